From an optimization exercise on the open Yosys and OpenROAD flow, aimed at small area, a short achievable clock period and few clock cycles; shortcuts taken in it are not production practice.
The RTL was checked by simulation tests, not by an equivalence proof against the original design.
Runs are listed by start time; runs that overlapped did not see each other's results, and the first one shown may already differ from the original design.
The series may have gaps, and a smaller design here may also do less where the tests do not look.
Power is estimated from default activity; no workload was simulated.

==> design.v <==
`timescale 1ns / 1ps
module toplama
	(
	input 	[31:0] sayi1,
	input 	[31:0] sayi2,
	input 	clk,
	input 	rst,
	input 	basla,
	output 	[63:0] sonuc,
	output 	hazir,
	output  gecerli,
	output	tasma
	);
	reg [31:0] temp_sonuc;
	reg [31:0] temp_sayi1;
	reg [31:0] temp_sayi2;
	reg carry_out;                           
	reg temp_hazir;
	reg temp_carry;
	reg [5:0] i;
	always@(posedge clk) begin
	   if (rst) begin
	       temp_hazir <= 1'b1;
	       i <= 6'd0;
	   end
	   else if (temp_hazir) begin
	       if (basla) begin
	           temp_hazir <= 1'b0;
	           temp_sonuc <= 32'b0;
	           temp_sayi1 <= sayi1;
	           temp_sayi2 <= sayi2;
	           carry_out <= 1'b0;
	           i <= 6'd0;
	       end
	   end
	   else begin
	       i <= i + 6'd1;
	       if (i < 6'd32) begin
	           temp_sonuc <= {temp_sayi1[0] ^ temp_sayi2[0] ^ carry_out, temp_sonuc[31:1]};
	           carry_out  <= (temp_sayi1[0] & temp_sayi2[0]) | (carry_out & (temp_sayi1[0] ^ temp_sayi2[0]));
	           temp_sayi1 <= temp_sayi1 >> 1;
	           temp_sayi2 <= temp_sayi2 >> 1;
	       end
	       else begin
	           temp_hazir <= 1'b1;
	           temp_carry <= carry_out;
	       end
	   end
	end
    assign sonuc[63:0] = {15'b0, temp_carry, temp_sonuc, 16'b0};
    assign hazir = temp_hazir;
    assign gecerli = 1'b1;
    assign tasma = 1'b0;                     
endmodule
`timescale 1ns / 1ps
module cikarma
    (
	input 	[31:0] sayi1,
	input 	[31:0] sayi2,
	input 	clk,
	input 	rst,
	input 	basla,
	output 	[63:0] sonuc,
	output 	hazir,
	output  gecerli,
	output	tasma
	);
	reg [31:0] temp_sonuc;
	reg [31:0] temp_sayi1;
	reg [31:0] temp_sayi2;
	reg carry_out;                           
	reg temp_hazir;
	reg temp_carry;
	reg [5:0] i;
	always@(posedge clk) begin
	   if (rst) begin
	       temp_hazir <= 1'b1;
	       i <= 6'd0;
	   end
	   else if (temp_hazir) begin
	       if (basla) begin
	           temp_hazir <= 1'b0;
	           temp_sonuc <= 32'b0;
	           temp_sayi1 <= sayi1;
	           temp_sayi2 <= ~sayi2;            
	           carry_out <= 1'b1;
	           i <= 6'd0;
	       end
	   end
	   else begin
	       i <= i + 6'd1;
	       if (i < 6'd32) begin
	           temp_sonuc <= {temp_sayi1[0] ^ temp_sayi2[0] ^ carry_out, temp_sonuc[31:1]};
	           carry_out  <= (temp_sayi1[0] & temp_sayi2[0]) | (carry_out & (temp_sayi1[0] ^ temp_sayi2[0]));
	           temp_sayi1 <= temp_sayi1 >> 1;
	           temp_sayi2 <= temp_sayi2 >> 1;
	       end
	       else begin
	           temp_hazir <= 1'b1;
	           temp_carry <= carry_out;         
	       end
	   end
	end
    assign sonuc[63:0] = {{16{~temp_carry}}, temp_sonuc, 16'b0};
    assign hazir = temp_hazir;
    assign gecerli = 1'b1;
    assign tasma = ~temp_carry;              
endmodule
`timescale 1ns / 1ps
module carpma(
    input clk, rst, basla,
    input [31:0] sayi1, 
    input [31:0] sayi2,
    output hazir,
    output gecerli, tasma, 
    output [63:0] sonuc
    );
    reg [64:0] sonuc_temp;
    reg [31:0] temp_sayi1;
    reg [5:0] i;
    reg temp_hazir;
    always @(posedge clk) begin
        if (rst) begin
            temp_hazir <= 1'b1;
        end
        else if (temp_hazir) begin
            if (basla) begin
                temp_hazir <= 1'b0;
                sonuc_temp <= {33'b0, sayi2};
                temp_sayi1 <= sayi1;
                i <= 6'd1;
            end
        end
        else begin
            if (sonuc_temp[0] == 1)
                sonuc_temp <= ({1'b0, temp_sayi1, 32'b0} + sonuc_temp) >> 1;   
            else
                sonuc_temp <= sonuc_temp >> 1;
            i <= i + 6'd1;
            if (i == 6'd32)
                temp_hazir <= 1'b1;
        end
    end
    assign sonuc = sonuc_temp[63:0];
    assign hazir = temp_hazir;
    assign gecerli = 1'b1;
    assign tasma = 1'b0;
endmodule
`timescale 1ns / 1ps
module bolme
	(
	input 	[31:0] bolunen,
	input 	[31:0] bolen,
	input 	clk,
	input 	rst,
	input 	basla,
	output 	[63:0] sonuc,
	output 	hazir,
	output  gecerli,
	output	tasma
	);
	reg [47:0] temp_sonuc;														 
	reg [31:0] reg_sonuc;														 
	reg [47:0] temp_bolunen;													 
	reg [79:0] temp_bolen;														 
	reg [5:0] tur;
	reg	temp_hazir;
	reg temp_gecerli;
	reg	temp_tasma;
	always @( posedge clk ) begin
		if (rst) begin
			temp_hazir <= 1'b1;
		end
		else if( temp_hazir ) begin										 
			if (basla) begin
				temp_hazir <= 1'b0;
				tur <= 47;
				temp_sonuc <= 0;												 
				temp_tasma <= 1'b0;												 
				temp_gecerli <= 1'b1;
				temp_bolunen <= {bolunen[31:0], 16'b0};							 
				temp_bolen <= {1'b0, bolen[31:0], 47'b0};
				if(bolen == 32'd0 || bolunen == 32'd0)begin						 
					temp_hazir <= 1'b1;											 
					temp_gecerli <= (bolen != 32'd0);
					reg_sonuc <= 32'd0;
				end
			end
		end
		else begin
			temp_bolen <= temp_bolen >> 1;										 
			tur <= tur - 1;														 
			if({32'b0, temp_bolunen} >= temp_bolen) begin						 
				temp_sonuc[tur] <= 1'b1;										 
				temp_bolunen <= temp_bolunen - temp_bolen[47:0];
			end
			if(tur == 0) begin													 
				temp_hazir <= 1'b1;
				reg_sonuc <= {temp_sonuc[31:1], ({32'b0, temp_bolunen} >= temp_bolen)};
				if (temp_sonuc[47:32] != 16'd0)									 
					temp_tasma <= 1'b1;
            end
		end
	end
	assign sonuc[63:0] = {16'b0, reg_sonuc[31:0], 16'b0};								
	assign hazir = temp_hazir;
	assign gecerli = temp_gecerli;
	assign tasma = temp_tasma;													 
endmodule
`timescale 1ns / 1ps
module karekok
    (
    input [31:0] sayi,
    input clk,
    input rst,
    input basla,
    output [63:0] sonuc,
    output hazir,
    output gecerli,
    output tasma
    );
    reg [31:0] temp_sayi;
    reg [15:0] temp_sonuc;
    reg [15:0] temp;
    reg [17:0] sol,sag,hatirlat;
    integer i;
    always@(*)begin
    temp_sayi = sayi;
    temp_sonuc = 0;
    sol = 0;    
    sag = 0;  
    hatirlat = 0;   
        for(i=0;i<16;i=i+1) begin 
            sag = {temp_sonuc,hatirlat[17],1'b1};
            sol = {hatirlat[15:0],temp_sayi[31:30]};
            temp_sayi = {temp_sayi[29:0],2'b00};     
            if (hatirlat[17] == 1)  
                hatirlat = sol + sag;
            else     
                hatirlat = sol - sag;
            temp_sonuc = {temp_sonuc[14:0],!hatirlat[17]};
        end
    end
    always@(posedge clk)begin
        if (basla && !rst)
            temp <= temp_sonuc;
    end
    assign sonuc = {24'b0, temp, 24'b0};
    assign hazir = 1'b1;
    assign tasma = 1'b0;
    assign gecerli = 1'b1;
endmodule
`timescale 1ns / 1ps
module anaModul
    (
	input 	[31:0] sayi1,
	input 	[31:0] sayi2,
	input   [2:0] tur,
	input   basla,
	input 	clk,
	input   rst,
	output 	[63:0] sonuc,
	output 	hazir,
	output  gecerli,
	output	tasma
	);
	reg [2:0] temp_tur;
	wire [63:0] temp_sonuc[4:0];
	wire temp_tasma [4:0];
	wire temp_hazir [4:0];
	wire temp_gecerli [4:0];
	wire [4:0] temp_basla;
	reg [63:0] son_sonuc;
	reg son_hazir;
	reg son_tasma;
	reg son_gecerli;
	wire kabul = basla & son_hazir & ~rst;            
	assign temp_basla[0] = kabul & (tur == 3'b000);
	assign temp_basla[1] = kabul & (tur == 3'b001);
	assign temp_basla[2] = kabul & (tur == 3'b010);
	assign temp_basla[3] = kabul & (tur == 3'b011);
	assign temp_basla[4] = kabul & (tur == 3'b100);
    toplama toplama1(.sayi1(sayi1),.sayi2(sayi2),.clk(clk),.rst(rst),.basla(temp_basla[0]),.sonuc(temp_sonuc[0]),.hazir( temp_hazir[0]),.gecerli(temp_gecerli[0]),.tasma(temp_tasma[0]));
	cikarma cikarma1(.sayi1(sayi1),.sayi2(sayi2),.clk(clk),.rst(rst),.basla(temp_basla[1]),.sonuc(temp_sonuc[1]),.hazir( temp_hazir[1]),.gecerli(temp_gecerli[1]),.tasma(temp_tasma[1]));
	carpma carpma1(.sayi1(sayi1),.sayi2(sayi2),.clk(clk),.rst(rst),.basla(temp_basla[2]),.sonuc(temp_sonuc[2]),.hazir( temp_hazir[2]),.gecerli(temp_gecerli[2]),.tasma(temp_tasma[2]));
	bolme bolme1(.bolunen(sayi1),.bolen(sayi2),.clk(clk),.rst(rst),.basla(temp_basla[3]),.sonuc(temp_sonuc[3]),.hazir( temp_hazir[3]),.gecerli(temp_gecerli[3]),.tasma(temp_tasma[3]));
	karekok karekok1(.sayi(sayi1),.clk(clk),.rst(rst),.basla(temp_basla[4]),.sonuc(temp_sonuc[4]),.hazir( temp_hazir[4]),.gecerli(temp_gecerli[4]),.tasma(temp_tasma[4]));
    always@(posedge clk) begin
        if (rst)
            temp_tur <= 3'b111;
        else if (kabul)
            temp_tur <= tur;
    end
    always@* begin
        case (temp_tur)
            3'b000:  begin son_sonuc = temp_sonuc[0]; son_hazir = temp_hazir[0]; son_gecerli = temp_gecerli[0]; son_tasma = temp_tasma[0]; end
            3'b001:  begin son_sonuc = temp_sonuc[1]; son_hazir = temp_hazir[1]; son_gecerli = temp_gecerli[1]; son_tasma = temp_tasma[1]; end
            3'b010:  begin son_sonuc = temp_sonuc[2]; son_hazir = temp_hazir[2]; son_gecerli = temp_gecerli[2]; son_tasma = temp_tasma[2]; end
            3'b011:  begin son_sonuc = temp_sonuc[3]; son_hazir = temp_hazir[3]; son_gecerli = temp_gecerli[3]; son_tasma = temp_tasma[3]; end
            3'b100:  begin son_sonuc = temp_sonuc[4]; son_hazir = temp_hazir[4]; son_gecerli = temp_gecerli[4]; son_tasma = temp_tasma[4]; end
            default: begin son_sonuc = 64'b0;         son_hazir = 1'b1;          son_gecerli = 1'b0;            son_tasma = 1'b0;          end
        endcase
    end
	assign sonuc[63:0] = son_sonuc[63:0];
	assign tasma = son_tasma;
	assign gecerli = son_gecerli;
	assign hazir = son_hazir;
endmodule
==> run.sh <==
#!/bin/bash
# synth_recipe.tcl (not shown) runs the flow's synth.tcl, then flattens the netlist and writes it again
# the make line also repeats each setting of config.mk as NAME=value (left out here)
make -C /OpenROAD-flow-scripts/flow DESIGN_CONFIG=/design/flow/config.mk WORK_HOME=/design/flow/orfs CLKGATE_MAP_FILE= SYNTH_SCRIPT=/design/flow/synth_recipe.tcl finish
==> config.mk <==
export PLATFORM = sky130hd
export DESIGN_NAME = anaModul
export DESIGN_NICKNAME = anaModul
export VERILOG_FILES = /design/flow/design.v
export SDC_FILE = /design/flow/constraint.sdc
export NUM_CORES = 4
export LEC_CHECK = 0
export CAP_MARGIN = 20
export CORE_MARGIN = 2
export CORE_UTILIZATION = 40
export SLEW_MARGIN = 20
==> constraint.sdc <==
create_clock -name core_clock -period 55.0 [get_ports {clk}]
set_input_delay 11.0000 -clock core_clock [delete_from_list [all_inputs] [get_ports {clk}]]
set_output_delay 11.0000 -clock core_clock [all_outputs]
set_load 0.01 [all_outputs]
==> run notes, run 1 <==
result of the run=complete, no violations; number of filler cells placed in the layout=8480; final count of hold timing violations=0; required time of the critical path=55.37 ns; Worst Setup Path Type=input port to register; share of the yosys chip area belonging to registers=44.0%; beginning of the worst register-to-register path=bolme1.temp_bolen[1]$_SDFFCE_PP0P_; final cycle utilization of the critical path=93.6%; wire length per cell after detailed routing=19.3 µm; worst setup path startpoint=sayi1[28]; first-pass GRT wire length=147000 µm; share of Yosys cell area claimed by the top area cell type=43.0%; top cell types by occurrence after synthesis=edfxtp_1 (528), nor2_1 (297), ha_1 (269); flip-flop and latch count after synthesis=547; IO Port Bufs=136; arrival time reported for the critical path endpoint=51.84 ns; largest cells by area after synthesis=edfxtp_1 (43%), ha_1 (9.1%), xnor2_1 (5.2%); CTS tree=yes; FMAX=19.4 MHz; library cell with the largest summed area after synthesis=edfxtp_1; Core ar.=91500 µm²; total number of H-tree levels=2; final setup violating endpoints=0; average cell area after synthesis=10.6 µm²; Starting Density=40.3%; Die H=308 µm; delay of the slowest critical-path stage=0.63 ns; slew at the pin with the worst max-slew slack=1.07 ns; library cell with the highest instance count after synthesis=edfxtp_1; Hold WC Path Type=register to register; synthesized instance count=3485; net count after synthesis=3828; number of global-route vias before repair=25700; post-route ant nets=0; minimum hold slack=0.491 ns; remaining global-route overflow=0; P&R area growth vs syn=13.2%; Post-layout nets=3959; worst skew pair latency=0.63 ns; number of antenna violations at the first check in global routing=2; count of boundary I/O pins=137; worst-case setup margin in the final layout=3.53 ns; DR vias=26300; # rows=111; post-detailed-route via-to-cell ratio=5.42; layout cells sized above 1=11.5%; worst clock skew=0.0382 ns; Storage cell area=16300 µm²; share of flip-flops with an asynchronous set or reset=0%; Synthesis Warnings=6; Maximum Capacitance Violations=0; largest net degree at the start of global routing=88; buffer type at the clock tree root=clkbuf_16; worst setup slack after placement=-0.117 ns; slowest stage cell on the critical path=clkdlybuf4s50_1; number of sinks on the clock net=547; final-report max-slew violation count=0; drt drc=0; clock buffer count from CTS=57; Die Width=308 µm; footprint of the multi-input gates=19400 µm²; Clock Path Buffers=3; Mapped Area=36900 µm²; count of unique library cells instantiated by Yosys=111; Crit path top cell by count=o21a_1; First-pass DRT Iterations=6; launch instance of the worst min-delay path=toplama1.i[1]$_SDFFE_PP0P_; sort of element at the start of the critical path=input port; EDFF count, synth=528; minimum clock period after layout=51.47 ns; estimated wirelength of the detail-placed design=67600 µm; Max-slew headroom=28.7%; routed wire length=93700 µm; prevailing post-synth register cell=edfxtp_1; Critical Path End Type=register; clock-pin slew reported for the worst setup and hold paths after clock tree synthesis=0.06 ns; violation count after the first detailed-route iteration=1908; largest driver fanout on the critical path=12; global-route usage over all layers=19.6%; global placement routability congestion=0.864; area enclosed by the die boundary=94700 µm²; Total Neg Setup Slack=0 ns
## final timing paths
check | slack (ns) | end | cells past startpoint
worst max-delay path | 3.53 | karekok1.temp[0]$_DFFE_PP_ | 234
worst min-delay path | 0.49 | toplama1.i[1]$_SDFFE_PP0P_ | 2
worst max register to register | 46.88 | bolme1.temp_bolunen[9]$_SDFFCE_PP0P_ | 30
worst min register to register | 0.49 | toplama1.i[1]$_SDFFE_PP0P_ | 2
## cells in the final DEF (no fill, tap or decap), types with 77 or more instances in the layout
master / count
edfxtp_1: 528
a21oi_1: 180
xor2_1: 100
o21ai_0: 169
inv_1: 229
nor3_1: 93
xnor2_1: 214
a21o_1: 77
nand2_1: 165
nor2b_1: 150
nor2_1: 294
clkdlybuf4s50_1: 133
mux2_2: 158
ha_1: 267
## state kept, by name, summed over array words and instances (netlist names), 47 cells and up
register	cells
bolme1.temp_bolen	79
carpma1.sonuc_temp	64
bolme1.temp_bolunen	48
bolme1.temp_sonuc	47
## cells by family (layout without fill, tap and decap cells)
| group | Yosys count | after routing | synth area share (%) |
|---|---|---|---|
| compound gates | 734 | 734 | 13.0 |
| xor+xnor | 337 | 337 | 8.55 |
| fa+ha+maj | 277 | 277 | 9.45 |
| buf+inv | 375 | 553 | 4.00 |
| flops | 547 | 547 | 44.0 |
| mux | 244 | 244 | 7.76 |
| other cells | 0 | 1 | 0 |
| simple gates | 971 | 971 | 13.2 |
## worst max-delay path, delay by kind of cell
| family | cells | cell delay [ns] |
|---|---|---|
| AOI/OAI and AO/OA | 114 | 20.52 |
| and+or+nand+nor | 65 | 7.53 |
| xor gates and xnor gates | 27 | 5.57 |
| adders and majority gates | 15 | 4.57 |
| buffers and inverters | 10 | 1.64 |
| muxes | 3 | 1.02 |
## repair_timing
item / 4_1_cts / 5_1_grt
setup buffers: 0 / 22
gates resized for setup: 0 / 32
hold buffers: 0 / 0
endpoints found under the setup margin: 0 / 2
## layer usage
layer  up-vias  track usage [%]  wire (µm)
met3        92             2.85       4590
met2       556             32.2      43500
met5         -                0          0
li1      12800                -          -
met4         0             4.21       1690
met1     12800             27.5      44000
## area by class of cell
type / instances / area share, %
diodes: 1 / 0.00599
clock buffers: 72 / 3.55
clock inverters: 34 / 0.838
inverters: 242 / 2.20
multi-input cells: 2563 / 46.4
flip-flops and latches: 547 / 38.9
well taps: 1186 / 3.55
repair buffers: 205 / 4.53
## metrics by stage
stage,util (%),cell area (µm²),instances
6_report,45.7,41800,4850
5_1_grt,45.7,41800,4850
4_1_cts,45.3,41500,4827
3_5_place_dp,43.3,39600,4721
3_3_place_gp,43.3,39600,4721
2_1_floorplan,-,36900,3485
Testbench counts, summed over its fixed seeds: cycles 48,230.
Power of run 1 is left out: the tool's default activity adds up to more than one toggle a clock period on the data nets, which glitch-free logic cannot reach.
==> run 2: changes to the inputs <==
==> design.v (replaced) <==
module anaModul
    (
    input   [31:0] sayi1,
    input   [31:0] sayi2,
    input   [2:0] tur,
    input   basla,
    input   clk,
    input   rst,
    output  [63:0] sonuc,
    output  hazir,
    output  gecerli,
    output  tasma
    );
    localparam K = 2;            
    reg        busy;
    reg [2:0]  op;
    reg [5:0]  cnt;              
    reg [63:0] P;
    reg [31:0] X;
    reg        gec, tas;
    wire op_add = (op == 3'd0);
    wire op_sub = (op == 3'd1);
    wire op_mul = (op == 3'd2);
    wire op_div = (op == 3'd3);
    wire op_sqr = (op == 3'd4);
    reg [31:0] hi, lo;
    reg [15:0] q;
    reg [32:0] a, b, s;
    reg        ci, co, ge, ovf;
    reg [33:0] sum;
    reg [32:0] s0;               
    reg        ge0;
    integer i;
    always @* begin
        hi  = P[63:32];
        lo  = P[31:0];
        q   = (cnt == 6'd0) ? 16'd0 : X[15:0];
        ovf = 1'b0;
        for (i = 0; i < K; i = i + 1) begin
            if (op_mul)
                a = {1'b0, hi};
            else if (i == 0 && (op_add | op_sub))
                a = {1'b0, lo};
            else
                a = {hi, lo[31] & ~cnt[5]};
            if (op_mul)
                b = lo[0] ? {1'b0, X} : 33'd0;
            else if (op_sqr)
                b = ~{15'd0, q, ~lo[30]};
            else if (op_add)
                b = {1'b0, X};
            else
                b = ~{1'b0, X};
            ci  = ~(op_mul | op_add);
            sum = {1'b0, a} + {1'b0, b} + {33'd0, ci};
            s   = sum[32:0];
            ge  = sum[33];
            if (i == 0) begin s0 = s; ge0 = ge; end
            ovf = ovf | (lo[31] & cnt[5]);
            if (op_mul) begin
                hi = s[32:1];
                lo = {s[0], lo[31:1]};
            end else if (op_sqr) begin
                hi = ge ? {s[30:0], ~lo[30]} : {a[30:0], lo[30]};
                lo = {lo[29:0], 2'b00};
                q  = {q[14:0], ge};
            end else begin
                hi = ge ? s[31:0] : a[31:0];
                lo = {lo[30:0], ge};
            end
        end
    end
    wire [5:0] cnt_n = cnt + K;
    wire last = op_mul ? (cnt_n == 6'd32) : op_div ? (cnt_n == 6'd48) : (cnt_n == 6'd16);
    always @(posedge clk) begin
        if (rst)
            busy <= 1'b0;
        else if (!busy)
            busy <= basla;
        else if (!(op_mul | op_div | op_sqr) || (op_div && X == 32'd0) || last)
            busy <= 1'b0;
    end
    always @(posedge clk) begin
        if (!busy) begin
            if (basla) begin
                op  <= tur;
                cnt <= 6'd0;
                P   <= {32'd0, sayi1};
                X   <= sayi2;
            end
        end else begin
            cnt <= cnt_n;
            case (op)
            3'd0: begin
                P <= {15'd0, s0, 16'd0};
                gec <= 1'b1; tas <= 1'b0;
            end
            3'd1: begin
                P <= {{16{~ge0}}, s0[31:0], 16'd0};
                gec <= 1'b1; tas <= ~ge0;
            end
            3'd2: begin
                P <= {hi, lo};
                gec <= 1'b1; tas <= 1'b0;
            end
            3'd3: begin
                if (X == 32'd0) begin
                    P <= 64'd0; gec <= 1'b0; tas <= 1'b0;
                end else begin
                    if (cnt == 6'd0) tas <= 1'b0;
                    if (ovf) tas <= 1'b1;
                    gec <= 1'b1;
                    P <= last ? {16'd0, lo, 16'd0} : {hi, lo};
                end
            end
            3'd4: begin
                X[15:0] <= q;
                P <= last ? {24'd0, q, 24'd0} : {hi, lo};
                gec <= 1'b1; tas <= 1'b0;
            end
            default: begin
                P <= 64'd0; gec <= 1'b0; tas <= 1'b0;
            end
            endcase
        end
    end
    assign sonuc   = P;
    assign hazir   = ~busy;
    assign gecerli = gec;
    assign tasma   = tas;
endmodule
==> run 2 against run 1 <==
  * Still clean
  * Via count decreased by 41%
  * Area after synthesis decreased by 63%
  * Die area decreased by 63%
  * Critical path depth decreased by 232
  * Hold slack improved by 0.18 ns
  * Final area decreased by 63%
  * Global-route usage increased by 14 points
  * Maximum frequency increased to 3.9 times the previous value
  * Sequential share of layout area decreased by 18 points
  * Wire length decreased by 34%
==> run notes, run 2 <==
required time of the critical path=44.00 ns (-11.37 ns); number of filler cells placed in the layout=3444 (-59%); count of cells along the worst hold path=1 (-1); number of buffers inserted for hold repair after clock tree synthesis=0 (unchanged); Post-layout nets=2018 (-49%); number of flip-flops in the largest register=64 (-19%); largest driver fanout on the critical path=25 (+13); top library cells by usage in the layout, fill and taps aside=nand2_1 (262), a21oi_1 (222), nor2_1 (210), o21ai_0 (156), clkdlybuf4s50_1 (136); post-detailed-route via-to-cell ratio=6.64 (+22%); Worst Setup Path Type=register to output pin; final cycle utilization of the critical path=23.9% (-70 points); synthesized instance count=1860 (-47%); worst setup slack after placement=42.23 ns (+42.35 ns); footprint of the multi-input gates=9690 µm² (-50%); largest net degree at the start of global routing=79 (-10%); number of global-route vias before repair=13700 (-47%); post-CTS setup buffer count=0 (unchanged); P&R area growth vs syn=13.5%; final-report max-slew violation count=0 (unchanged); EDFF count, synth=106 (-80%); top flop regs=P x64, X x32, cnt x5; arrival time reported for the critical path endpoint=2.16 ns (-49.68 ns); placed cell areas=15100 µm² (-62%); global placement routability congestion=1.03 (+19%); first-pass GRT wire length=89800 µm (-39%); Hold WC Path Type=register to register; slew at the pin with the worst max-slew slack=1.14 ns (+0.0730 ns); top cell types by occurrence after synthesis=nand2_1 (263), a21oi_1 (225), nor2_1 (215); delay of the slowest critical-path stage=1.02 ns (+0.39 ns); result of the run=complete, no violations; number of sinks on the clock net=107 (-80%); worst skew pair latency=0.40 ns (-0.23 ns); setup repair after global routing missed its margin=false; library cell with the largest summed area after synthesis=edfxtp_1; Starting Density=40.5% (+0.21 points); worst-case setup margin in the final layout=41.84 ns (+38.31 ns); share of Yosys cell area claimed by the top area cell type=23.4% (-20 points); Clock Path Buffers=2 (-1); clock buffer count from CTS=9 (-84%); share of flip-flops with an asynchronous set or reset=0% (unchanged); global-route usage over all layers=33.8% (+14 points); register with the most flip-flops=P; Critical Path End Type=output pin; total inserted antenna cells=0 (-1); violation count after the first detailed-route iteration=2738 (+44%); remaining global-route overflow=0 (unchanged); buffer type at the clock tree root=clkbuf_16; wire length per cell after detailed routing=26.4 µm (+37%); count of unique library cells instantiated by Yosys=89 (-20%); worst clock skew=0.0208 ns (-0.0174 ns); routed wire length=61600 µm (-34%); most frequent standard cell in the layout excluding fill and tap cells=nand2_1; cells traversed along the worst timing path=clkinv_1 > clkdlybuf4s50_1; # rows=67 (-40%); First-pass DRT Iterations=6 (unchanged); number of antenna violations at the first check in global routing=0 (-2); share of the yosys chip area belonging to registers=23.6% (-20 points); Maximum Capacitance Violations=0 (unchanged); Synthesis Warnings=1 (-5); Die Width=188 µm (-39%); estimated wirelength of the detail-placed design=46400 µm (-31%); Total Neg Setup Slack=0 ns (unchanged); library cell with the highest instance count after synthesis=nand2_1; post-route standard cell area excluding fillers=15400 µm² (-63%); average cell area after synthesis=7.31 µm² (-31%); IO Port Bufs=136 (unchanged); number of gates resized after cts=0 (unchanged); Storage cell area=3200 µm² (-80%); CTS tree=yes; post-route ant nets=0 (unchanged); final setup violating endpoints=0 (unchanged); final count of hold timing violations=0 (unchanged); Core ar.=33500 µm² (-63%); Max-slew headroom=23.2% (-5.5 points); overall power consumption=548 µW; flip-flop and latch count after synthesis=107 (-80%); Mapped Area=13600 µm² (-63%); prevailing post-synth register cell=edfxtp_1; Die H=188 µm (-39%); FMAX=76.0 MHz (+290%); drt drc=0 (unchanged); total number of H-tree levels=3 (+1); area enclosed by the die boundary=35500 µm² (-63%); minimum clock period after layout=13.16 ns (-38.31 ns); worst vdd rail ir drop=0.0175 mV; sort of element at the start of the critical path=register; slowest stage cell on the critical path=dfxtp_1; Worst R2R Path Depth=29 (-3.3%); DR vias=15500 (-41%); count of boundary I/O pins=137 (unchanged); Power Dens Cells=35.5 nW/µm²; clock-pin slew reported for the worst setup and hold paths after clock tree synthesis=0.07 ns (about the same); layout cells sized above 1=5.41% (-6.1 points); largest cells by area after synthesis=edfxtp_1 (23%), a21oi_1 (8.3%), nand2_1 (7.3%); Leakage Power=5.56 nW; net count after synthesis=1999 (-48%)
run 2: cell type report:
| type | instances | area share [%] |
|---|---|---|
| sequential | 107 | 20.8 |
| multi-input combinational | 1568 | 62.8 |
| tap | 448 | 3.63 |
| inverter | 29 | 0.706 |
| clock buffer | 10 | 1.48 |
| timing repair buffer | 164 | 10.2 |
| clock inverter | 6 | 0.389 |
run 2: routing by layer:
metal,track usage (%),vias to the layer above,routed length [µm]
met4,12.3,0,2220
met5,0,-,0
li1,-,7011,-
met2,47.4,1044,24900
met3,8.18,98,7340
met1,49.7,7330,27200
run 2: cell families (layout without fill, tap and decap cells):
logic type | Yosys count | in the layout | synth area share [%]
fa+ha+maj | 69 | 69 | 6.57
simple gates | 642 | 642 | 20.7
compound gates | 744 | 744 | 35.5
buf+inv | 185 | 209 | 5.68
mux | 54 | 54 | 4.15
flops | 107 | 107 | 23.6
xor+xnor | 59 | 59 | 3.91
run 2: report_power, final:
part / switching, mW / total, mW / internal, mW
sequential: 0.0150 / 0.115 / 0.0996
clock: 0.0367 / 0.0685 / 0.0318
combinational: 0.240 / 0.364 / 0.125
total: 0.292 / 0.548 / 0.256
run 2: worst paths after layout:
path / endpoint / slack, ns / startpoint
max: hazir / 41.84 / busy$_SDFF_PP0_
min: cnt[1]$_SDFFCE_PN0P_ / 0.68 / cnt[1]$_SDFFCE_PN0P_
max reg2reg: P[33]$_SDFFCE_PN0P_ / 44.86 / op[1]$_DFFE_PP_
min reg2reg: cnt[1]$_SDFFCE_PN0P_ / 0.68 / cnt[1]$_SDFFCE_PN0P_
run 2: metrics by stage:
step           util, %  hold slack [ns]  std cells
6_report          46.0            0.675       2332
5_1_grt           46.0            0.724       2332
4_1_cts           46.0            0.678       2332
3_5_place_dp      45.1            0.665       2316
3_3_place_gp      45.1            0.665       2316
2_1_floorplan        -            0.432       1860
run 2: critical path, delay by kind of cell, from the launching register on:
kind / cells / cell delay, ns
flops: 1 / 1.02
buf+inv: 2 / 0.76
Testbench counts for the RTL of run 2, summed over its fixed seeds: cycles 17,799.
==> run 3: changes to the inputs <==
--- a/design.v
+++ b/design.v
@@ -12,6 +12,8 @@
     output  tasma
     );
     localparam K = 2;            
+    localparam MSTEPS = (32 % K == 0) ? 32 : 33;
+    localparam SREM = 16 % K;    
     reg        busy;
     reg [2:0]  op;
     reg [5:0]  cnt;              
@@ -24,16 +26,17 @@
     wire op_div = (op == 3'd3);
     wire op_sqr = (op == 3'd4);
     reg [31:0] hi, lo;
-    reg [15:0] q;
+    reg [15:0] q, q1;
     reg [32:0] a, b, s;
     reg        ci, co, ge, ovf;
     reg [33:0] sum;
     reg [32:0] s0;               
     reg        ge0;
     integer i;
+    wire skip = op_div & (cnt == 6'd0) & (|X[31:24]);
     always @* begin
-        hi  = P[63:32];
-        lo  = P[31:0];
+        hi  = skip ? {8'd0, P[31:8]}   : P[63:32];
+        lo  = skip ? {P[7:0], 24'd0}   : P[31:0];
         q   = (cnt == 6'd0) ? 16'd0 : X[15:0];
         ovf = 1'b0;
         for (i = 0; i < K; i = i + 1) begin
@@ -42,7 +45,7 @@
             else if (i == 0 && (op_add | op_sub))
                 a = {1'b0, lo};
             else
-                a = {hi, lo[31] & ~cnt[5]};
+                a = {hi, lo[31] & (cnt + i < 32)};
             if (op_mul)
                 b = lo[0] ? {1'b0, X} : 33'd0;
             else if (op_sqr)
@@ -56,7 +59,7 @@
             s   = sum[32:0];
             ge  = sum[33];
             if (i == 0) begin s0 = s; ge0 = ge; end
-            ovf = ovf | (lo[31] & cnt[5]);
+            ovf = ovf | (lo[31] & (cnt + i >= 32));
             if (op_mul) begin
                 hi = s[32:1];
                 lo = {s[0], lo[31:1]};
@@ -64,28 +67,32 @@
                 hi = ge ? {s[30:0], ~lo[30]} : {a[30:0], lo[30]};
                 lo = {lo[29:0], 2'b00};
                 q  = {q[14:0], ge};
+                if (i == SREM - 1) q1 = q;
             end else begin
                 hi = ge ? s[31:0] : a[31:0];
                 lo = {lo[30:0], ge};
             end
         end
     end
-    wire [5:0] cnt_n = cnt + K;
-    wire last = op_mul ? (cnt_n == 6'd32) : op_div ? (cnt_n == 6'd48) : (cnt_n == 6'd16);
+    wire [5:0] cnt_n = (skip ? 6'd24 : cnt) + K;
+    wire last = op_mul ? (cnt_n == MSTEPS) : op_div ? (cnt_n == 6'd48) : (cnt_n >= 6'd16);
+    wire [15:0] qfin = (SREM == 0) ? q : q1;
+    wire done = !(op_mul | op_div | op_sqr) || (op_div && X == 32'd0) || last;
+    wire busy_n = rst ? 1'b0 : busy ? ~done : basla;
+    reg  hazir_q;                
     always @(posedge clk) begin
-        if (rst)
-            busy <= 1'b0;
-        else if (!busy)
-            busy <= basla;
-        else if (!(op_mul | op_div | op_sqr) || (op_div && X == 32'd0) || last)
-            busy <= 1'b0;
+        busy    <= busy_n;
+        hazir_q <= ~busy_n;
     end
     always @(posedge clk) begin
         if (!busy) begin
             if (basla) begin
                 op  <= tur;
                 cnt <= 6'd0;
-                P   <= {32'd0, sayi1};
+                if (MSTEPS == 33 && tur == 3'd2)
+                    P <= {31'd0, sayi1, 1'b0};
+                else
+                    P <= {32'd0, sayi1};
                 X   <= sayi2;
             end
         end else begin
@@ -115,7 +122,7 @@
             end
             3'd4: begin
                 X[15:0] <= q;
-                P <= last ? {24'd0, q, 24'd0} : {hi, lo};
+                P <= last ? {24'd0, qfin, 24'd0} : {hi, lo};
                 gec <= 1'b1; tas <= 1'b0;
             end
             default: begin
@@ -125,7 +132,7 @@
         end
     end
     assign sonuc   = P;
-    assign hazir   = ~busy;
+    assign hazir   = hazir_q;
     assign gecerli = gec;
     assign tasma   = tas;
 endmodule
==> run 3 against run 2 <==
  * Still clean
  * Die area is 4.6% higher
  * Clock skew is 0.0020 ns lower
  * Flip-flop and latch count up 2
  * Wire length grew 15%
  * Power increased by 14%
  * Critical path depth fell by 1
  * Clock power rose by 2%
  * Global-route usage increased by 3.7 points
  * Combinational power up 19%
  * First-iteration DRC count increased by 8.2%
  * Largest power group unchanged
  * Highest routed layer is now met5
==> run notes, run 3 <==
wire length per cell after detailed routing=29.5 µm (+12%); number of flip-flops in the largest register=64 (unchanged); number of filler cells placed in the layout=3614 (+4.9%); Power Dens Cells=38.7 nW/µm² (+8.9%); Maximum Capacitance Violations=0 (unchanged); Starting Density=40.3% (-0.22 points); Worst R2R Path Depth=30 (+3.4%); Buf/Inv on CP=1 (-1); average cell area after synthesis=7.47 µm² (+2.2%); P&R area growth vs syn=13.2%; worst skew pair latency=0.40 ns (about the same); post-route ant nets=0 (unchanged); launch instance of the worst min-delay path=cnt[0]$_SDFFCE_PN0P_; crit-path leading delay family=flip-flops; first-pass GRT wire length=101000 µm (+12%); end point of the worst hold path=cnt[0]$_SDFFCE_PN0P_; setup repair after global routing missed its margin=false; largest driver fanout on the critical path=7 (-72%); Clock Path Buffers=2 (unchanged); Max-slew headroom=26.7% (+3.6 points); final setup violating endpoints=0 (unchanged); CTS tree=yes; minimum clock period after layout=12.76 ns (-0.397 ns); clock buffer count from CTS=9 (unchanged); prevailing post-synth register cell=edfxtp_1; drt drc=0 (unchanged); global-route usage over all layers=37.4% (+3.7 points); violation count after the first detailed-route iteration=2963 (+8.2%); First-pass DRT Iterations=7 (+1); most frequent standard cell in the layout excluding fill and tap cells=nand2_1; sort of element at the start of the critical path=register; flip-flop and latch count after synthesis=109 (+1.9%); synthesized instance count=1906 (+2.5%); Post-layout nets=2068 (+2.5%); DR vias=16600 (+7.1%); result of the run=complete, no violations; global placement routability congestion=1.04 (+0.85%); buffer type at the clock tree root=clkbuf_16; worst clock skew=0.0188 ns (-0.00204 ns); beginning of the worst register-to-register path=op[0]$_DFFE_PP_; Mapped Area=14200 µm² (+4.7%); # rows=69 (+3.0%); FMAX=78.3 MHz (+3.1%); top flop regs=P x64, X x32, cnt x6; top library cells by usage in the layout, fill and taps aside=nand2_1 (235), a21oi_1 (221), nor2_1 (191), o21ai_0 (155), clkdlybuf4s50_1 (136); number of sinks on the clock net=109 (+1.9%); Critical Path End Type=output pin; count of unique library cells instantiated by Yosys=110 (+24%); Die Width=193 µm (+2.3%); Total Neg Setup Slack=0 ns (unchanged); final-report max-slew violation count=0 (unchanged); estimated wirelength of the detail-placed design=53600 µm (+15%); number of global-route vias before repair=14700 (+8.0%); final count of hold timing violations=0 (unchanged); Hold WC Path Type=register to register; count of boundary I/O pins=137 (unchanged); library cell with the highest instance count after synthesis=nand2_1; number of antenna violations at the first check in global routing=4 (+4); Core ar.=35300 µm² (+5.3%); delay of the slowest critical-path stage=0.73 ns (-0.29 ns); Worst Setup Path Type=register to output pin; post-detailed-route via-to-cell ratio=6.92 (+4.3%); layout cells sized above 1=7.70% (+2.3 points); final cycle utilization of the critical path=23.2% (-0.72 points); share of flip-flops with an asynchronous set or reset=0% (unchanged); top cell types by occurrence after synthesis=nand2_1 (237), a21oi_1 (223), nor2_1 (197); cells traversed along the worst timing path=clkdlybuf4s50_1; worst vdd rail ir drop=0.0281 mV (+61%); area enclosed by the die boundary=37100 µm² (+4.6%); placed cell areas=15800 µm² (+4.5%); clock-pin slew reported for the worst setup and hold paths after clock tree synthesis=0.08 ns (about the same); total number of H-tree levels=3 (unchanged); net count after synthesis=2045 (+2.3%); Leakage Power=5.79 nW (+4.0%); share of Yosys cell area claimed by the top area cell type=22.6% (-0.85 points); r2r endpoint=P[34]$_SDFFCE_PN0P_; worst-case register-to-register setup slack=44.21 ns (-0.65 ns); required time of the critical path=44.00 ns (about the same); largest net degree at the start of global routing=84 (+6.3%); library cell with the largest summed area after synthesis=edfxtp_1; number of buffers inserted for hold repair after clock tree synthesis=0 (unchanged); EDFF count, synth=107 (+0.94%); post-route standard cell area excluding fillers=16100 µm² (+4.5%); Die H=193 µm (+2.3%); remaining global-route overflow=0 (unchanged); post-CTS setup buffer count=0 (unchanged); IO Port Bufs=136 (unchanged); share of the yosys chip area belonging to registers=22.8% (-0.71 points); count of cells along the worst hold path=1 (unchanged); arrival time reported for the critical path endpoint=1.76 ns (-0.40 ns); Synthesis Warnings=1 (unchanged); number of gates resized after cts=0 (unchanged); register with the most flip-flops=P; slowest stage cell on the critical path=edfxtp_1; largest cells by area after synthesis=edfxtp_1 (23%), a21oi_1 (7.8%), nand2_1 (6.2%); slew at the pin with the worst max-slew slack=1.09 ns (-0.0476 ns); routed wire length=70700 µm (+15%)
[run 3: through the flow]
stage          util [%]  setup slack (ns)  cells  hold WS [ns]  total power [mW]
2_1_floorplan         -             42.15   1906         0.432             0.387
3_5_place_dp       44.8             42.04   2379         0.662             0.531
3_3_place_gp       44.7             42.08   2378         0.655             0.528
6_report           45.7             42.24   2396         0.686             0.623
5_1_grt            45.7             42.23   2395         0.716             0.651
4_1_cts            45.6             42.27   2395         0.685             0.601
[run 3: worst max path at each step]
stage | end | cells past startpoint | from | slack, ns
floorplan | P[0]$_DFFE_PP_ | 2 | basla | 42.15
CTS | sonuc[19] | 1 | P[19]$_DFFE_PP_ | 42.27
detailed placement | P[53]$_SDFFCE_PN0P_ | 4 | basla | 42.04
finish | sonuc[19] | 1 | P[19]$_DFFE_PP_ | 42.24
global route | sonuc[19] | 1 | P[19]$_DFFE_PP_ | 42.23
global placement | P[53]$_SDFFCE_PN0P_ | 4 | basla | 42.08
[run 3: report_power, final]
part	switching [mW]	leakage, nW	internal (mW)	total [mW]
combinational	0.289	4.53	0.144	0.433
sequential	0.0182	1.11	0.103	0.121
clock	0.0363	0.149	0.0333	0.0696
[run 3: cell families after synthesis]
kind of cell             synth area share, %
multiplexers                            4.13
adder cells (fa/ha/maj)                 6.27
XOR/XNOR                                3.44
flip-flops                              22.8
buffers and inverters                   5.83
AND/OR/NAND/NOR                         19.6
AO/OA/AOI/OAI                           37.9
[run 3: area by class of cell]
cell class | instances | area [µm²] | area share (%)
Sequential cell | 109 | 3250 | 20.2
Inverter | 33 | 124 | 0.768
Clock inverter | 6 | 62.6 | 0.388
Clock buffer | 10 | 239 | 1.48
Antenna cell | 1 | 2.50 | 0.0155
Tap cell | 461 | 577 | 3.58
Timing Repair Buffer | 173 | 1650 | 10.2
Multi-Input combinational cell | 1603 | 10200 | 63.4
[run 3: metal layers]
| layer | part of all wire, % | wire [µm] | global-route usage [%] |
|---|---|---|---|
| met2 | 40 | 28600 | 52.1 |
| met5 | 0.045 | 32 | 0 |
| met1 | 41 | 29200 | 53.1 |
| met3 | 15 | 10400 | 13.8 |
| met4 | 3.5 | 2460 | 11.7 |
Testbench counts for the RTL of run 3, summed over its fixed seeds: cycles 15,231.
==> run 4: changes to the inputs <==
==> flow/run.sh (new file) <==
#!/bin/bash
# The standard layout (standard.sh: the standard flow's synthesis and ORFS flow), with one
# change: the buffers that ORFS puts on the input and output ports are buf_2
# cells instead of the cell buffer_ports picks by default (clkdlybuf4s50_1).
set -e
export BUFFER_PORTS_ARGS="-buffer_cell sky130_fd_sc_hd__buf_2"
bash standard.sh > standard.log 2>&1
==> standard.sh (new file) <==
#!/bin/bash
# synth_recipe.tcl (not shown) runs the flow's synth.tcl, then flattens the netlist and writes it again
# the make line also repeats each setting of config.mk as NAME=value (left out here)
make -C /OpenROAD-flow-scripts/flow DESIGN_CONFIG=/design/flow/config.mk WORK_HOME=/design/flow/orfs CLKGATE_MAP_FILE= SYNTH_SCRIPT=/design/flow/synth_recipe.tcl "${@:-finish}"
removed: run.sh
==> run 4 against run 3 <==
  * Critical path type unchanged
  * Still clean on timing, DRC and antenna
  * Wire length down 4.1%
  * Sequential share of layout area up 0.87 points
  * Via count up 0.16%
  * Sequential power about the same
==> run notes, run 4 <==
result of the run=complete, no violations; First-pass DRT Iterations=10 (+3); routed wire length=67800 µm (-4.1%); top library cells by usage in the layout, fill and taps aside=nand2_1 (235), a21oi_1 (221), nor2_1 (190), o21ai_0 (155), buf_2 (136); final setup violating endpoints=0 (unchanged); Worst Setup Path Type=register to output pin; count of cells along the worst hold path=1 (unchanged); number of buffers inserted for hold repair after clock tree synthesis=0 (unchanged); post-detailed-route via-to-cell ratio=6.94 (+0.20%); total number of H-tree levels=3 (unchanged); CTS tree=yes; prevailing post-synth register cell=edfxtp_1; P_sw=332 µW (-3.2%); drt drc=0 (unchanged); met2 usage=49.9% (-2.2 points); IO Port Bufs=136 (unchanged); total inserted antenna cells=0 (-1); worst clock skew=0.0182 ns (-0.000563 ns); share of the yosys chip area belonging to registers=22.8% (unchanged); P&R area growth vs syn=8.54%; clock-pin slew reported for the worst setup and hold paths after clock tree synthesis=0.09 ns (about the same); remaining global-route overflow=0 (unchanged); number of antenna violations at the first check in global routing=2 (-2); launch instance of the worst min-delay path=cnt[0]$_SDFFCE_PN0P_; count of boundary I/O pins=137 (unchanged); library cell with the highest instance count after synthesis=nand2_1; delay of the slowest critical-path stage=0.72 ns (about the same); estimated wirelength of the detail-placed design=51200 µm (-4.4%); Power Dens Cells=39.2 nW/µm² (+1.4%); minimum clock period after layout=12.36 ns (-0.404 ns); largest driver fanout on the critical path=6 (-1); library cell with the largest summed area after synthesis=edfxtp_1; number of gates resized after cts=0 (unchanged); net count after synthesis=2045 (unchanged); count of unique library cells instantiated by Yosys=110 (unchanged); final-report max-slew violation count=0 (unchanged); layout cells sized above 1=14.8% (+7.1 points); global routing met3 resource utilization=11.7% (-2.2 points); worst-case register-to-register setup slack=44.24 ns (+0.03 ns); violation count after the first detailed-route iteration=2738 (-7.6%); cells traversed along the worst timing path=buf_2; Clock Path Buffers=2 (unchanged); wire length per cell after detailed routing=28.3 µm (-4.1%); r2r endpoint=P[48]$_SDFFCE_PN0P_; switching fraction of total power=54.9% (-0.22 points); average cell area after synthesis=7.47 µm² (unchanged); worst vdd rail ir drop=0.0191 mV (-32%); most frequent standard cell in the layout excluding fill and tap cells=nand2_1; required time of the critical path=44.00 ns (about the same); worst setup slack after placement=42.49 ns (+0.447 ns); Critical Path End Type=output pin; buffer type at the clock tree root=clkbuf_16; EDFF count, synth=107 (unchanged); Internal Power=273 µW (-2.4%); slew at the pin with the worst max-slew slack=1.08 ns (-0.0143 ns); register with the most flip-flops=P; setup repair after global routing missed its margin=false; arrival time reported for the critical path endpoint=1.36 ns (-0.40 ns); Starting Density=40.3% (unchanged); flip-flop and latch count after synthesis=109 (unchanged); Combinational Power Share=67.9% (-1.5 points); FMAX=80.9 MHz (+3.3%); Hold WC Path Type=register to register; number of global-route vias before repair=14400 (-2.3%); sort of element at the start of the critical path=register; top cell types by occurrence after synthesis=nand2_1 (237), a21oi_1 (223), nor2_1 (197); final count of hold timing violations=0 (unchanged); busiest layer in global routing=met2; largest cells by area after synthesis=edfxtp_1 (23%), a21oi_1 (7.8%), nand2_1 (6.2%); first-pass GRT wire length=96200 µm (-4.8%); Synthesis Warnings=1 (unchanged); Post-layout nets=2068 (unchanged); post-CTS setup buffer count=0 (unchanged); worst setup path startpoint=P[28]$_DFFE_PP_; final cycle utilization of the critical path=22.5% (-0.74 points); share of Yosys cell area claimed by the top area cell type=22.6% (unchanged); Core ar.=35300 µm² (unchanged); number of flip-flops in the largest register=64 (unchanged); Leakage Power=5.84 nW (+0.86%); share of flip-flops with an asynchronous set or reset=0% (unchanged); top flop regs=P x64, X x32, cnt x6; synthesized instance count=1906 (unchanged); global-route usage over all layers=35.4% (-2.1 points); crit-path leading delay family=flip-flops; Total Neg Setup Slack=0 ns (unchanged); clock buffer count from CTS=9 (unchanged); clock network fraction of design power=12.0% (+0.8 points); Worst R2R Path Depth=33 (+10%); number of sinks on the clock net=109 (unchanged); DR vias=16600 (+0.16%); beginning of the worst register-to-register path=op[0]$_DFFE_PP_; worst skew pair latency=0.40 ns (about the same); area enclosed by the die boundary=37100 µm² (unchanged); largest net degree at the start of global routing=81 (-3.6%); slowest stage cell on the critical path=edfxtp_1; global placement routability congestion=1.06 (+2.1%); sequential power share=20.1% (+0.7 points); Die Width=193 µm (unchanged); Maximum Capacitance Violations=0 (unchanged); Die H=193 µm (unchanged); Buf/Inv on CP=1 (unchanged); post-route ant nets=0 (unchanged); met1 Use GR=49.1% (-4.0 points); Mapped Area=14200 µm² (unchanged); Max-slew headroom=27.8% (+1.0 points); worst-case setup margin in the final layout=42.64 ns (+0.404 ns); # rows=69 (unchanged); end point of the worst hold path=cnt[0]$_SDFFCE_PN0P_
## run 4: cell counts after synthesis
Identical to the previous run, type by type.
## run 4: cell families (layout without fill, tap and decap cells)
kind of cell    count (synthesis)  count (layout)  synth area share [%]
compound gates                801             801                  37.9
xor+xnor                       56              56                  3.44
fa+ha+maj                      69              69                  6.27
buf+inv                       194             222                  5.83
flops                         109             109                  22.8
mux                            54              54                  4.13
simple gates                  623             623                  19.6
## run 4: per-stage QoR
| stage | power (mW) | instances | utilization, % | hold WS [ns] | instance area, µm² |
|---|---|---|---|---|---|
| after floorplan | 0.387 | 1906 | - | 0.432 | 14200 |
| after detailed placement | 0.513 | 2378 | 42.8 | 0.642 | 15100 |
| after CTS | 0.584 | 2394 | 43.7 | 0.665 | 15400 |
| final | 0.606 | 2395 | 43.8 | 0.658 | 15500 |
| after global placement | 0.510 | 2378 | 42.8 | 0.642 | 15100 |
| after global routing | 0.631 | 2395 | 43.8 | 0.702 | 15500 |
## run 4: per-layer routing
metal	routed length (µm)	vias to the layer above
met1	27200	7875
li1	-	7317
met5	18	-
met3	9730	223
met2	27700	1196
met4	3200	2
## run 4: area by class of cell
class / count / area, µm²
Sequential cell: 109 / 3250
Tap cell: 461 / 577
Timing Repair Buffer: 173 / 978
Clock inverter: 5 / 48.8
Clock buffer: 11 / 253
Fill cell: 3626 / 19900
Multi-Input combinational cell: 1603 / 10200
Inverter: 33 / 124
## run 4: worst max path at each step
stage,endpoint,slack (ns),cells past startpoint
2_1_floorplan,P[0]$_DFFE_PP_,42.15,2
3_3_place_gp,P[55]$_SDFFCE_PN0P_,42.52,4
3_5_place_dp,P[51]$_SDFFCE_PN0P_,42.49,4
4_1_cts,sonuc[28],42.73,1
5_1_grt,sonuc[19],42.65,1
6_report,sonuc[28],42.64,1
## run 4: power by group through the flow
stage                     clock network [mW]  logic (mW)  registers (mW)
after floorplan                            0       0.273           0.114
after global placement                     0       0.388           0.122
after detailed placement                   0       0.391           0.122
after CTS                             0.0721       0.392           0.120
after global routing                  0.0738       0.435           0.122
final                                 0.0724       0.411           0.122
==> run 5: changes to the inputs <==
--- a/design.v
+++ b/design.v
@@ -27,9 +27,10 @@
     wire op_sqr = (op == 3'd4);
     reg [31:0] hi, lo;
     reg [15:0] q, q1;
-    reg [32:0] a, b, s;
-    reg        ci, co, ge, ovf;
-    reg [33:0] sum;
+    reg [32:0] s;
+    reg [33:0] a, b, sum;
+    reg        ci, ge, ovf, neg;
+    reg        rn;               
     reg [32:0] s0;               
     reg        ge0;
     integer i;
@@ -39,38 +40,40 @@
         lo  = skip ? {P[7:0], 24'd0}   : P[31:0];
         q   = (cnt == 6'd0) ? 16'd0 : X[15:0];
         ovf = 1'b0;
+        neg = rn & (cnt != 6'd0);
         for (i = 0; i < K; i = i + 1) begin
             if (op_mul)
-                a = {1'b0, hi};
+                a = {2'b0, hi};
             else if (i == 0 && (op_add | op_sub))
-                a = {1'b0, lo};
+                a = {2'b0, lo};
             else
-                a = {hi, lo[31] & (cnt + i < 32)};
+                a = {neg & op_div, hi, lo[31] & (cnt + i < 32)};
             if (op_mul)
-                b = lo[0] ? {1'b0, X} : 33'd0;
+                b = lo[0] ? {2'b0, X} : 34'd0;
             else if (op_sqr)
-                b = ~{15'd0, q, ~lo[30]};
-            else if (op_add)
-                b = {1'b0, X};
+                b = ~{16'd0, q, ~lo[30]};
+            else if (op_add | (op_div & neg))
+                b = {2'b0, X};
             else
-                b = ~{1'b0, X};
-            ci  = ~(op_mul | op_add);
-            sum = {1'b0, a} + {1'b0, b} + {33'd0, ci};
+                b = ~{2'b0, X};
+            ci  = ~(op_mul | op_add | (op_div & neg));
+            sum = a + b + {33'd0, ci};
             s   = sum[32:0];
-            ge  = sum[33];
+            ge  = ~sum[33];
             if (i == 0) begin s0 = s; ge0 = ge; end
             ovf = ovf | (lo[31] & (cnt + i >= 32));
             if (op_mul) begin
                 hi = s[32:1];
                 lo = {s[0], lo[31:1]};
             end else if (op_sqr) begin
-                hi = ge ? {s[30:0], ~lo[30]} : {a[30:0], lo[30]};
+                hi = {12'd0, ge ? {s[18:0], ~lo[30]} : {a[18:0], lo[30]}};
                 lo = {lo[29:0], 2'b00};
                 q  = {q[14:0], ge};
                 if (i == SREM - 1) q1 = q;
             end else begin
-                hi = ge ? s[31:0] : a[31:0];
-                lo = {lo[30:0], ge};
+                hi  = s[31:0];
+                neg = ~ge;
+                lo  = {lo[30:0], ge};
             end
         end
     end
@@ -114,6 +117,7 @@
                 if (X == 32'd0) begin
                     P <= 64'd0; gec <= 1'b0; tas <= 1'b0;
                 end else begin
+                    rn <= neg;
                     if (cnt == 6'd0) tas <= 1'b0;
                     if (ovf) tas <= 1'b1;
                     gec <= 1'b1;
==> run.sh (new file) <==
#!/bin/bash
# synth_recipe.tcl (not shown) runs the flow's synth.tcl, then flattens the netlist and writes it again
# the make line also repeats each setting of config.mk as NAME=value (left out here)
make -C /OpenROAD-flow-scripts/flow DESIGN_CONFIG=/design/flow/config.mk WORK_HOME=/design/flow/orfs CLKGATE_MAP_FILE= SYNTH_SCRIPT=/design/flow/synth_recipe.tcl finish
removed: flow/run.sh
removed: standard.sh
==> run 5 against run 4 <==
  * Utilization grew 2.8 points
  * Non-clock buffer count grew 1
  * Count of clock-buffer cells in the layout is the same
  * Maximum frequency shrank 2.8%
  * Final area shrank 1.9%
  * Register-to-register slack lost 1.1 ns
  * Clock power shrank 2%
  * Critical path type unchanged
  * Largest cell class unchanged
==> run notes, run 5 <==
result of the run=complete, no violations; slowest stage cell on the critical path=edfxtp_1; Die Width=186 µm (-3.7%); crit-path leading delay family=flip-flops; Post-layout nets=1904 (-7.9%); first-pass GRT wire length=94600 µm (-1.6%); share of the core filled with cells in the final layout=46.6% (+2.8 points); beginning of the worst register-to-register path=cnt[0]$_SDFFCE_PN0P_; worst vdd rail ir drop=0.0374 mV (+95%); Die H=186 µm (-3.7%); library cell with the highest instance count after synthesis=nand2_1; First-pass DRT Iterations=8 (-2); library cell with the largest summed area after synthesis=edfxtp_1; number of antenna violations at the first check in global routing=1 (-1); global placement routability congestion=1.02 (-3.8%); overall power consumption=675 µW (+11%); end point of the worst hold path=cnt[1]$_SDFFCE_PN0P_; # rows=66 (-4.3%); number of flip-flops in the largest register=64 (unchanged); net count after synthesis=1866 (-8.8%); number of filler cells placed in the layout=3316 (-8.5%); total number of H-tree levels=3 (unchanged); Hold WC Path Type=register to register; Core ar.=32500 µm² (-7.9%); register with the most flip-flops=P; clock buffer count from CTS=9 (unchanged); cells traversed along the worst timing path=clkdlybuf4s50_1; share of Yosys cell area claimed by the top area cell type=24.6% (+2.0 points); worst-case register-to-register setup slack=43.19 ns (-1.05 ns); final-report max-slew violation count=0 (unchanged); Total Neg Setup Slack=0 ns (unchanged); number of buffers inserted for hold repair after clock tree synthesis=0 (unchanged); post-route ant nets=0 (unchanged); Critical Path End Type=output pin; DR vias=15600 (-6.4%); clock-pin slew reported for the worst setup and hold paths after clock tree synthesis=0.09 ns (about the same); wire length per cell after detailed routing=30.0 µm (+6.0%); largest net degree at the start of global routing=71 (-12%); share of the yosys chip area belonging to registers=24.9% (+2.0 points); count of cells along the worst hold path=1 (unchanged); routed wire length=66400 µm (-2.1%); launch instance of the worst min-delay path=cnt[1]$_SDFFCE_PN0P_; prevailing post-synth register cell=edfxtp_1; Final Instance Count excl. Fillers=2212 (-7.6%); delay of the slowest critical-path stage=0.68 ns (-0.04 ns); EDFF count, synth=108 (+0.93%); violation count after the first detailed-route iteration=2414 (-12%); Buf/Inv on CP=1 (unchanged); sort of element at the start of the critical path=register; total inserted antenna cells=0 (unchanged); slew at the pin with the worst max-slew slack=1.13 ns (+0.0497 ns); count of boundary I/O pins=137 (unchanged); Leakage Power=5.60 nW (-4.1%); Clock Path Buffers=2 (unchanged); Storage cell area=3280 µm² (+0.92%); minimum clock period after layout=12.71 ns (+0.355 ns); largest driver fanout on the critical path=7 (+1); P&R area growth vs syn=14.9%; Starting Density=40.5% (+0.22 points); count of unique library cells instantiated by Yosys=92 (-16%); Worst Setup Path Type=register to output pin; Max-slew headroom=24.2% (-3.5 points); final setup violating endpoints=0 (unchanged); top cell types by occurrence after synthesis=nand2_1 (185), nor2_1 (172), a21oi_1 (167); CTS tree=yes; post-detailed-route via-to-cell ratio=7.03 (+1.3%); Maximum Capacitance Violations=0 (unchanged); footprint of the multi-input gates=9240 µm² (-9.6%); flip-flop and latch count after synthesis=110 (+0.92%); global-route usage over all layers=38.1% (+2.7 points); remaining global-route overflow=0 (unchanged); final cycle utilization of the critical path=23.1% (+0.64 points); number of gates resized after cts=0 (unchanged); synthesized instance count=1727 (-9.4%); layout cells sized above 1=6.10% (-8.7 points); number of global-route vias before repair=13600 (-5.8%); estimated wirelength of the detail-placed design=50400 µm (-1.7%); Power Dens Cells=44.5 nW/µm² (+14%); top flop regs=P x64, X x32, cnt x6; FMAX=78.6 MHz (-2.8%); most frequent standard cell in the layout excluding fill and tap cells=nand2_1; area enclosed by the die boundary=34500 µm² (-7.2%); required time of the critical path=44.00 ns (about the same); average cell area after synthesis=7.64 µm² (+2.3%); arrival time reported for the critical path endpoint=1.71 ns (+0.35 ns); Mapped Area=13200 µm² (-7.3%); IO Port Bufs=136 (unchanged); drt drc=0 (unchanged); Synthesis Warnings=1 (unchanged); post-CTS setup buffer count=0 (unchanged); buffer type at the clock tree root=clkbuf_16; r2r endpoint=P[49]$_SDFFCE_PN0P_; Cell Count Post-Placement=2196 (-7.7%); Worst R2R Path Depth=32 (-3.0%); setup repair after global routing missed its margin=false; worst clock skew=0.0150 ns (-0.00317 ns); share of flip-flops with an asynchronous set or reset=0% (unchanged); number of sinks on the clock net=110 (+0.92%); final count of hold timing violations=0 (unchanged); top library cells by usage in the layout, fill and taps aside=nand2_1 (183), nor2_1 (169), a21oi_1 (167), clkdlybuf4s50_1 (136), o21ai_0 (113); largest cells by area after synthesis=edfxtp_1 (25%), a21oi_1 (6.3%), ha_1 (6.2%); worst skew pair latency=0.40 ns (about the same)
-- run 5: cell count changes after synthesis, sizes merged, moves of 12 or more --
cell,previous run,this run
nor2,201,173
mux2,22,10
buf,51,37
o21ai,178,115
nand2,240,186
o22ai,50,80
a21oi,225,169
a22oi,44,29
a211oi,33,50
a22o,17,36
-- run 5: where the power goes --
part / total (mW) / switching, mW / internal, mW / leakage [nW]
logic: 0.481 / 0.321 / 0.160 / 4.33
clock network: 0.0706 / 0.0363 / 0.0343 / 0.150
registers: 0.123 / 0.0188 / 0.105 / 1.12
-- run 5: logic make-up (layout without fill, tap and decap cells) --
family                     count (synthesis)  in the layout  synth area share, %
AOI/OAI and AO/OA                        720            720                 36.8
DFF                                      110            110                 24.9
buffers and inverters                    182            225                 5.59
muxes                                     44             44                 3.43
and+or+nand+nor                          542            542                 18.5
adders and majority gates                 69             69                 6.77
xor gates and xnor gates                  60             60                 3.98
-- run 5: layout make-up --
class | instances | share of cell area, %
Clock buffer | 11 | 1.67
Sequential cell | 110 | 21.7
Tap cell | 442 | 3.65
Timing Repair Buffer | 174 | 10.9
Multi-Input combinational cell | 1435 | 61.0
Clock inverter | 5 | 0.322
Inverter | 35 | 0.867
-- run 5: metal layers --
layer	track usage (%)	part of all wire, %	vias up
li1	-	-	6729
met1	55.7	42	7419
met2	52.0	39	1234
met3	11.1	14	168
met4	14.4	4.4	0
met5	0	0	-
-- run 5: worst max-delay path by stage --
| stage | start | endpoint | slack, ns | cells past startpoint |
|---|---|---|---|---|
| final | P[31]$_DFFE_PP_ | sonuc[31] | 42.29 | 1 |
| after global routing | P[31]$_DFFE_PP_ | sonuc[31] | 42.26 | 1 |
| after CTS | P[31]$_DFFE_PP_ | sonuc[31] | 42.27 | 1 |
| after detailed placement | basla | X[26]$_DFFE_PP_ | 42.14 | 2 |
| after global placement | basla | X[26]$_DFFE_PP_ | 42.18 | 2 |
| after floorplan | basla | P[0]$_DFFE_PP_ | 42.15 | 2 |
-- run 5: stage by stage --
step	hold WS, ns	instance area [µm²]	worst slack, ns
after detailed placement	0.666	14800	42.14
after global routing	0.715	15200	42.26
after CTS	0.682	15200	42.27
final	0.685	15200	42.29
after global placement	0.650	14800	42.18
after floorplan	0.432	13200	42.15
Testbench counts for the RTL of run 5, summed over its fixed seeds: cycles 15,231.
==> run 6: changes to the inputs <==
--- a/design.v
+++ b/design.v
@@ -36,7 +36,7 @@
     integer i;
     wire skip = op_div & (cnt == 6'd0) & (|X[31:24]);
     always @* begin
-        hi  = skip ? {8'd0, P[31:8]}   : P[63:32];
+        hi  = skip ? {8'd0, P[31:8]} : (cnt == 6'd0) ? 32'd0 : P[63:32];
         lo  = skip ? {P[7:0], 24'd0}   : P[31:0];
         q   = (cnt == 6'd0) ? 16'd0 : X[15:0];
         ovf = 1'b0;
@@ -89,15 +89,11 @@
     end
     always @(posedge clk) begin
         if (!busy) begin
-            if (basla) begin
-                op  <= tur;
-                cnt <= 6'd0;
-                if (MSTEPS == 33 && tur == 3'd2)
-                    P <= {31'd0, sayi1, 1'b0};
-                else
-                    P <= {32'd0, sayi1};
-                X   <= sayi2;
-            end
+            op  <= tur;
+            cnt <= 6'd0;
+            X   <= sayi2;
+            if (basla)
+                P[31:0] <= sayi1;
         end else begin
             cnt <= cnt_n;
             case (op)
==> flow/run.sh (new file) <==
#!/bin/bash
# The standard layout (standard.sh: the standard flow's synthesis and ORFS flow), with one
# change: the buffers that ORFS puts on the input and output ports are buf_1
# cells instead of the cell buffer_ports picks by default (clkdlybuf4s50_1).
set -e
export BUFFER_PORTS_ARGS="-buffer_cell sky130_fd_sc_hd__buf_1"
bash standard.sh > standard.log 2>&1
==> standard.sh (new file) <==
#!/bin/bash
# synth_recipe.tcl (not shown) runs the flow's synth.tcl, then flattens the netlist and writes it again
# the make line also repeats each setting of config.mk as NAME=value (left out here)
make -C /OpenROAD-flow-scripts/flow DESIGN_CONFIG=/design/flow/config.mk WORK_HOME=/design/flow/orfs CLKGATE_MAP_FILE= SYNTH_SCRIPT=/design/flow/synth_recipe.tcl "${@:-finish}"
removed: run.sh
==> run 6 against run 5 <==
  * Still clean on timing, DRC and antenna
  * Non-clock buffer count shrank 2
  * Final cell count shrank 3.4%
  * Worst setup slack gained 0.41 ns
  * Final area shrank 6.6%
  * Wire length shrank 5.4%
  * Sequential power grew 5%
  * Global-route usage shrank 2.0 points
  * Highest routed layer is now met5
==> run notes, run 6 <==
DR vias=14700 (-5.2%); Total Neg Setup Slack=0 ns (unchanged); Worst R2R Path Depth=32 (unchanged); Core ar.=32400 µm² (-0.51%); number of antenna violations at the first check in global routing=2 (+1); clock buffer count from CTS=9 (unchanged); Combinational Power Share=71.1% (-0.2 points); Hold WC Path Type=register to register; final-report max-slew violation count=0 (unchanged); end of the critical path=sonuc[22]; synthesized instance count=1647 (-4.6%); top cell types by occurrence after synthesis=a21oi_1 (170), nand2_1 (169), nor2_1 (140); remaining global-route overflow=0 (unchanged); slowest stage cell on the critical path=edfxtp_1; Synthesis Warnings=1 (unchanged); final setup violating endpoints=0 (unchanged); total number of H-tree levels=3 (unchanged); number of global-route vias before repair=13300 (-2.3%); post-route ant nets=0 (unchanged); Post-layout nets=1829 (-3.9%); beginning of the worst register-to-register path=op[2]$_DFFE_PN_; library cell with the largest summed area after synthesis=edfxtp_1; minimum clock period after layout=12.30 ns (-0.412 ns); global-route usage over all layers=36.1% (-2.0 points); IO Port Bufs=136 (unchanged); net count after synthesis=1786 (-4.3%); EDFF count, synth=102 (-5.6%); required time of the critical path=44.00 ns (about the same); worst skew pair latency=0.41 ns (about the same); Die H=185 µm (-0.41%); sequential power share=18.0% (-0.3 points); largest cells by area after synthesis=edfxtp_1 (23%), a21oi_1 (6.5%), ha_1 (6.2%); post-CTS setup buffer count=0 (unchanged); Leakage Power=5.23 nW (-6.5%); top library cells by usage in the layout, fill and taps aside=a21oi_1 (170), nand2_1 (168), buf_1 (136), nor2_1 (135), o21ai_0 (110); CTS tree=yes; share of flip-flops with an asynchronous set or reset=0% (unchanged); worst clock skew=0.0148 ns (-0.000211 ns); number of sinks on the clock net=110 (unchanged); slew at the pin with the worst max-slew slack=1.11 ns (-0.0168 ns); worst setup path startpoint=P[22]$_DFFE_PP_; area enclosed by the die boundary=34200 µm² (-0.83%); arrival time reported for the critical path endpoint=1.30 ns (-0.41 ns); Critical Path End Type=output pin; register with the most flip-flops=P; Die Width=185 µm (-0.41%); average cell area after synthesis=7.94 µm² (+4.0%); most frequent standard cell in the layout excluding fill and tap cells=a21oi_1; global placement routability congestion=1.01 (-1.5%); cells traversed along the worst timing path=buf_1; flip-flop and latch count after synthesis=110 (unchanged); FMAX=81.3 MHz (+3.4%); buffer type at the clock tree root=clkbuf_16; Worst Setup Path Type=register to output pin; Buf/Inv on CP=1 (unchanged); share of Yosys cell area claimed by the top area cell type=23.4% (-1.2 points); Maximum Capacitance Violations=0 (unchanged); Power Dens Cells=50.8 nW/µm² (+14%); Mapped Area=13100 µm² (-0.84%); First-pass DRT Iterations=7 (-1); crit-path leading delay family=flip-flops; share of the yosys chip area belonging to registers=24.6% (-0.25 points); Clock Path Buffers=2 (unchanged); sort of element at the start of the critical path=register; number of filler cells placed in the layout=3372 (+1.7%); r2r endpoint=P[60]$_DFFE_PP_; library cell with the highest instance count after synthesis=a21oi_1; P_sw=396 µW (+5.5%); estimated wirelength of the detail-placed design=47300 µm (-6.2%); drt drc=0 (unchanged); layout cells sized above 1=8.14% (+2.0 points); Levels on crit path=1 (unchanged); total inserted antenna cells=0 (unchanged); # rows=66 (unchanged); violation count after the first detailed-route iteration=2641 (+9.4%); post-detailed-route via-to-cell ratio=6.90 (-1.9%); largest driver fanout on the critical path=7 (unchanged); share of the core filled with cells in the final layout=43.7% (-2.9 points); prevailing post-synth register cell=edfxtp_1; worst vdd rail ir drop=0.0213 mV (-43%); delay of the slowest critical-path stage=0.69 ns (about the same); routed wire length=62800 µm (-5.4%); final cycle utilization of the critical path=22.4% (-0.75 points); number of flip-flops in the largest register=64 (unchanged); Max-slew headroom=25.6% (+1.4 points); result of the run=complete, no violations; wire length per cell after detailed routing=29.4 µm (-2.1%); P&R area growth vs syn=8.21%; clock network fraction of design power=10.9% (+0.4 points); final count of hold timing violations=0 (unchanged); clock-pin slew reported for the worst setup and hold paths after clock tree synthesis=0.08 ns (about the same); switching fraction of total power=55.1% (-0.56 points); Internal Power=323 µW (+7.9%); first-pass GRT wire length=89400 µm (-5.5%); largest net degree at the start of global routing=62 (-13%); top flop regs=P x64, X x32, cnt x6; worst-case register-to-register setup slack=43.76 ns (+0.57 ns); Starting Density=40.4% (-0.14 points); number of buffers inserted for hold repair after clock tree synthesis=0 (unchanged); number of gates resized after cts=0 (unchanged); count of boundary I/O pins=137 (unchanged); setup repair after global routing missed its margin=false; count of unique library cells instantiated by Yosys=99 (+7.6%)
[run 6: cell types whose count changed after synthesis, moves of 14 or more]
cell | previous run | this run
a211oi_1 | 50 | 18
a31oi_1 | 35 | 10
clkbuf_1 | 110 | 96
mux2i_1 | 34 | 51
nand2_1 | 185 | 169
nor2_1 | 172 | 140
nor3_1 | 50 | 34
o211ai_1 | 12 | 27
o22ai_1 | 80 | 48
[run 6: final cells by class]
class | instances | area, µm² | share of cell area (%)
Tap cell | 442 | 553 | 3.91
Clock buffer | 9 | 225 | 1.59
Inverter | 35 | 131 | 0.928
Timing Repair Buffer | 172 | 788 | 5.57
Sequential cell | 110 | 3220 | 22.8
Clock inverter | 7 | 104 | 0.734
Multi-Input combinational cell | 1362 | 9130 | 64.5
[run 6: worst min path at each step]
stage	from	to	slack [ns]	cells past startpoint
after global placement	cnt[1]$_SDFF_PN0_	cnt[1]$_SDFF_PN0_	0.49	1
after floorplan	cnt[1]$_SDFF_PN0_	cnt[1]$_SDFF_PN0_	0.46	1
after CTS	cnt[1]$_SDFF_PN0_	cnt[1]$_SDFF_PN0_	0.52	1
after detailed placement	cnt[1]$_SDFF_PN0_	cnt[1]$_SDFF_PN0_	0.50	1
final	cnt[1]$_SDFF_PN0_	cnt[1]$_SDFF_PN0_	0.52	1
after global routing	cnt[0]$_SDFF_PN0_	cnt[0]$_SDFF_PN0_	0.55	1
[run 6: cells by family after synthesis]
group / Yosys count / synth area share, %
mux: 68 / 5.37
simple gates: 471 / 16.6
xor+xnor: 64 / 4.34
flops: 110 / 24.6
compound gates: 690 / 36.4
fa+ha+maj: 69 / 6.83
buf+inv: 175 / 5.88
[run 6: layer usage]
metal	vias to the layer above	routed length, µm	track usage [%]
li1	6404	-	-
met1	7048	25600	49.9
met2	1067	25900	52.6
met3	221	7840	9.08
met4	4	3440	16.6
met5	-	27	0
[run 6: through the flow]
| stage | total power, mW | cells | area [µm²] | worst slack (ns) | hold WS [ns] |
|---|---|---|---|---|---|
| 6_report | 0.719 | 2137 | 14200 | 42.70 | 0.519 |
| 5_1_grt | 0.751 | 2137 | 14200 | 42.75 | 0.551 |
| 4_1_cts | 0.696 | 2137 | 14200 | 42.77 | 0.518 |
| 3_5_place_dp | 0.616 | 2121 | 13800 | 42.86 | 0.499 |
| 3_3_place_gp | 0.616 | 2120 | 13800 | 42.89 | 0.488 |
| 2_1_floorplan | 0.458 | 1647 | 13100 | 43.17 | 0.460 |
[run 6: power groups by stage]
stage	clock, mW	sequential, mW	combinational [mW]
5_1_grt	0.0819	0.130	0.539
2_1_floorplan	0	0.123	0.335
4_1_cts	0.0790	0.128	0.489
3_3_place_gp	0	0.130	0.486
6_report	0.0785	0.129	0.511
3_5_place_dp	0	0.130	0.486
Testbench counts for the RTL of run 6, summed over its fixed seeds: cycles 15,231.
==> run 7: changes to the inputs <==
--- a/config.mk
+++ b/config.mk
@@ -7,5 +7,5 @@
 export LEC_CHECK = 0
 export CAP_MARGIN = 20
 export CORE_MARGIN = 2
-export CORE_UTILIZATION = 40
+export CORE_UTILIZATION = 60
 export SLEW_MARGIN = 20
==> run 7 against run 6 <==
  * Non-clock buffer count decreased by 7
  * Final area is 2.0% lower
  * Maximum frequency increased by 0.29%
  * Hold slack gained 0.011 ns
  * Flip-flop and latch count unchanged
  * Critical path depth unchanged
  * Critical path type unchanged
  * Critical endpoint is now sonuc[1]
  * Largest cell class unchanged
==> run notes, run 7 <==
required time of the critical path=44.00 ns (about the same); Combinational Power Share=71.5% (+0.4 points); Max-slew headroom=26.4% (+0.78 points); EDFF count, synth=102 (unchanged); largest driver fanout on the critical path=8 (+1); Power Dens Cells=50.9 nW/µm² (+0.25%); violation count after the first detailed-route iteration=2707 (+2.5%); Maximum Capacitance Violations=0 (unchanged); FMAX=81.5 MHz (+0.29%); number of buffers inserted for hold repair after clock tree synthesis=0 (unchanged); minimum clock period after layout=12.27 ns (-0.0359 ns); layout cells sized above 1=7.64% (-0.50 points); P&R area growth vs syn=6.03%; cells traversed along the worst timing path=buf_1; prevailing post-synth register cell=edfxtp_1; count of boundary I/O pins=137 (unchanged); Leakage Power=5.18 nW (-1.0%); most frequent standard cell in the layout excluding fill and tap cells=a21oi_1; result of the run=complete, no violations; number of global-route vias before repair=13200 (-0.29%); number of gates resized after cts=0 (unchanged); worst vdd rail ir drop=0.0450 mV (+110%); Synthesis Warnings=1 (unchanged); Final Instance Count excl. Fillers=1970 (-7.8%); global-route usage over all layers=48.3% (+12 points); post-route standard cell area excluding fillers=13900 µm² (-2.0%); share of flip-flops with an asynchronous set or reset=0% (unchanged); Mapped Area=13100 µm² (unchanged); clock-pin slew reported for the worst setup and hold paths after clock tree synthesis=0.10 ns (+0.02 ns); Starting Density=60.5% (+20 points); flip-flop and latch count after synthesis=110 (unchanged); IO Port Bufs=136 (unchanged); clock buffer count from CTS=9 (unchanged); number of sinks on the clock net=110 (unchanged); slew at the pin with the worst max-slew slack=1.10 ns (-0.00505 ns); slowest stage cell on the critical path=edfxtp_1; Worst Setup Path Type=register to output pin; register with the most flip-flops=P; final cycle utilization of the critical path=22.3% (-0.065 points); largest net degree at the start of global routing=72 (+16%); worst skew pair latency=0.38 ns (-0.03 ns); Clock Path Buffers=2 (unchanged); average cell area after synthesis=7.94 µm² (unchanged); post-CTS setup buffer count=0 (unchanged); library cell with the largest summed area after synthesis=edfxtp_1; library cell with the highest instance count after synthesis=a21oi_1; number of antenna violations at the first check in global routing=1 (-1); final setup violating endpoints=0 (unchanged); global placement routability congestion=1.06 (+5.8%); top flop regs=P x64, X x32, cnt x6; crit-path leading delay family=flip-flops; estimated wirelength of the detail-placed design=42000 µm (-11%); count of unique library cells instantiated by Yosys=99 (unchanged); DR vias=15000 (+1.6%); first-pass GRT wire length=82000 µm (-8.2%); Buf/Inv on CP=1 (unchanged); delay of the slowest critical-path stage=0.68 ns (about the same); wire length per cell after detailed routing=29.0 µm (-1.5%); total number of H-tree levels=3 (unchanged); clock network fraction of design power=10.3% (-0.6 points); number of flip-flops in the largest register=64 (unchanged); buffer type at the clock tree root=clkbuf_16; Total Neg Setup Slack=0 ns (unchanged); worst clock skew=0.0142 ns (-0.000651 ns); Core ar.=21600 µm² (-33%); number of filler cells placed in the layout=1976 (-41%); # rows=54 (-18%); area enclosed by the die boundary=23000 µm² (-33%); sort of element at the start of the critical path=register; Hold WC Path Type=register to register; Post-layout nets=1822 (-0.38%); final count of hold timing violations=0 (unchanged); share of Yosys cell area claimed by the top area cell type=23.4% (unchanged); Critical Path End Type=output pin; switching fraction of total power=55.7% (+0.53 points); P_sw=393 µW (-0.82%); top cell types by occurrence after synthesis=a21oi_1 (170), nand2_1 (169), nor2_1 (140); largest cells by area after synthesis=edfxtp_1 (23%), a21oi_1 (6.5%), ha_1 (6.2%); routed wire length=57000 µm (-9.2%); post-detailed-route via-to-cell ratio=7.60 (+10%); post-route ant nets=0 (unchanged); net count after synthesis=1786 (unchanged); CTS tree=yes; top library cells by usage in the layout, fill and taps aside=a21oi_1 (170), nand2_1 (168), nor2_1 (137), buf_1 (136), o21ai_0 (110); First-pass DRT Iterations=9 (+2); sequential power share=18.2% (+0.2 points); Die Width=152 µm (-18%); arrival time reported for the critical path endpoint=1.27 ns (-0.03 ns); Internal Power=313 µW (-2.9%); Die H=152 µm (-18%); setup repair after global routing missed its margin=false; placed cell areas=13600 µm² (-2.0%); share of the yosys chip area belonging to registers=24.6% (unchanged); Cell Count Post-Placement=1952 (-8.0%); synthesized instance count=1647 (unchanged); final-report max-slew violation count=0 (unchanged); drt drc=0 (unchanged); remaining global-route overflow=0 (unchanged)
[run 7: worst paths after layout]
path | from | slack (ns) | cells after the start | endpoint
worst max-delay path | P[1]$_DFFE_PP_ | 42.73 | 1 | sonuc[1]
worst max register to register | op[1]$_DFFE_PN_ | 43.58 | 27 | P[43]$_DFFE_PP_
worst min-delay path | cnt[0]$_SDFF_PN0_ | 0.53 | 1 | cnt[0]$_SDFF_PN0_
worst min register to register | cnt[0]$_SDFF_PN0_ | 0.53 | 1 | cnt[0]$_SDFF_PN0_
[run 7: cell families (layout without fill, tap and decap cells)]
family | Yosys count | after routing | share of synthesized area (%)
compound gates | 690 | 690 | 36.4
xor+xnor | 64 | 64 | 4.34
fa+ha+maj | 69 | 69 | 6.83
buf+inv | 175 | 216 | 5.88
flops | 110 | 110 | 24.6
mux | 68 | 68 | 5.37
other cells | 0 | 2 | 0
simple gates | 471 | 471 | 16.6
[run 7: worst reg2reg max path: cells and delay by family, from the launching register on]
family,cells,cell delay [ns]
simple gates,12,5.18
xor+xnor,1,0.79
flops,1,0.73
buf+inv,1,0.38
fa+ha+maj,2,0.77
compound gates,11,3.40
[run 7: layout make-up]
| class | instances | area, µm² | share of cell area (%) |
|---|---|---|---|
| Multi-Input combinational cell | 1362 | 9120 | 65.8 |
| Sequential cell | 110 | 3220 | 23.2 |
| Timing Repair Buffer | 165 | 728 | 5.25 |
| Tap cell | 280 | 350 | 2.53 |
| Clock buffer | 9 | 225 | 1.62 |
| Inverter | 35 | 131 | 0.947 |
| Clock inverter | 7 | 85.1 | 0.613 |
| Antenna cell | 2 | 5.00 | 0.0361 |
[run 7: routing by layer]
layer / wire (µm) / global-route usage (%) / up-vias
li1: - / - / 6403
met1: 21000 / 63.4 / 6916
met2: 23000 / 69.1 / 1352
met3: 9280 / 18.9 / 303
met4: 3670 / 23.6 / 0
met5: 0 / 0 / -
[run 7: through the flow]
step | worst slack [ns] | power [mW] | utilization (%) | hold slack [ns]
final | 42.73 | 0.706 | 64.1 | 0.530
after global routing | 42.74 | 0.732 | 64.1 | 0.531
after CTS | 42.79 | 0.675 | 64.1 | 0.527
after detailed placement | 42.85 | 0.603 | 62.7 | 0.506
after global placement | 42.91 | 0.599 | 62.7 | 0.498
after floorplan | 43.17 | 0.458 | - | 0.460
[run 7: power by group through the flow]
stage | combinational, mW | sequential, mW | clock, mW
6_report | 0.505 | 0.128 | 0.0728
5_1_grt | 0.528 | 0.129 | 0.0750
4_1_cts | 0.477 | 0.127 | 0.0719
3_5_place_dp | 0.474 | 0.129 | 0
3_3_place_gp | 0.471 | 0.128 | 0
2_1_floorplan | 0.335 | 0.123 | 0
==> run 8: changes to the inputs <==
--- a/design.v
+++ b/design.v
@@ -34,10 +34,14 @@
     reg [32:0] s0;               
     reg        ge0;
     integer i;
-    wire skip = op_div & (cnt == 6'd0) & (|X[31:24]);
+    wire dfirst = op_div & (cnt == 6'd0);
+    wire skip32 = 1'b0;
+    wire skip   = dfirst & (|X[31:24]);
+    wire skip16 = dfirst & ~(|X[31:24]) & (|X[23:16]);
     always @* begin
-        hi  = skip ? {8'd0, P[31:8]} : (cnt == 6'd0) ? 32'd0 : P[63:32];
-        lo  = skip ? {P[7:0], 24'd0}   : P[31:0];
+        hi  = skip32 ? P[31:0] : skip ? {8'd0, P[31:8]} : skip16 ? {16'd0, P[31:16]} :
+              (cnt == 6'd0) ? 32'd0 : P[63:32];
+        lo  = skip32 ? 32'd0 : skip ? {P[7:0], 24'd0} : skip16 ? {P[15:0], 16'd0} : P[31:0];
         q   = (cnt == 6'd0) ? 16'd0 : X[15:0];
         ovf = 1'b0;
         neg = rn & (cnt != 6'd0);
@@ -77,7 +81,7 @@
             end
         end
     end
-    wire [5:0] cnt_n = (skip ? 6'd24 : cnt) + K;
+    wire [5:0] cnt_n = (skip32 ? 6'd32 : skip ? 6'd24 : skip16 ? 6'd16 : cnt) + K;
     wire last = op_mul ? (cnt_n == MSTEPS) : op_div ? (cnt_n == 6'd48) : (cnt_n >= 6'd16);
     wire [15:0] qfin = (SREM == 0) ? q : q1;
     wire done = !(op_mul | op_div | op_sqr) || (op_div && X == 32'd0) || last;
--- a/config.mk
+++ b/config.mk
@@ -7,5 +7,5 @@
 export LEC_CHECK = 0
 export CAP_MARGIN = 20
 export CORE_MARGIN = 2
-export CORE_UTILIZATION = 60
+export CORE_UTILIZATION = 40
 export SLEW_MARGIN = 20
==> run 8 against run 7 <==
  * Utilization fell by 20 points
  * Highest routed layer unchanged
  * Critical endpoint unchanged
  * Still clean
  * Critical path type unchanged
  * Maximum frequency barely moved
  * Largest power group unchanged
  * Wire length rose by 7.4%
==> run notes, run 8 <==
sort of element at the start of the critical path=register; Hold WC Path Type=register to register; worst skew pair latency=0.39 ns (about the same); sequential power share=17.4% (-0.8 points); remaining global-route overflow=0 (unchanged); final setup violating endpoints=0 (unchanged); Final Instance Count excl. Fillers=2104 (+6.8%); arrival time reported for the critical path endpoint=1.26 ns (about the same); share of the core filled with cells in the final layout=44.1% (-20 points); Maximum Capacitance Violations=0 (unchanged); number of gates resized after cts=0 (unchanged); final-report max-slew violation count=0 (unchanged); CTS tree=yes; post-route ant nets=0 (unchanged); count of boundary I/O pins=137 (unchanged); worst clock skew=0.0158 ns (+0.00159 ns); largest net degree at the start of global routing=72 (unchanged); area enclosed by the die boundary=33700 µm² (+47%); Total Neg Setup Slack=0 ns (unchanged); Worst Setup Path Type=register to output pin; Synthesis Warnings=1 (unchanged); synthesized instance count=1652 (+0.30%); share of flip-flops with an asynchronous set or reset=0% (unchanged); Clock Path Buffers=2 (unchanged); estimated wirelength of the detail-placed design=45700 µm (+8.8%); net count after synthesis=1791 (+0.28%); wire length per cell after detailed routing=29.1 µm (+0.54%); largest driver fanout on the critical path=9 (+1); number of buffers inserted for hold repair after clock tree synthesis=0 (unchanged); post-detailed-route via-to-cell ratio=6.99 (-8.1%); minimum hold slack=0.500 ns (-0.0299 ns); slew at the pin with the worst max-slew slack=1.14 ns (+0.0382 ns); top cell types by occurrence after synthesis=nand2_1 (192), nor2_1 (175), a21oi_1 (137); most frequent standard cell in the layout excluding fill and tap cells=nand2_1; top library cells by usage in the layout, fill and taps aside=nand2_1 (189), nor2_1 (170), a21oi_1 (137), buf_1 (136), o21ai_0 (113); Buf/Inv on CP=1 (unchanged); Die H=184 µm (+21%); required time of the critical path=44.00 ns (about the same); largest cells by area after synthesis=edfxtp_1 (24%), ha_1 (6.3%), nand2_1 (5.6%); DR vias=14700 (-1.8%); beginning of the worst register-to-register path=op[0]$_DFFE_PN_; library cell with the highest instance count after synthesis=nand2_1; top flop regs=P x64, X x32, cnt x6; P&R area growth vs syn=8.04%; prevailing post-synth register cell=edfxtp_1; overall power consumption=779 µW (+10%); clock network fraction of design power=8.9% (-1.4 points); Post-layout nets=1836 (+0.77%); worst vdd rail ir drop=0.0354 mV (-21%); number of sinks on the clock net=110 (unchanged); minimum clock period after layout=12.26 ns (-0.00440 ns); number of antenna violations at the first check in global routing=0 (-1); violation count after the first detailed-route iteration=2057 (-24%); worst setup path startpoint=P[1]$_DFFE_PP_; Starting Density=40.8% (-20 points); setup repair after global routing missed its margin=false; register with the most flip-flops=P; result of the run=complete, no violations; IO Port Bufs=136 (unchanged); library cell with the largest summed area after synthesis=edfxtp_1; total number of H-tree levels=3 (unchanged); delay of the slowest critical-path stage=0.67 ns (about the same); First-pass DRT Iterations=9 (unchanged); switching fraction of total power=55.7% (about the same); clock buffer count from CTS=9 (unchanged); number of filler cells placed in the layout=3224 (+63%); Mapped Area=12900 µm² (-1.3%); final cycle utilization of the critical path=22.3% (about the same); number of global-route vias before repair=13200 (-0.48%); global-route usage over all layers=35.4% (-13 points); launch instance of the worst min-delay path=cnt[1]$_SDFF_PN0_; Leakage Power=5.12 nW (-1.2%); drt drc=0 (unchanged); Max-slew headroom=23.7% (-2.7 points); buffer type at the clock tree root=clkbuf_16; layout cells sized above 1=6.40% (-1.2 points); average cell area after synthesis=7.81 µm² (-1.6%); Internal Power=345 µW (+10%); EDFF count, synth=102 (unchanged); share of Yosys cell area claimed by the top area cell type=23.7% (+0.31 points); crit-path leading delay family=flip-flops; post-CTS setup buffer count=0 (unchanged); count of unique library cells instantiated by Yosys=89 (-10%); Power Dens Cells=55.8 nW/µm² (+9.7%); FMAX=81.6 MHz (about the same); routed wire length=61200 µm (+7.4%); Critical Path End Type=output pin; slowest stage cell on the critical path=edfxtp_1; Combinational Power Share=73.7% (+2.2 points); number of flip-flops in the largest register=64 (unchanged); cells traversed along the worst timing path=buf_1; clock-pin slew reported for the worst setup and hold paths after clock tree synthesis=0.08 ns (-0.02 ns); # rows=65 (+20%); share of the yosys chip area belonging to registers=25.0% (+0.33 points); Core ar.=31600 µm² (+46%); Die Width=184 µm (+21%); P_sw=434 µW (+10%); global placement routability congestion=1.05 (-1.2%); total inserted antenna cells=0 (-2); Cell Count Post-Placement=2087 (+6.9%); flip-flop and latch count after synthesis=110 (unchanged); final count of hold timing violations=0 (unchanged); first-pass GRT wire length=88300 µm (+7.6%)
-- run 8: changes by cell type in the layout (fill, tap and decap cells not counted), sizes merged, moves of 7 or more --
cell / previous run / this run
o21a: 10 / 20
mux2i: 51 / 22
a211oi: 21 / 52
nand2: 170 / 192
nor2: 143 / 177
a32oi: 13 / 3
o221ai: 10 / 18
nor3: 34 / 19
a22oi: 42 / 52
inv: 38 / 31
o22ai: 48 / 34
a21oi: 174 / 137
a31oi: 12 / 20
-- run 8: power groups by stage --
stage | clock network (mW) | logic [mW] | registers (mW)
after global placement | 0 | 0.554 | 0.135
after global routing | 0.0722 | 0.610 | 0.136
after CTS | 0.0692 | 0.556 | 0.134
after detailed placement | 0 | 0.553 | 0.136
final | 0.0694 | 0.574 | 0.135
after floorplan | 0 | 0.384 | 0.128
-- run 8: layout make-up --
| type | instances | area, µm² | area share (%) |
|---|---|---|---|
| multi-input combinational | 1378 | 9060 | 65.0 |
| sequential | 110 | 3220 | 23.1 |
| timing repair buffer | 168 | 751 | 5.38 |
| tap | 402 | 503 | 3.61 |
| clock buffer | 10 | 239 | 1.71 |
| inverter | 30 | 113 | 0.807 |
| clock inverter | 6 | 53.8 | 0.386 |
-- run 8: kinds of logic after synthesis --
family | count (synthesis) | synth area share, %
simple gates | 509 | 17.7
compound gates | 697 | 37.6
buf+inv | 164 | 5.19
fa+ha+maj | 69 | 6.92
mux | 38 | 3.10
xor+xnor | 65 | 4.47
flops | 110 | 25.0
-- run 8: worst register-to-register path: cells and delay by family (launching register included) --
family | cells | cell delay [ns]
flops | 1 | 0.76
compound gates | 16 | 5.43
buf+inv | 4 | 1.82
fa+ha+maj | 2 | 0.54
simple gates | 8 | 3.32
-- run 8: final timing paths --
check | end | slack, ns | cells after the start
max reg2reg | P[46]$_DFFE_PP_ | 42.87 | 30
min | cnt[1]$_SDFF_PN0_ | 0.50 | 1
min reg2reg | cnt[1]$_SDFF_PN0_ | 0.50 | 1
max | sonuc[1] | 42.74 | 1
-- run 8: per-layer routing --
layer	part of all wire, %	wire, µm	GRT usage, %
met1	40	24300	48.2
met2	41	25400	51.2
met3	12	7470	8.14
met4	6.6	4040	20.5
met5	0	0	0
-- run 8: stage by stage --
step,cell area [µm²],worst slack (ns)
2_1_floorplan,12900,42.93
5_1_grt,13900,42.54
6_report,13900,42.74
4_1_cts,13900,42.78
3_3_place_gp,13600,43.04
3_5_place_dp,13600,43.03
Testbench counts for the RTL of run 8, summed over its fixed seeds: cycles 14,759.
==> run 9: changes to the inputs <==
==> design.v (replaced) <==
module anaModul
    (
    input   [31:0] sayi1,
    input   [31:0] sayi2,
    input   [2:0] tur,
    input   basla,
    input   clk,
    input   rst,
    output  [63:0] sonuc,
    output  hazir,
    output  gecerli,
    output  tasma
    );
    localparam K = 2;            
    reg        busy;
    reg [2:0]  op;
    reg        op_add, op_sub, op_mul, op_div, op_sqr;
    reg        first;            
    reg        skip24, skip16, sskip;
    reg [5:0]  cnt;              
    reg [63:0] P;
    reg [31:0] X;
    reg        rn;               
    reg        gec, tas;
    reg [31:0] hi, lo;
    reg [15:0] q;
    reg [33:0] a, b, sum;
    reg        ci, ge, ovf, neg;
    reg [32:0] s0;               
    reg        ge0;
    integer i;
    always @* begin
        hi  = skip24 ? {8'd0, P[31:8]} : skip16 ? {16'd0, P[31:16]} : first ? 32'd0 : P[63:32];
        lo  = skip24 ? {P[7:0], 24'd0} : (skip16 | sskip) ? {P[15:0], 16'd0} : P[31:0];
        q   = first ? 16'd0 : X[15:0];
        neg = rn & ~first;
        ovf = 1'b0;
        s0  = 33'd0;
        ge0 = 1'b0;
        for (i = 0; i < K; i = i + 1) begin
            if (op_mul)
                a = {2'b0, hi};
            else if (i == 0 && (op_add | op_sub))
                a = {2'b0, lo};
            else
                a = {neg & op_div, hi, lo[31] & ~cnt[5]};
            if (op_mul)
                b = lo[0] ? {2'b0, X} : 34'd0;
            else if (op_sqr)
                b = ~{16'd0, q, ~lo[30]};
            else if (op_add | (op_div & neg))
                b = {2'b0, X};
            else
                b = ~{2'b0, X};
            ci  = ~(op_mul | op_add | (op_div & neg));
            sum = a + b + {33'd0, ci};
            ge  = ~sum[33];
            if (i == 0) begin s0 = sum[32:0]; ge0 = ge; end
            ovf = ovf | (lo[31] & cnt[5]);
            if (op_mul) begin
                hi = sum[32:1];
                lo = {sum[0], lo[31:1]};
            end else if (op_sqr) begin
                hi = {12'd0, ge ? {sum[18:0], ~lo[30]} : {a[18:0], lo[30]}};
                lo = {lo[29:0], 2'b00};
                q  = {q[14:0], ge};
            end else begin
                hi  = sum[31:0];
                neg = ~ge;
                lo  = {lo[30:0], ge};
            end
        end
    end
    wire [5:0] cnt_n = (skip24 ? 6'd24 : skip16 ? 6'd16 : sskip ? 6'd8 : cnt) + K;
    wire last = op_mul ? (cnt_n == 6'd32) : op_div ? (cnt_n == 6'd48) : (cnt_n == 6'd16);
    wire done = !(op_mul | op_div | op_sqr) || (op_div && X == 32'd0) || last;
    wire busy_n = rst ? 1'b0 : busy ? ~done : basla;
    reg  hazir_q;                
    always @(posedge clk) begin
        busy    <= busy_n;
        hazir_q <= ~busy_n;
    end
    always @(posedge clk) begin
        if (!busy) begin
            op     <= tur;
            op_add <= (tur == 3'd0);
            op_sub <= (tur == 3'd1);
            op_mul <= (tur == 3'd2);
            op_div <= (tur == 3'd3);
            op_sqr <= (tur == 3'd4);
            first  <= 1'b1;
            skip24 <= (tur == 3'd3) & (|sayi2[31:24]);
            skip16 <= (tur == 3'd3) & ~(|sayi2[31:24]) & (|sayi2[23:16]);
            sskip  <= (tur == 3'd4) & ~(|sayi1[31:16]);
            cnt <= 6'd0;
            X   <= sayi2;
            if (basla)
                P[31:0] <= sayi1;
        end else begin
            first  <= 1'b0;
            skip24 <= 1'b0;
            skip16 <= 1'b0;
            sskip  <= 1'b0;
            cnt <= cnt_n;
            case (op)
            3'd0: begin
                P <= {15'd0, s0, 16'd0};
                gec <= 1'b1; tas <= 1'b0;
            end
            3'd1: begin
                P <= {{16{~ge0}}, s0[31:0], 16'd0};
                gec <= 1'b1; tas <= ~ge0;
            end
            3'd2: begin
                P <= {hi, lo};
                gec <= 1'b1; tas <= 1'b0;
            end
            3'd3: begin
                if (X == 32'd0) begin
                    P <= 64'd0; gec <= 1'b0; tas <= 1'b0;
                end else begin
                    rn <= neg;
                    if (first) tas <= 1'b0;
                    if (ovf) tas <= 1'b1;
                    gec <= 1'b1;
                    P <= last ? {16'd0, lo, 16'd0} : {hi, lo};
                end
            end
            3'd4: begin
                X[15:0] <= q;
                P <= last ? {24'd0, q, 24'd0} : {hi, lo};
                gec <= 1'b1; tas <= 1'b0;
            end
            default: begin
                P <= 64'd0; gec <= 1'b0; tas <= 1'b0;
            end
            endcase
        end
    end
    assign sonuc   = P;
    assign hazir   = hazir_q;
    assign gecerli = gec;
    assign tasma   = tas;
endmodule
==> run 9 against run 8 <==
  * Still clean on timing, DRC and antenna
  * Worst setup slack lost 0.096 ns
  * Maximum frequency fell by 0.78%
  * Clock power up 63%
  * Wire length up 6.5%
  * Final cell count up 12%
  * Count of clock-buffer cells in the layout increased by 8
  * Final area is 10% higher
  * Utilization up 0.40 points
  * Critical endpoint unchanged
==> run notes, run 9 <==
delay of the slowest critical-path stage=0.69 ns (+0.02 ns); slowest stage cell on the critical path=edfxtp_1; share of flip-flops with an asynchronous set or reset=0% (unchanged); post-route ant nets=0 (unchanged); DR vias=16100 (+9.4%); number of sinks on the clock net=119 (+8.2%); worst skew pair latency=0.47 ns (+0.08 ns); largest cells by area after synthesis=edfxtp_1 (23%), a21oi_1 (6.9%), ha_1 (5.8%); count of unique library cells instantiated by Yosys=89 (unchanged); sort of element at the start of the critical path=register; number of antenna violations at the first check in global routing=2 (+2); flip-flop and latch count after synthesis=119 (+8.2%); net count after synthesis=1992 (+11%); most frequent standard cell in the layout excluding fill and tap cells=nand2_1; post-detailed-route via-to-cell ratio=6.82 (-2.4%); share of the yosys chip area belonging to registers=24.5% (-0.44 points); count of boundary I/O pins=137 (unchanged); Maximum Capacitance Violations=0 (unchanged); IO Port Bufs=136 (unchanged); Total Neg Setup Slack=0 ns (unchanged); met1 Use GR=48.6% (+0.47 points); Max-slew headroom=25.8% (+2.1 points); global placement routability congestion=1.01 (-3.6%); met2 usage=50.8% (-0.38 points); final setup violating endpoints=0 (unchanged); Post-layout nets=2030 (+11%); final cycle utilization of the critical path=22.5% (+0.17 points); Hold WC Path Type=register to register; busiest layer in global routing=met2; final-report max-slew violation count=0 (unchanged); Critical Path End Type=output pin; remaining global-route overflow=0 (unchanged); Die Width=192 µm (+4.3%); synthesized instance count=1853 (+12%); Buf/Inv on CP=1 (unchanged); global routing met3 resource utilization=7.16% (-0.98 points); Power Dens Cells=53.0 nW/µm² (-5.1%); clock-pin slew reported for the worst setup and hold paths after clock tree synthesis=0.06 ns (-0.02 ns); setup repair after global routing missed its margin=false; clock buffer count from CTS=17 (+8); Leakage Power=5.74 nW (+12%); largest net degree at the start of global routing=128 (+78%); worst setup slack after placement=42.73 ns (-0.294 ns); Die H=192 µm (+4.3%); required time of the critical path=44.00 ns (about the same); final count of hold timing violations=0 (unchanged); worst vdd rail ir drop=0.0260 mV (-27%); result of the run=complete, no violations; worst-case setup margin in the final layout=42.64 ns (-0.0960 ns); crit-path leading delay family=flip-flops; wire length per cell after detailed routing=27.6 µm (-5.0%); number of global-route vias before repair=14200 (+7.7%); Clock Path Buffers=2 (unchanged); minimum clock period after layout=12.36 ns (+0.0960 ns); slew at the pin with the worst max-slew slack=1.10 ns (-0.0395 ns); arrival time reported for the critical path endpoint=1.36 ns (+0.10 ns); library cell with the largest summed area after synthesis=edfxtp_1; EDFF count, synth=107 (+4.9%); area enclosed by the die boundary=36700 µm² (+8.9%); estimated wirelength of the detail-placed design=49400 µm (+8.1%); Worst Setup Path Type=register to output pin; Starting Density=40.7% (-0.14 points); P&R area growth vs syn=9.41%; # rows=68 (+4.6%); register with the most flip-flops=P; prevailing post-synth register cell=edfxtp_1; FMAX=80.9 MHz (-0.78%); layout cells sized above 1=6.04% (-0.36 points); share of Yosys cell area claimed by the top area cell type=22.8% (-0.91 points); worst clock skew=0.0258 ns (+0.0100 ns); largest driver fanout on the critical path=10 (+1); first-pass GRT wire length=93000 µm (+5.3%); buffer type at the clock tree root=clkbuf_16; CTS tree=yes; library cell with the highest instance count after synthesis=nand2_1; number of flip-flops in the largest register=64 (unchanged); drt drc=0 (unchanged); post-CTS setup buffer count=0 (unchanged); First-pass DRT Iterations=8 (-1); global-route usage over all layers=34.6% (-0.87 points); Core ar.=34600 µm² (+9.5%); top library cells by usage in the layout, fill and taps aside=nand2_1 (213), nor2_1 (202), a21oi_1 (193), o21ai_0 (146), buf_1 (136); top cell types by occurrence after synthesis=nand2_1 (213), nor2_1 (205), a21oi_1 (193); cells traversed along the worst timing path=buf_1; violation count after the first detailed-route iteration=2512 (+22%); number of buffers inserted for hold repair after clock tree synthesis=0 (unchanged); total inserted antenna cells=0 (unchanged); Mapped Area=14100 µm² (+9.1%); top flop regs=P x64, X x32, cnt x6; total number of H-tree levels=4 (+1); routed wire length=65200 µm (+6.5%); number of gates resized after cts=0 (unchanged); average cell area after synthesis=7.60 µm² (-2.8%); Synthesis Warnings=1 (unchanged)
[run 9: cell count changes after synthesis, moves of 25 or more]
cell      change
a211oi_1     -26
a21oi_1      +56
a22oi_1      -26
mux2i_1      +25
nor2_1       +30
o21ai_0      +33
[run 9: final timing paths]
path / start / end / slack (ns) / cells past startpoint
max: P[1]$_DFFE_PP_ / sonuc[1] / 42.64 / 1
min: cnt[0]$_SDFF_PN0_ / cnt[0]$_SDFF_PN0_ / 0.50 / 1
max reg2reg: skip16$_SDFF_PP0_ / P[38]$_DFFE_PP_ / 44.23 / 31
min reg2reg: cnt[0]$_SDFF_PN0_ / cnt[0]$_SDFF_PN0_ / 0.50 / 1
[run 9: kinds of logic (layout without fill, tap and decap cells)]
| family | Yosys count | after routing | synth area share (%) |
|---|---|---|---|
| compound gates | 734 | 734 | 35.0 |
| buf+inv | 176 | 227 | 5.04 |
| simple gates | 615 | 615 | 19.6 |
| fa+ha+maj | 69 | 69 | 6.34 |
| flops | 119 | 119 | 24.5 |
| xor+xnor | 80 | 80 | 5.03 |
| mux | 60 | 60 | 4.38 |
[run 9: layer usage]
layer  routed length [µm]  part of all wire (%)
met1                27200                    42
met4                 2990                   4.6
met2                27300                    42
met3                 7680                    12
met5                   33                 0.051
[run 9: layout make-up]
type                            count  area [µm²]
Clock buffer                       18         429
Clock inverter                     14         125
Fill cell                        3517       19200
Inverter                           29         109
Multi-Input combinational cell   1558        9950
Sequential cell                   119        3460
Tap cell                          455         569
Timing Repair Buffer              166         761
[run 9: where the power goes]
part           internal, mW  leakage, nW  switching (mW)
clock                0.0623        0.267          0.0502
combinational         0.193         4.29           0.372
sequential            0.119         1.18          0.0209
[run 9: through the flow]
step                area, µm²  hold WS (ns)  cells  util (%)  power [mW]
floorplan               14100         0.453   1853         -       0.510
global placement        14800         0.474   2326      42.9       0.676
detailed placement      14800         0.477   2327      42.9       0.678
CTS                     15400         0.490   2359      44.5       0.791
global route            15400         0.498   2359      44.5       0.851
finish                  15400         0.496   2359      44.5       0.817
Testbench counts for the RTL of run 9, summed over its fixed seeds: cycles 14,587.
==> run 10: changes to the inputs <==
==> design.v (replaced) <==
module anaModul
    (
    input   [31:0] sayi1,
    input   [31:0] sayi2,
    input   [2:0] tur,
    input   basla,
    input   clk,
    input   rst,
    output  [63:0] sonuc,
    output  hazir,
    output  gecerli,
    output  tasma
    );
    localparam K = 2;            
    localparam MSTEPS = (32 % K == 0) ? 32 : 33;
    localparam SREM = 16 % K;    
    reg        busy;
    reg [2:0]  op;
    reg [5:0]  cnt;              
    reg [63:0] P;
    reg [31:0] X;
    reg        gec, tas;
    wire op_add = (op == 3'd0);
    wire op_sub = (op == 3'd1);
    wire op_mul = (op == 3'd2);
    wire op_div = (op == 3'd3);
    wire op_sqr = (op == 3'd4);
    reg [31:0] hi, lo;
    reg [15:0] q, q1;
    reg [32:0] s;
    reg [33:0] a, b, sum;
    reg        ci, ge, ovf, neg;
    reg        rn;               
    reg [32:0] s0;               
    reg        ge0;
    integer i;
    wire dfirst = op_div & (cnt == 6'd0);
    wire skip32 = 1'b0;
    wire skip   = dfirst & (|X[31:24]);
    wire skip16 = dfirst & ~(|X[31:24]) & (|X[23:16]);
    wire sskip  = op_sqr & (cnt == 6'd0) & ~(|P[31:16]);
    always @* begin
        hi  = skip32 ? P[31:0] : skip ? {8'd0, P[31:8]} : skip16 ? {16'd0, P[31:16]} :
              (cnt == 6'd0) ? 32'd0 : P[63:32];
        lo  = skip32 ? 32'd0 : skip ? {P[7:0], 24'd0} : (skip16 | sskip) ? {P[15:0], 16'd0} : P[31:0];
        q   = (cnt == 6'd0) ? 16'd0 : X[15:0];
        ovf = 1'b0;
        neg = rn & (cnt != 6'd0);
        for (i = 0; i < K; i = i + 1) begin
            if (op_mul)
                a = {2'b0, hi};
            else if (i == 0 && (op_add | op_sub))
                a = {2'b0, lo};
            else
                a = {neg & op_div, hi, lo[31] & (cnt + i < 32)};
            if (op_mul)
                b = lo[0] ? {2'b0, X} : 34'd0;
            else if (op_sqr)
                b = ~{16'd0, q, ~lo[30]};
            else if (op_add | (op_div & neg))
                b = {2'b0, X};
            else
                b = ~{2'b0, X};
            ci  = ~(op_mul | op_add | (op_div & neg));
            sum = a + b + {33'd0, ci};
            s   = sum[32:0];
            ge  = ~sum[33];
            if (i == 0) begin s0 = s; ge0 = ge; end
            ovf = ovf | (lo[31] & (cnt + i >= 32));
            if (op_mul) begin
                hi = s[32:1];
                lo = {s[0], lo[31:1]};
            end else if (op_sqr) begin
                hi = {12'd0, ge ? {s[18:0], ~lo[30]} : {a[18:0], lo[30]}};
                lo = {lo[29:0], 2'b00};
                q  = {q[14:0], ge};
                if (i == SREM - 1) q1 = q;
            end else begin
                hi  = s[31:0];
                neg = ~ge;
                lo  = {lo[30:0], ge};
            end
        end
    end
    wire [5:0] cnt_n = (skip32 ? 6'd32 : skip ? 6'd24 : skip16 ? 6'd16 : sskip ? 6'd8 : cnt) + K;
    wire last = op_mul ? (cnt_n == MSTEPS) : op_div ? (cnt_n == 6'd48) : (cnt_n >= 6'd16);
    wire [15:0] qfin = (SREM == 0) ? q : q1;
    wire done = !(op_mul | op_div | op_sqr) || (op_div && X == 32'd0) || last;
    wire busy_n = rst ? 1'b0 : busy ? ~done : basla;
    reg  hazir_q;                
    always @(posedge clk) begin
        busy    <= busy_n;
        hazir_q <= ~busy_n;
    end
    always @(posedge clk) begin
        if (!busy) begin
            op  <= tur;
            cnt <= 6'd0;
            X   <= sayi2;
            if (basla)
                P[31:0] <= sayi1;
        end else begin
            cnt <= cnt_n;
            case (op)
            3'd0: begin
                P <= {15'd0, s0, 16'd0};
                gec <= 1'b1; tas <= 1'b0;
            end
            3'd1: begin
                P <= {{16{~ge0}}, s0[31:0], 16'd0};
                gec <= 1'b1; tas <= ~ge0;
            end
            3'd2: begin
                P <= {hi, lo};
                gec <= 1'b1; tas <= 1'b0;
            end
            3'd3: begin
                if (X == 32'd0) begin
                    P <= 64'd0; gec <= 1'b0; tas <= 1'b0;
                end else begin
                    rn <= neg;
                    if (cnt == 6'd0) tas <= 1'b0;
                    if (ovf) tas <= 1'b1;
                    gec <= 1'b1;
                    P <= last ? {16'd0, lo, 16'd0} : {hi, lo};
                end
            end
            3'd4: begin
                X[15:0] <= q;
                P <= last ? {24'd0, qfin, 24'd0} : {hi, lo};
                gec <= 1'b1; tas <= 1'b0;
            end
            default: begin
                P <= 64'd0; gec <= 1'b0; tas <= 1'b0;
            end
            endcase
        end
    end
    assign sonuc   = P;
    assign hazir   = hazir_q;
    assign gecerli = gec;
    assign tasma   = tas;
endmodule
==> run 10 against run 9 <==
  * Die area fell by 5.6%
  * Via count fell by 4.4%
  * Largest cell class unchanged
  * Global-route usage rose by 1.4 points
  * Flip-flop and latch count fell by 9
  * Largest power group unchanged
  * Maximum frequency rose by 0.44%
==> run notes, run 10 <==
area enclosed by the die boundary=34600 µm² (-5.6%); Worst R2R Path Depth=28 (-9.7%); Power Dens Cells=56.5 nW/µm² (+6.6%); sequential power share=17.3% (+0.2 points); slowest stage cell on the critical path=edfxtp_1; First-pass DRT Iterations=7 (-1); Hold WC Path Type=register to register; number of flip-flops in the largest register=64 (unchanged); drt drc=0 (unchanged); worst clock skew=0.0115 ns (-0.0143 ns); beginning of the worst register-to-register path=P[17]$_DFFE_PP_; top flop regs=P x64, X x32, cnt x6; Total Neg Setup Slack=0 ns (unchanged); synthesized instance count=1691 (-8.7%); global routing met3 resource utilization=8.16% (+1.0 points); clock-pin slew reported for the worst setup and hold paths after clock tree synthesis=0.09 ns (+0.03 ns); final cycle utilization of the critical path=22.4% (-0.098 points); setup repair after global routing missed its margin=false; Internal Power=349 µW (-6.6%); worst skew pair latency=0.39 ns (-0.08 ns); met1 Use GR=49.7% (+1.1 points); FMAX=81.3 MHz (+0.44%); worst-case register-to-register setup slack=43.65 ns (-0.58 ns); register with the most flip-flops=P; library cell with the highest instance count after synthesis=nor2_1; count of boundary I/O pins=137 (unchanged); r2r endpoint=X[0]$_DFFE_PP_; busiest layer in global routing=met2; buffer type at the clock tree root=clkbuf_16; count of unique library cells instantiated by Yosys=96 (+7.9%); most frequent standard cell in the layout excluding fill and tap cells=nor2_1; met2 usage=51.4% (+0.57 points); cells traversed along the worst timing path=buf_1; global-route usage over all layers=35.9% (+1.4 points); minimum clock period after layout=12.30 ns (-0.0538 ns); final-report max-slew violation count=0 (unchanged); number of antenna violations at the first check in global routing=1 (-1); share of the yosys chip area belonging to registers=24.3% (-0.23 points); Maximum Capacitance Violations=0 (unchanged); Mapped Area=13300 µm² (-5.8%); Leakage Power=5.22 nW (-9.0%); number of global-route vias before repair=13400 (-5.1%); wire length per cell after detailed routing=29.1 µm (+5.4%); P&R area growth vs syn=7.84%; prevailing post-synth register cell=edfxtp_1; number of buffers inserted for hold repair after clock tree synthesis=0 (unchanged); worst-case setup margin in the final layout=42.70 ns (+0.0538 ns); slew at the pin with the worst max-slew slack=1.24 ns (+0.132 ns); Buf/Inv on CP=1 (unchanged); EDFF count, synth=102 (-4.7%); Critical Path End Type=output pin; Combinational Power Share=74.2% (+5.1 points); total inserted antenna cells=0 (unchanged); largest driver fanout on the critical path=8 (-2); clock buffer count from CTS=9 (-8); required time of the critical path=44.00 ns (about the same); worst setup path startpoint=P[1]$_DFFE_PP_; Synthesis Warnings=1 (unchanged); CTS tree=yes; DR vias=15400 (-4.4%); estimated wirelength of the detail-placed design=47200 µm (-4.3%); end of the critical path=sonuc[1]; Post-layout nets=1868 (-8.0%); switching fraction of total power=56.8% (+2.6 points); top library cells by usage in the layout, fill and taps aside=nor2_1 (194), nand2_1 (164), a21oi_1 (142), buf_1 (136), edfxtp_1 (102); P_sw=459 µW (+3.8%); result of the run=complete, no violations; arrival time reported for the critical path endpoint=1.30 ns (-0.06 ns); library cell with the largest summed area after synthesis=edfxtp_1; number of gates resized after cts=0 (unchanged); largest cells by area after synthesis=edfxtp_1 (23%), ha_1 (6.1%), nor2_1 (5.6%); IO Port Bufs=136 (unchanged); remaining global-route overflow=0 (unchanged); Clock Path Buffers=2 (unchanged); delay of the slowest critical-path stage=0.71 ns (+0.02 ns); worst setup slack after placement=42.93 ns (+0.195 ns); layout cells sized above 1=6.86% (+0.82 points); first-pass GRT wire length=91000 µm (-2.2%); share of Yosys cell area claimed by the top area cell type=23.1% (+0.26 points); share of flip-flops with an asynchronous set or reset=0% (unchanged); Max-slew headroom=17.0% (-8.8 points); flip-flop and latch count after synthesis=110 (-7.6%); top cell types by occurrence after synthesis=nor2_1 (198), nand2_1 (166), a21oi_1 (142); violation count after the first detailed-route iteration=2730 (+8.7%); # rows=66 (-2.9%); Worst Setup Path Type=register to output pin; Die H=186 µm (-2.9%); final setup violating endpoints=0 (unchanged); largest net degree at the start of global routing=82 (-36%); Levels on crit path=1 (unchanged); net count after synthesis=1830 (-8.1%); final count of hold timing violations=0 (unchanged); total number of H-tree levels=3 (-1); number of sinks on the clock net=110 (-7.6%); Core ar.=32600 µm² (-5.8%); post-route ant nets=0 (unchanged); Die Width=186 µm (-2.9%); Starting Density=40.7% (about the same); routed wire length=63400 µm (-2.8%); post-CTS setup buffer count=0 (unchanged); average cell area after synthesis=7.85 µm² (+3.3%); global placement routability congestion=1.07 (+6.1%); number of filler cells placed in the layout=3356 (-4.6%); sort of element at the start of the critical path=register; worst vdd rail ir drop=0.0212 mV (-19%); post-detailed-route via-to-cell ratio=7.06 (+3.6%); crit-path leading delay family=flip-flops; clock network fraction of design power=8.5% (-5.3 points)
## run 10: changes by cell type after synthesis, sizes merged, moves of 15 or more
cell / delta
xnor2: -15
a221oi: +20
a21oi: -49
o22ai: +17
a211oi: +27
o21ai: -48
nand2: -47
## run 10: metrics by stage
stage / cells / instance area [µm²] / hold slack, ns / total power [mW] / utilization, %
3_3_place_gp: 2160 / 14000 / 0.540 / 0.710 / 43.0
4_1_cts: 2176 / 14300 / 0.575 / 0.783 / 43.8
6_report: 2176 / 14300 / 0.580 / 0.809 / 43.9
5_1_grt: 2176 / 14300 / 0.587 / 0.849 / 43.9
3_5_place_dp: 2160 / 14000 / 0.559 / 0.713 / 43.0
2_1_floorplan: 1691 / 13300 / 0.525 / 0.529 / -
## run 10: layout make-up
cell class | count | area [µm²] | share of cell area (%)
timing repair buffer | 167 | 743 | 5.19
clock inverter | 6 | 52.6 | 0.367
tap | 442 | 553 | 3.86
inverter | 32 | 120 | 0.839
clock buffer | 10 | 229 | 1.60
sequential | 110 | 3220 | 22.5
multi-input combinational | 1409 | 9390 | 65.6
## run 10: routing by layer
metal	vias up	routed length (µm)
li1	6670	-
met1	7252	25200
met2	1226	25700
met3	223	8240
met4	2	4160
met5	-	13
## run 10: worst min-delay path by stage
stage          slack (ns)               from  cells past startpoint                 to
6_report             0.58  cnt[0]$_SDFF_PN0_                      1  cnt[0]$_SDFF_PN0_
5_1_grt              0.59  cnt[0]$_SDFF_PN0_                      1  cnt[0]$_SDFF_PN0_
4_1_cts              0.58  cnt[0]$_SDFF_PN0_                      1  cnt[0]$_SDFF_PN0_
3_5_place_dp         0.56  cnt[1]$_SDFF_PN0_                      1  cnt[1]$_SDFF_PN0_
3_3_place_gp         0.54  cnt[1]$_SDFF_PN0_                      1  cnt[1]$_SDFF_PN0_
2_1_floorplan        0.53  cnt[0]$_SDFF_PN0_                      1  cnt[0]$_SDFF_PN0_
## run 10: cell families after synthesis
logic type	count (synthesis)	share of synthesized area, %
AND/OR/NAND/NOR	534	18.5
adder cells (fa/ha/maj)	69	6.73
AO/OA/AOI/OAI	692	36.9
buffers and inverters	172	5.31
flip-flops	110	24.3
multiplexers	54	4.28
XOR/XNOR	60	3.96
## run 10: power groups by stage
stage	clock [mW]	combinational (mW)	sequential, mW
after floorplan	0	0.400	0.129
after global placement	0	0.570	0.140
after detailed placement	0	0.573	0.140
after CTS	0.0693	0.576	0.138
after global routing	0.0720	0.636	0.141
final	0.0690	0.600	0.140
Testbench counts for the RTL of run 10, summed over its fixed seeds: cycles 14,587.
==> run 11: changes to the inputs <==
==> run.sh (new file) <==
#!/bin/bash
# synth_recipe.tcl (not shown) runs the flow's synth.tcl, then flattens the netlist and writes it again
# the make line also repeats each setting of config.mk as NAME=value (left out here)
make -C /OpenROAD-flow-scripts/flow DESIGN_CONFIG=/design/flow/config.mk WORK_HOME=/design/flow/orfs CLKGATE_MAP_FILE= SYNTH_SCRIPT=/design/flow/synth_recipe.tcl finish
removed: flow/run.sh
removed: standard.sh
==> run 11 against run 10 <==
  * Largest power group unchanged
  * Critical endpoint unchanged
  * Register-to-register slack better by 0.57 ns
  * Still clean
  * Maximum frequency down 3.8%
  * Sequential share of layout area fell by 1.3 points
==> run notes, run 11 <==
result of the run=complete, no violations; Worst R2R Path Depth=29 (+3.6%); Die Width=186 µm (unchanged); DR vias=15300 (-0.19%); Total Neg Setup Slack=0 ns (unchanged); Worst Setup Path Type=register to output pin; share of Yosys cell area claimed by the top area cell type=23.1% (unchanged); worst setup path startpoint=P[1]$_DFFE_PP_; number of gates resized after cts=0 (unchanged); r2r endpoint=X[0]$_DFFE_PP_; Critical Path End Type=output pin; Starting Density=40.7% (unchanged); clock buffer count from CTS=9 (unchanged); worst clock skew=0.0210 ns (+0.00958 ns); EDFF count, synth=102 (unchanged); CTS tree=yes; worst skew pair latency=0.41 ns (+0.02 ns); post-route standard cell area excluding fillers=15200 µm² (+6.3%); arrival time reported for the critical path endpoint=1.79 ns (+0.49 ns); prevailing post-synth register cell=edfxtp_1; Synthesis Warnings=1 (unchanged); largest net degree at the start of global routing=80 (-2.4%); sort of element at the start of the critical path=register; Power Dens Cells=55.3 nW/µm² (-2.3%); overall power consumption=841 µW (+3.9%); share of the core filled with cells in the final layout=46.6% (+2.8 points); count of boundary I/O pins=137 (unchanged); Hold WC Path Type=register to register; end of the critical path=sonuc[1]; library cell with the highest instance count after synthesis=nor2_1; worst vdd rail ir drop=0.0343 mV (+62%); delay of the slowest critical-path stage=0.74 ns (+0.03 ns); Leakage Power=5.62 nW (+7.6%); P&R area growth vs syn=14.7%; required time of the critical path=44.00 ns (about the same); Buf/Inv on CP=1 (unchanged); Levels on crit path=1 (unchanged); worst-case register-to-register setup slack=44.22 ns (+0.57 ns); cells traversed along the worst timing path=clkdlybuf4s50_1; crit-path leading delay family=flip-flops; number of antenna violations at the first check in global routing=1 (unchanged); area enclosed by the die boundary=34600 µm² (unchanged); final cycle utilization of the critical path=23.3% (+0.88 points); library cell with the largest summed area after synthesis=edfxtp_1; share of flip-flops with an asynchronous set or reset=0% (unchanged); post-route ant nets=0 (unchanged); share of the yosys chip area belonging to registers=24.3% (unchanged); slew at the pin with the worst max-slew slack=1.20 ns (-0.0363 ns); net count after synthesis=1830 (unchanged); clock-pin slew reported for the worst setup and hold paths after clock tree synthesis=0.09 ns (about the same); minimum hold slack=0.571 ns (-0.00910 ns); final count of hold timing violations=0 (unchanged); number of flip-flops in the largest register=64 (unchanged); global-route usage over all layers=37.2% (+1.3 points); Max-slew headroom=20.1% (+3.1 points); beginning of the worst register-to-register path=op[2]$_DFFE_PN_; wire length per cell after detailed routing=29.9 µm (+2.8%); number of sinks on the clock net=110 (unchanged); largest driver fanout on the critical path=8 (unchanged); final-report max-slew violation count=0 (unchanged); largest cells by area after synthesis=edfxtp_1 (23%), ha_1 (6.1%), nor2_1 (5.6%); Maximum Capacitance Violations=0 (unchanged); post-detailed-route via-to-cell ratio=7.04 (-0.37%); count of unique library cells instantiated by Yosys=96 (unchanged); FMAX=78.2 MHz (-3.8%); drt drc=0 (unchanged); top library cells by usage in the layout, fill and taps aside=nor2_1 (194), nand2_1 (164), a21oi_1 (142), clkdlybuf4s50_1 (136), edfxtp_1 (102); first-pass GRT wire length=93800 µm (+3.2%); Core ar.=32600 µm² (unchanged); IO Port Bufs=136 (unchanged); Die H=186 µm (unchanged); most frequent standard cell in the layout excluding fill and tap cells=nor2_1; total inserted antenna cells=0 (unchanged); flip-flop and latch count after synthesis=110 (unchanged); number of global-route vias before repair=13600 (+1.2%); routed wire length=65300 µm (+3.0%); layout cells sized above 1=7.13% (+0.27 points); post-CTS setup buffer count=0 (unchanged); First-pass DRT Iterations=6 (-1); estimated wirelength of the detail-placed design=48600 µm (+2.9%); slowest stage cell on the critical path=edfxtp_1; buffer type at the clock tree root=clkbuf_16; violation count after the first detailed-route iteration=2605 (-4.6%); # rows=66 (unchanged); minimum clock period after layout=12.79 ns (+0.485 ns); average cell area after synthesis=7.85 µm² (unchanged); Post-layout nets=1872 (+0.21%); Clock Path Buffers=2 (unchanged); register with the most flip-flops=P; top flop regs=P x64, X x32, cnt x6; number of buffers inserted for hold repair after clock tree synthesis=0 (unchanged); final setup violating endpoints=0 (unchanged); top cell types by occurrence after synthesis=nor2_1 (198), nand2_1 (166), a21oi_1 (142); total number of H-tree levels=3 (unchanged); remaining global-route overflow=0 (unchanged); Mapped Area=13300 µm² (unchanged); synthesized instance count=1691 (unchanged); global placement routability congestion=0.991 (-7.7%); placed cell areas=14900 µm² (+6.3%); setup repair after global routing missed its margin=false
-- run 11: cell types whose count changed in the layout (fill, tap and decap cells not counted), moves of 2 or more --
cell,delta
clkdlybuf4s50_1,+136
buf_4,+4
clkinv_4,-2
buf_1,-136
-- run 11: worst min-delay path by stage --
stage / start / end / slack [ns] / cells past startpoint
finish: cnt[1]$_SDFF_PN0_ / cnt[1]$_SDFF_PN0_ / 0.57 / 1
global placement: cnt[1]$_SDFF_PN0_ / cnt[1]$_SDFF_PN0_ / 0.55 / 1
detailed placement: cnt[1]$_SDFF_PN0_ / cnt[1]$_SDFF_PN0_ / 0.55 / 1
floorplan: cnt[0]$_SDFF_PN0_ / cnt[0]$_SDFF_PN0_ / 0.53 / 1
global route: cnt[0]$_SDFF_PN0_ / cnt[0]$_SDFF_PN0_ / 0.59 / 1
CTS: cnt[1]$_SDFF_PN0_ / cnt[1]$_SDFF_PN0_ / 0.57 / 1
-- run 11: layout make-up --
class,count,area [µm²]
fill,3212,17400
clock inverter,6,60.1
sequential,110,3220
clock buffer,10,250
inverter,32,120
timing repair buffer,171,1620
multi-input combinational,1409,9380
tap,442,553
-- run 11: report_power, final --
part	internal [mW]	total, mW	switching [mW]
sequential	0.113	0.140	0.0272
clock	0.0349	0.0751	0.0403
combinational	0.219	0.625	0.407
-- run 11: metrics by stage --
stage | instances | worst slack (ns)
floorplan | 1691 | 42.93
global placement | 2164 | 42.18
detailed placement | 2164 | 42.56
CTS | 2180 | 42.31
global route | 2180 | 42.24
finish | 2180 | 42.21
-- run 11: logic make-up (layout without fill, tap and decap cells) --
family | after synthesis | in the layout | synth area share [%]
AO/OA/AOI/OAI | 692 | 692 | 36.9
AND/OR/NAND/NOR | 534 | 534 | 18.5
buffers and inverters | 172 | 219 | 5.31
flip-flops | 110 | 110 | 24.3
adder cells (fa/ha/maj) | 69 | 69 | 6.73
XOR/XNOR | 60 | 60 | 3.96
multiplexers | 54 | 54 | 4.28
-- run 11: layer usage --
metal / GRT usage, % / vias to the layer above / share of wire [%] / routed length (µm)
met1: 52.0 / 7300 / 41 / 26900
met4: 16.8 / 2 / 5.2 / 3390
met5: 0 / - / 0.026 / 17
met2: 54.2 / 1161 / 41 / 26900
li1: - / 6677 / - / -
met3: 8.96 / 204 / 12 / 8120

## afterwards: timing with drivers on the ports
The flow's constraints put no driver on any port. The routed layouts listed below were extracted and timed again, unchanged, in two steps. Step 1 assumes that a clkbuf_16 drives the clock port and a buf_2 every other input. Step 2 times the ports against the registers' clock, not the clock port: input delays grow and output delays shrink by t, the midpoint of the rising clock arrivals with the driver on. Three values: no drivers, after step 1, after step 2; two values: the first two.
run | t (ns) | setup slack, ns | worst data-port slew with drivers (ns)
run 1 | 0.679 | 3.528 / 3.543 / 2.863 | 0.09
run 2 | 0.442 | 41.839 / 41.789 / 42.231 | 0.06
run 3 | 0.443 | 42.236 / 42.185 / 42.006 | 0.08
run 4 | 0.450 | 42.640 / 42.584 / 42.457 | 0.07
run 5 | 0.443 | 42.285 / 42.231 / 42.158 | 0.06
run 6 | 0.453 | 42.698 / 42.648 / 42.852 | 0.05
run 7 | 0.427 | 42.734 / 42.682 / 42.832 | 0.06
run 8 | 0.433 | 42.738 / 42.685 / 42.872 | 0.04
run 9 | 0.512 | 42.642 / 42.590 / 42.585 | 0.04
run 10 | 0.441 | 42.696 / 42.643 / 42.919 | 0.09
run 11 | 0.448 | 42.211 / 42.159 / 42.555 | 0.06
After both steps every run listed still meets setup and hold. For run 1, which loses most, drivers alone change the setup slack by +0.015 ns; drivers and shift together by -0.665 ns.
